Source: an optimization exercise on an open RTL-to-GDS flow (aim: small area). Production flows keep margins and buffers that such runs may drop.
Function was checked by simulation only, so behaviour that the tests miss may differ from the original.
Order is by start time. A run may have started before the one above it ended, and the first run may already hold edits.
Not every run is shown, and edits may drop behaviour that the tests do not exercise.

File: flow/run.sh
#!/bin/bash
# synth_recipe.tcl (not shown) runs the flow's synth.tcl, then flattens the netlist and writes it again
# the make line also repeats each setting of config.mk as NAME=value (left out here)
make -C /OpenROAD-flow-scripts/flow DESIGN_CONFIG=/design/flow/config.mk WORK_HOME=/design/flow/orfs CLKGATE_MAP_FILE= SYNTH_SCRIPT=/design/flow/synth_recipe.tcl finish
File: flow/config.mk
export PLATFORM = sky130hd
export DESIGN_NAME = mips_cpu
export DESIGN_NICKNAME = mips_cpu
export VERILOG_FILES = /design/flow/design.v
export SDC_FILE = /design/flow/constraint.sdc
export NUM_CORES = 4
export LEC_CHECK = 0
export CAP_MARGIN = 20
export CORE_MARGIN = 2
export CORE_UTILIZATION = 40
export SLEW_MARGIN = 20
File: flow/constraint.sdc
create_clock -name core_clock -period 90.0 [get_ports {clock}]
set_input_delay 18.0000 -clock core_clock [delete_from_list [all_inputs] [get_ports {clock}]]
set_output_delay 18.0000 -clock core_clock [all_outputs]
set_load 0.01 [all_outputs]
File: flow/design.v
module fetch (clock, reset, pc_out, rw, stall, address, access_size, i_mem_enable, pc_effective, do_branch);
input wire clock;
input wire reset;
input wire stall;
input wire [31:0] pc_effective;
input wire do_branch;
output reg [31:0] pc_out;
output reg rw;
output reg [31:0] address;
output reg [1:0] access_size;
output reg i_mem_enable;
reg [31:0] pc;
parameter base_addr = 32'h80020000;
parameter word_size = 2'b00;     
always @(*)
begin
    case(stall)
        1'b0: i_mem_enable <= 1;
        1'b1: i_mem_enable <= 0;
    endcase
    access_size <= word_size;
    rw <= 1;
    address <= pc;
end
always @(posedge clock)
begin
    if (reset) begin
        pc <= base_addr;
        pc_out <= 32'h0;
    end else
    case(stall)
        1'b0: begin
            case(do_branch)
                1'b0: begin
                    pc <= pc + 32'h4;
                    pc_out <= pc;
                end
                1'b1: begin
                    pc <= pc_effective;
                    pc_out <= 32'h0;
                end
                default: begin
                    pc <= pc + 32'h4;
                    pc_out <= pc;
                end
            endcase
        end
        1'b1: begin
            case(do_branch)
                1'b0: begin
                    pc <= pc;
                    pc_out <= pc;
                end
                1'b1: begin 
                    pc <= pc_effective;
                    pc_out <= 32'h0;
                end
            endcase
        end
    endcase
end
endmodule
module regfile(clock, s1, s2, d, rs, rt, rd, rwe);
input wire clock;
input wire [4:0] s1;
input wire [4:0] s2;
input wire [4:0] d;
input wire [31:0] rd;
input wire rwe;
output [31:0] rs;
output [31:0] rt;
reg [31:0] REGFILE [31:0];
assign rs = (s1 != 0) ? ((rwe == 1 && d == s1) ? rd : REGFILE[s1]) : 0;
assign rt = (s2 != 0) ? ((rwe == 1 && d == s2) ? rd : REGFILE[s2]) : 0;
always @(posedge clock)
begin
    if (rwe == 1) begin
        REGFILE[d] <= rd;
    end
end
endmodule
module decode(clock, pc, insn, rA, rB, br, jp, aluinb, aluop, dmwe, rwe, rdst, rwd, dm_byte, dm_half, rd, d, rwe_wb);
parameter ADD           = 6'b100000; 
parameter ADDU          = 6'b100001; 
parameter SUB           = 6'b100010; 
parameter SUBU          = 6'b100011;    
parameter MULT          = 6'b011000;    
parameter MULTU         = 6'b011001;        
parameter DIV           = 6'b011010;        
parameter DIVU          = 6'b011011;        
parameter MFHI          = 6'b010000;        
parameter MFLO          = 6'b010010;        
parameter SLT           = 6'b101010; 
parameter SLTU          = 6'b101011; 
parameter SLL           = 6'b000000; 
parameter SLLV          = 6'b000100; 
parameter SRL           = 6'b000010; 
parameter SRLV          = 6'b000110; 
parameter SRA           = 6'b000011; 
parameter SRAV          = 6'b000111; 
parameter AND           = 6'b100100; 
parameter OR            = 6'b100101; 
parameter XOR           = 6'b100110; 
parameter NOR           = 6'b100111; 
parameter JALR          = 6'b001001;        
parameter JR            = 6'b001000;
parameter MUL_OP        = 6'b011100;     
parameter MUL_FUNC      = 6'b000010;     
parameter ADDI          = 6'b001000; 
parameter ADDIU         = 6'b001001; 
parameter SLTI          = 6'b001010; 
parameter SLTIU         = 6'b001011; 
parameter ANDI          = 6'b001100; 
parameter ORI           = 6'b001101; 
parameter XORI          = 6'b001110; 
parameter LW            = 6'b100011; 
parameter LH            = 6'b100001;
parameter LHU           = 6'b100101;
parameter SW            = 6'b101011; 
parameter SH            = 6'b101001;
parameter LB            = 6'b100000; 
parameter LUI           = 6'b001111; 
parameter SB            = 6'b101000; 
parameter LBU           = 6'b100100; 
parameter BEQ           = 6'b000100; 
parameter BNE           = 6'b000101; 
parameter BGTZ          = 6'b000111; 
parameter BLEZ          = 6'b000110; 
parameter BLTZ          = 6'b00000; 
parameter BGEZ          = 6'b00001; 
parameter J             = 6'b000010;
parameter JAL           = 6'b000011;
parameter NOP           = 6'b000000;
parameter RTYPE         = 6'b000000;
parameter ADD_OP        = 6'b000000;
parameter SUB_OP        = 6'b000001;
parameter MULT_OP       = 6'b000010;
parameter DIV_OP        = 6'b000011;
parameter MFHI_OP       = 6'b000100;
parameter MFLO_OP       = 6'b000101;
parameter SLT_OP        = 6'b000110;
parameter SLL_OP        = 6'b000111;
parameter SLLV_OP       = 6'b001000;
parameter SRL_OP        = 6'b001001;
parameter SRLV_OP       = 6'b001010;
parameter SRA_OP        = 6'b001011;
parameter SRAV_OP       = 6'b001100;
parameter AND_OP        = 6'b001101;
parameter OR_OP         = 6'b001110;
parameter XOR_OP        = 6'b001111;
parameter NOR_OP        = 6'b010000;
parameter JALR_OP       = 6'b010001;
parameter JR_OP         = 6'b010010;
parameter LW_OP         = 6'b010011;
parameter SW_OP         = 6'b010100;
parameter LB_OP         = 6'b010101;
parameter LUI_OP        = 6'b010110;
parameter SB_OP         = 6'b010111;
parameter LBU_OP        = 6'b011000;
parameter BEQ_OP        = 6'b011001;
parameter BNE_OP        = 6'b011010;
parameter BGTZ_OP       = 6'b011011;
parameter BLEZ_OP       = 6'b011100;
parameter BLTZ_OP       = 6'b011101;
parameter BGEZ_OP       = 6'b011110;
parameter J_OP          = 6'b011111;
parameter JAL_OP        = 6'b100000;
parameter NOP_OP        = 6'b100001;
parameter MUL_PSEUDO_OP = 6'b100010;
parameter LH_OP         = 6'b100011;
parameter SH_OP         = 6'b100100;
parameter LHU_OP        = 6'b100101;
input clock;
input wire [31:0] pc;        
input wire [31:0] insn;      
input wire [31:0] rd;        
input wire [4:0] d;          
input wire rwe_wb;
output [31:0] rA;            
output [31:0] rB;            
output reg br;               
output reg jp;               
output reg aluinb;           
output reg [5:0] aluop;      
output reg dmwe;             
output reg rwe;              
output reg rdst;             
output reg rwd;              
output reg dm_byte;          
output reg dm_half;          
reg [4:0] s1;
reg [4:0] s2;
regfile R0 (
    .clock(clock),
    .s1(s1),
    .s2(s2),
    .d(d),
    .rs(rA),
    .rt(rB),
    .rd(rd),
    .rwe(rwe_wb)
);
always @(*)
begin : DECODE
    br = 0;
    jp = 0;
    aluinb = 0;
    aluop = NOP_OP;
    rwe = 0;
    rdst = 1;
    rwd = 0;
    dmwe = 0;
    dm_byte = 0;
    dm_half = 0;
    s1 = 5'h0;
    s2 = 5'h0;
    if (insn == 32'h0) begin
        br = 0;
        jp = 0;
        aluinb = 0;
        aluop = NOP_OP;
        rwe = 0;
        rdst = 1;
        rwd = 0;
        dmwe = 0;
        dm_byte = 0;
        dm_half = 0;
        s1 = 5'h0;
        s2 = 5'h0;
    end else if (insn[31:26] == RTYPE || insn[31:26] == MUL_OP) begin
        case(insn[5:0])
            ADD: begin
                br = 0;
                jp = 0;
                aluinb = 0;
                aluop = ADD_OP;
                dmwe = 0;
                rwe = 1;
                rdst = 1;
                rwd = 0;
                dm_byte = 0;
                dm_half = 0;
                s1 = insn[25:21];   
                s2 = insn[20:16];
            end
            ADDU: begin
                br = 0;
                jp = 0;
                aluinb = 0;
                aluop = ADD_OP;
                dmwe = 0;
                rwe = 1;
                rdst = 1;
                rwd = 0;
                dm_byte = 0;
                dm_half = 0;
                s1 = insn[25:21];   
                s2 = insn[20:16];   
            end
            SUB: begin
                br = 0;
                jp = 0;
                aluinb = 0;
                aluop = SUB_OP;
                dmwe = 0;
                rwe = 1;
                rdst = 1;
                rwd = 0;
                dm_byte = 0;
                dm_half = 0;
                s1 = insn[25:21];   
                s2 = insn[20:16];   
            end
            SUBU: begin
                br = 0;
                jp = 0;
                aluinb = 0;
                aluop = SUB_OP;
                dmwe = 0;
                rwe = 1;
                rdst = 1;
                rwd = 0;
                dm_byte = 0;
                dm_half = 0;
                s1 = insn[25:21];   
                s2 = insn[20:16];   
            end
            MUL_FUNC: begin
                br = 0;
                jp = 0;
                aluinb = 0;
                aluop = MUL_PSEUDO_OP;
                dmwe = 0;
                rwe = 1;
                rdst = 1;
                rwd = 0;
                dm_byte = 0;
                dm_half = 0;
                s1 = insn[25:21];   
                s2 = insn[20:16];   
            end
            MULT: begin
                br = 0;
                jp = 0;
                aluinb = 0;
                aluop = MULT_OP;
                dmwe = 0;
                rwe = 0;
                rdst = 1'b0;
                rwd = 1'b0;
                dm_byte = 0;
                dm_half = 0;
                s1 = insn[25:21];   
                s2 = insn[20:16];   
            end
            MULTU: begin
                br = 0;
                jp = 0;
                aluinb = 0;
                aluop = MULT_OP;
                dmwe = 0;
                rwe = 0;
                rdst = 1'b0;
                rwd = 1'b0;
                dm_byte = 0;
                dm_half = 0;
                s1 = insn[25:21];   
                s2 = insn[20:16];   
            end
            DIV: begin
                br = 0;
                jp = 0;
                aluinb = 0;
                aluop = DIV_OP;
                dmwe = 0;
                rwe = 0;
                rdst = 1'b0;
                rwd = 1'b0;
                dm_byte = 0;
                dm_half = 0;
                s1 = insn[25:21];   
                s2 = insn[20:16];   
            end
            DIVU: begin
                br = 0;
                jp = 0;
                aluinb = 0;
                aluop = DIV_OP;
                dmwe = 0;
                rwe = 0;
                rdst = 1'b0;
                rwd = 1'b0;
                dm_byte = 0;
                dm_half = 0;
                s1 = insn[25:21];   
                s2 = insn[20:16];   
            end
            MFHI: begin
                br = 0;
                jp = 0;
                aluinb = 0;
                aluop = MFHI_OP;
                dmwe = 0;
                rwe = 1;
                rdst = 1;
                rwd = 0;        
                dm_byte = 0;
                dm_half = 0;
                s1 = 5'h0;   
                s2 = 5'h0;   
            end
            MFLO: begin
                br = 0;
                jp = 0;
                aluinb = 0;
                aluop = MFLO_OP;
                dmwe = 0;
                rwe = 1;
                rdst = 1;
                rwd = 0;        
                dm_byte = 0;
                dm_half = 0;
                s1 = 5'h0;   
                s2 = 5'h0;   
            end
            SLT: begin
                br = 0;
                jp = 0;
                aluinb = 0;
                aluop = SLT_OP;
                dmwe = 0;
                rwe = 1;
                rdst = 1;
                rwd = 0;
                dm_byte = 0;
                dm_half = 0;
                s1 = insn[25:21];   
                s2 = insn[20:16];   
            end
            SLTU: begin
                br = 0;
                jp = 0;
                aluinb = 0;
                aluop = SLT_OP;
                dmwe = 0;
                rwe = 1;
                rdst = 1;
                rwd = 0;
                dm_byte = 0;
                dm_half = 0;
                s1 = insn[25:21];   
                s2 = insn[20:16];   
            end
            SLL: begin
                br = 0;
                jp = 0;
                aluinb = 0;
                aluop = SLL_OP;
                dmwe = 0;
                rwe = 1;
                rdst = 1;
                rwd = 0;
                dm_byte = 0;
                dm_half = 0;
                s1 = 5'h0;      
                s2 = insn[20:16];   
            end
            SLLV: begin
                br = 0;
                jp = 0;
                aluinb = 0;
                aluop = SLLV_OP;
                dmwe = 0;
                rwe = 1;
                rdst = 1;
                rwd = 0;
                dm_byte = 0;
                dm_half = 0;
                s1 = insn[25:21];   
                s2 = insn[20:16];   
            end
            SRL: begin
                br = 0;
                jp = 0;
                aluinb = 0;
                aluop = SRL_OP;
                dmwe = 0;
                rwe = 1;
                rdst = 1;
                rwd = 0;
                dm_byte = 0;
                dm_half = 0;
                s1 = 5'h0;          
                s2 = insn[20:16];   
            end
            SRLV: begin
                br = 0;
                jp = 0;
                aluinb = 0;
                aluop = SRLV_OP;
                dmwe = 0;
                rwe = 1;
                rdst = 1;
                rwd = 0;
                dm_byte = 0;
                dm_half = 0;
                s1 = insn[25:21];   
                s2 = insn[20:16];   
            end
            SRA: begin
                br = 0;
                jp = 0;
                aluinb = 0;
                aluop = SRA_OP;
                dmwe = 0;
                rwe = 1;
                rdst = 1;
                rwd = 0;
                dm_byte = 0;
                dm_half = 0;
                s1 = 5'h0;          
                s2 = insn[20:16];   
            end
            SRAV: begin
                br = 0;
                jp = 0;
                aluinb = 0;
                aluop = SRAV_OP;
                dmwe = 0;
                rwe = 1;
                rdst = 1;
                rwd = 0;
                dm_byte = 0;
                dm_half = 0;
                s1 = insn[25:21];
                s2 = insn[20:16];
            end
            AND: begin
                br = 0;
                jp = 0;
                aluinb = 0;
                aluop = AND_OP;
                dmwe = 0;
                rwe = 1;
                rdst = 1;
                rwd = 0;
                dm_byte = 0;
                dm_half = 0;
                s1 = insn[25:21];
                s2 = insn[20:16];
            end
            OR: begin
                br = 0;
                jp = 0;
                aluinb = 0;
                aluop = OR_OP;
                dmwe = 0;
                rwe = 1;
                rdst = 1;
                rwd = 0;
                dm_byte = 0;
                dm_half = 0;
                s1 = insn[25:21];
                s2 = insn[20:16];
            end
            NOR: begin
                br = 0;
                jp = 0;
                aluinb = 0;
                aluop = NOR_OP;
                dmwe = 0;
                rwe = 1;
                rdst = 1;
                rwd = 0;
                dm_byte = 0;
                dm_half = 0;
                s1 = insn[25:21];
                s2 = insn[20:16];
            end
            JALR: begin
                br = 0;
                jp = 1;
                aluinb = 0;
                aluop = JALR_OP;
                dmwe = 0;
                rwe = 1;
                rdst = 1;
                rwd = 0;
                dm_byte = 0;
                dm_half = 0;
                s1 = insn[25:21];
                s2 = 5'h0;
            end
            JR: begin
                br = 0;
                jp = 1;
                aluinb = 0;
                aluop = JR_OP;  
                dmwe = 0;
                rwe = 0;
                rdst = 1;
                rwd = 0;
                dm_byte = 0;
                dm_half = 0;
                s1 = insn[25:21];
                s2 = 5'h0;
            end
        endcase
    end else if (insn[31:26] != RTYPE && insn[31:27] != 5'b00001 && insn[31:26] != 6'b000001) begin
        case (insn[31:26])
            ADDI: begin
                br = 0;
                jp = 0;
                aluinb = 1;
                aluop = ADD_OP;
                dmwe = 0;
                rwe = 1;
                rdst = 0;
                rwd = 0;
                dm_byte = 0;
                dm_half = 0;
                s1 = insn[25:21];
                s2 = insn[20:16];
            end
            ADDIU: begin
                br = 0;
                jp = 0;
                aluinb = 1;
                aluop = ADD_OP;
                dmwe = 0;
                rwe = 1;
                rdst = 0;
                rwd = 0;
                dm_byte = 0;
                dm_half = 0;
                s1 = insn[25:21];
                s2 = insn[20:16];
            end
            SLTI: begin
                br = 0;
                jp = 0;
                aluinb = 1;
                aluop = SLT_OP;
                dmwe = 0;
                rwe = 1;
                rdst = 0;
                rwd = 0;
                dm_byte = 0;
                dm_half = 0;
                s1 = insn[25:21];
                s2 = insn[20:16];
            end
            SLTIU: begin
                br = 0;
                jp = 0;
                aluinb = 1;
                aluop = SLT_OP;
                dmwe = 0;
                rwe = 1;
                rdst = 0;
                rwd = 0;
                dm_byte = 0;
                dm_half = 0;
                s1 = insn[25:21];
                s2 = insn[20:16];
            end
            ANDI: begin
                br = 0;
                jp = 0;
                aluinb = 1;
                aluop = AND_OP;
                dmwe = 0;
                rwe = 1;
                rdst = 0;
                rwd = 0;
                dm_byte = 0;
                dm_half = 0;
                s1 = insn[25:21];
                s2 = insn[20:16];
            end
            ORI: begin
                br = 0;
                jp = 0;
                aluinb = 1;
                aluop = OR_OP;
                dmwe = 0;
                rwe = 1;
                rdst = 0;
                rwd = 0;
                dm_byte = 0;
                dm_half = 0;
                s1 = insn[25:21];
                s2 = insn[20:16];
            end
            XORI: begin
                br = 0;
                jp = 0;
                aluinb = 1;
                aluop = XOR_OP;
                dmwe = 0;
                rwe = 1;
                rdst = 0;
                rwd = 0;
                dm_byte = 0;
                dm_half = 0;
                s1 = insn[25:21];
                s2 = insn[20:16];
            end
            LW: begin
                br = 0;
                jp = 0;
                aluinb = 1;
                aluop = LW_OP;
                dmwe = 0;
                rwe = 1;
                rdst = 0;
                rwd = 1;
                dm_byte = 0;
                dm_half = 0;
                s1 = insn[25:21];
                s2 = insn[20:16];
            end
            LH: begin
                br = 0;
                jp = 0;
                aluinb = 1;
                aluop = LH_OP;
                dmwe = 0;
                rwe = 1;
                rdst = 0;
                rwd = 1;
                dm_byte = 0;
                dm_half = 1;
                s1 = insn[25:21];
                s2 = insn[20:16];
            end
            LHU: begin
                br = 0;
                jp = 0;
                aluinb = 1;
                aluop = LH_OP;
                dmwe = 0;
                rwe = 1;
                rdst = 0;
                rwd = 1;
                dm_byte = 0;
                dm_half = 1;
                s1 = insn[25:21];
                s2 = insn[20:16];
            end
            SW: begin
                br = 0;
                jp = 0;
                aluinb = 1;
                aluop = SW_OP;
                dmwe = 1;
                rwe = 0;
                dm_byte = 0;
                dm_half = 0;
                s1 = insn[25:21];
                s2 = insn[20:16];
            end
            SH: begin
                br = 0;
                jp = 0;
                aluinb = 1;
                aluop = SH_OP;
                dmwe = 1;
                rwe = 0;
                dm_byte = 0;
                dm_half = 1;
                s1 = insn[25:21];
                s2 = insn[20:16];
            end
            LB: begin
                br = 0;
                jp = 0;
                aluinb = 1;
                aluop = LB_OP;
                dmwe = 0;
                rwe = 1;
                rdst = 0;
                rwd = 1;
                dm_byte = 1;
                dm_half = 0;
                s1 = insn[25:21];
                s2 = insn[20:16];
            end
            LUI: begin
                br = 0;
                jp = 0;
                aluinb = 1;
                aluop = LUI_OP;
                dmwe = 0;
                rwe = 1;
                rdst = 0;
                rwd = 0;
                dm_byte = 0;
                dm_half = 0;
                s1 = 5'h0;
                s2 = insn[20:16];
            end
            SB: begin
                br = 0;
                jp = 0;
                aluinb = 1;
                aluop = SB_OP;
                dmwe = 1;
                rwe = 0;
                dm_byte = 1;
                dm_half = 0;
                s1 = insn[25:21];
                s2 = insn[20:16];
            end
            LBU: begin
                br = 0;
                jp = 0;
                aluinb = 1;
                aluop = LBU_OP;
                dmwe = 0;
                rwe = 1;
                rdst = 0;
                rwd = 1;
                dm_byte = 1;
                dm_half = 0;
                s1 = insn[25:21];
                s2 = insn[20:16];
            end
            BEQ: begin
                br = 1;
                jp = 0;
                aluinb = 0;
                aluop = BEQ_OP;
                dmwe = 0;
                rwe = 0;
                dm_byte = 0;
                dm_half = 0;
                s1 = insn[25:21];
                s2 = insn[20:16];
            end
            BNE: begin
                br = 1;
                jp = 0;
                aluinb = 0;
                aluop = BNE_OP;
                dmwe = 0;
                rwe = 0;
                dm_byte = 0;
                dm_half = 0;
                s1 = insn[25:21];
                s2 = insn[20:16];
            end
            BGTZ: begin
                br = 1;
                jp = 0;
                aluinb = 0;
                aluop = BGTZ_OP;
                dmwe = 0;
                rwe = 0;
                dm_byte = 0;
                dm_half = 0;
                s1 = insn[25:21];
                s2 = 5'h0;
            end
            BLEZ: begin
                br = 1;
                jp = 0;
                aluinb = 0;
                aluop = BLEZ_OP;
                dmwe = 0;
                rwe = 0;
                dm_byte = 0;
                dm_half = 0;
                s1 = insn[25:21];
                s2 = 5'h0;
            end
        endcase
    end else if (insn[31:6] == 6'b000001) begin
        case (insn[20:16])
            BLTZ: begin
                br = 1;
                jp = 0;
                aluinb = 0;
                aluop = BLTZ_OP;
                dmwe = 0;
                rwe = 0;
                dm_byte = 0;
                dm_half = 0;
                s1 = insn[25:21];
                s2 = 5'h0;
            end
            BGEZ: begin
                br = 1;
                jp = 0;
                aluinb = 0;
                aluop = BGEZ_OP;
                dmwe = 0;
                rwe = 0;
                dm_byte = 0;
                dm_half = 0;
                s1 = insn[25:21];
                s2 = 5'h0;
            end
        endcase
    end else if (insn[31:27] == 5'b00001) begin
        case (insn[31:26])
            J: begin
                br = 0;
                jp = 1;
                aluinb = 0;
                aluop = J_OP;
                dmwe = 0;
                rwe = 0;
                dm_byte = 0;
                dm_half = 0;
            end
            JAL: begin
                br = 0;
                jp = 1;
                aluinb = 0;
                aluop = JAL_OP;
                dmwe = 0;
                rwe = 1;
                rwd = 0;
                dm_byte = 0;
                dm_half = 0;
            end
        endcase
    end
end
endmodule
module execute (clock, pc, rA, rB, insn, aluOut, rBOut, br, jp, aluinb, aluop, dmwe, rwe, rdst, rwd, dm_byte, dm_half, pc_effective, do_branch, mx_bypass, do_mx_bypass_a, wx_bypass, do_wx_bypass_a, mx_bypass_b, do_mx_bypass_b, wx_bypass_b, do_wx_bypass_b);
parameter ADD_OP        = 6'b000000;
parameter SUB_OP        = 6'b000001;
parameter MULT_OP       = 6'b000010;
parameter DIV_OP        = 6'b000011;
parameter MFHI_OP       = 6'b000100;
parameter MFLO_OP       = 6'b000101;
parameter SLT_OP        = 6'b000110;
parameter SLL_OP        = 6'b000111;
parameter SLLV_OP       = 6'b001000;
parameter SRL_OP        = 6'b001001;
parameter SRLV_OP       = 6'b001010;
parameter SRA_OP        = 6'b001011;
parameter SRAV_OP       = 6'b001100;
parameter AND_OP        = 6'b001101;
parameter OR_OP         = 6'b001110;
parameter XOR_OP        = 6'b001111;
parameter NOR_OP        = 6'b010000;
parameter JALR_OP       = 6'b010001;
parameter JR_OP         = 6'b010010;
parameter LW_OP         = 6'b010011;
parameter SW_OP         = 6'b010100;
parameter LB_OP         = 6'b010101;
parameter LUI_OP        = 6'b010110;
parameter SB_OP         = 6'b010111;
parameter LBU_OP        = 6'b011000;
parameter BEQ_OP        = 6'b011001;
parameter BNE_OP        = 6'b011010;
parameter BGTZ_OP       = 6'b011011;
parameter BLEZ_OP       = 6'b011100;
parameter BLTZ_OP       = 6'b011101;
parameter BGEZ_OP       = 6'b011110;
parameter J_OP          = 6'b011111;
parameter JAL_OP        = 6'b100000;
parameter NOP_OP        = 6'b100001;
parameter MUL_PSEUDO_OP = 6'b100010;
parameter LH_OP         = 6'b100011;
parameter SH_OP         = 6'b100100;
parameter LHU_OP        = 6'b100101;
input wire clock;
input wire [31:0] pc;
input wire [31:0] insn;
input wire [31:0] rA;
input wire [31:0] rB;
input wire [31:0] mx_bypass;
input wire do_mx_bypass_a;
input wire [31:0] wx_bypass;
input wire do_wx_bypass_a;
input wire [31:0] mx_bypass_b;
input wire do_mx_bypass_b;
input wire [31:0] wx_bypass_b;
input wire do_wx_bypass_b;
input wire br;
input wire jp;
input wire aluinb;
input wire [5:0] aluop;
input wire dmwe;
input wire rwe;
input wire rdst;
input wire rwd;
input wire dm_byte;
input wire dm_half;
output reg [31:0] aluOut;
output wire [31:0] rBOut;
output [31:0] pc_effective;
output do_branch;
reg branch_output;
reg [31:0] branch_effective_address;
reg [31:0] jump_effective_address;
reg [31:0] hi;
reg [31:0] lo;
reg [31:0] rA_REG, rB_REG;
reg [63:0] temp;
wire [25:0] imm;
assign rBOut = rB_REG;
assign pc_effective = (jp) ? jump_effective_address : (br ? branch_effective_address : 32'h0);
assign do_branch = (branch_output && br) | jp;
assign imm = insn[25:0];
always @ (posedge clock)
begin
    case(aluop)
        DIV_OP: begin
            hi <= temp[63:32];
            lo <= temp[31:0];
        end
        MULT_OP: begin
            hi <= temp[63:32];
            lo <= temp[31:0];
        end
        default: begin
            hi <= hi;
            lo <= lo;
        end
    endcase
end
always @(*)
begin : EXECUTE
    aluOut = 32'h0;
    temp = 64'h0;
    jump_effective_address = 32'h0;
    branch_effective_address = 32'h0;
    branch_output = 1'b0;
    if (do_wx_bypass_a == 1) begin
        rA_REG = wx_bypass;
    end else if (do_mx_bypass_a == 1) begin
        rA_REG = mx_bypass;
    end else begin
        rA_REG = rA;
    end
    if (do_wx_bypass_b == 1) begin
        rB_REG = wx_bypass_b;
    end else if (do_mx_bypass_b == 1) begin
        rB_REG = mx_bypass_b;
    end else begin
        rB_REG = rB;
    end
    case (aluop)
        ADD_OP: begin
            case (aluinb)
                1'b0: aluOut = rA_REG + rB_REG;
                1'b1: aluOut = rA_REG + { { 16{ imm[15] } }, imm[15:0] };
            endcase
        end
        SUB_OP: begin
            case (aluinb)
                1'b0: aluOut = rA_REG - rB_REG;
                1'b1: aluOut = rA_REG - { { 16{ imm[15] } }, imm[15:0] };
            endcase
        end
        MUL_PSEUDO_OP: begin
            temp = rA_REG * rB_REG;
            aluOut = temp[31:0];
        end
        MULT_OP: begin
            temp = rA_REG * rB_REG;
        end
        DIV_OP: begin
            temp[31:0] = (rB_REG == 32'h0) ? 32'hffffffff : rA_REG / rB_REG;
            temp[63:32] = (rB_REG == 32'h0) ? rA_REG : rA_REG % rB_REG;
        end
        MFHI_OP: begin
            aluOut = hi;
        end
        MFLO_OP: begin
            aluOut = lo;
        end
        SLT_OP: begin
            case (aluinb)
                1'b0: aluOut = (rA_REG < rB_REG) ? 32'h1 : 32'h0;
                1'b1: aluOut = (rA_REG < { { 16{ imm[15] } }, imm[15:0] }) ? 32'h1 : 32'h0;
            endcase
        end
        SLL_OP: begin
            aluOut = rB_REG << insn[10:6];
        end
        SLLV_OP: begin
            aluOut = rB_REG << rA_REG;
        end
        SRL_OP: begin
            aluOut = rB_REG >> insn[10:6];
        end
        SRLV_OP: begin
            aluOut = rB_REG >> rA_REG;
        end
        SRA_OP: begin   
            aluOut = rB_REG >>> insn[10:6];
        end
        SRAV_OP: begin  
            aluOut = rB_REG >>> rA_REG;
        end
        AND_OP: begin
            case (aluinb)
                1'b0: aluOut = rA_REG & rB_REG;
                1'b1: aluOut = rA_REG & { { 16{ 1'b0 } }, imm[15:0] };
            endcase
        end
        OR_OP: begin
            case (aluinb)
                1'b0: aluOut = rA_REG | rB_REG;
                1'b1: aluOut = rA_REG | { { 16{ 1'b0 } }, imm[15:0] };
            endcase
        end
        XOR_OP: begin
            case (aluinb)
                1'b0: aluOut = rA_REG ^ rB_REG;
                1'b1: aluOut = rA_REG ^ { { 16{ 1'b0 } }, imm[15:0] };
            endcase
        end
        NOR_OP: begin
            aluOut = ~(rA_REG | rB_REG);
        end
        J_OP: begin
            jump_effective_address = {pc[31:28], imm[25:0], 2'b00};
        end
        JAL_OP: begin
            jump_effective_address = {pc[31:28], imm[25:0], 2'b00};
            aluOut = pc + 32'h8;
        end
        JALR_OP: begin
            jump_effective_address = rA_REG;
            aluOut = pc + 32'h8;
        end
        JR_OP: begin
            jump_effective_address = rA_REG;
        end
        LW_OP: begin
            aluOut = rA_REG + { { 16{ imm[15] } }, imm[15:0] };
        end
        LH_OP: begin
            aluOut = rA_REG + { { 16{ imm[15] } }, imm[15:0] };
        end
        LB_OP: begin
            aluOut = rA_REG + { { 16{ imm[15] } }, imm[15:0] };
        end
        LUI_OP: begin
            aluOut = imm[15:0] << 16;
        end
        SW_OP: begin
            aluOut = rA_REG + { { 16{ imm[15] } }, imm[15:0] };
        end
        SH_OP: begin
            aluOut = rA_REG + { { 16{ imm[15] } }, imm[15:0] };
        end
        SB_OP: begin
            aluOut = rA_REG + { { 16{ imm[15] } }, imm[15:0] };
        end
        LBU_OP: begin
            aluOut = rA_REG + { { 16{ imm[15] } }, imm[15:0] };
        end
        BEQ_OP: begin
            if (rA_REG == rB_REG) begin
                branch_effective_address = pc + {{14{imm[15]}}, imm[15:0], 2'b00} + 32'h4;
                branch_output = 1;              
            end else begin
                branch_output = 0;
            end
        end
        BNE_OP: begin
            if (rA_REG != rB_REG) begin
                branch_effective_address = pc + {{14{imm[15]}}, imm[15:0], 2'b00} + 32'h4;
                branch_output = 1;
            end else begin
                branch_output = 0;
            end
        end
        BGTZ_OP: begin
            if (rA_REG > 32'h0) begin
                branch_effective_address = pc + {{14{imm[15]}}, imm[15:0], 2'b00} + 32'h4;
                branch_output = 1;
            end else begin
                branch_output = 0;
            end
        end
        BLEZ_OP: begin
            if (rA_REG <= 32'h0) begin
                branch_effective_address = pc + {{14{imm[15]}}, imm[15:0], 2'b00} + 32'h4;
                branch_output = 1;
            end else begin
                branch_output = 0;
            end
        end
        BLTZ_OP: begin
            if (rA_REG < 32'h0) begin
                branch_effective_address = pc + {{14{imm[15]}}, imm[15:0], 2'b00} + 32'h4;
                branch_output = 1;
            end else begin
                branch_output = 0;
            end
        end
        BGEZ_OP: begin
            if (rA_REG >= 32'h0) begin
                branch_effective_address = pc + {{14{imm[15]}}, imm[15:0], 2'b00} + 32'h4;
                branch_output = 1;
            end else begin
                branch_output = 0;
            end
        end
    endcase
end
endmodule
module writeback(o, d, dataout, insn, br, jp, aluinb, aluop, dmwe, rwe, rdst, rwd, dm_byte, dm_half, insn_to_d, rwe_wb);
parameter JAL_OP    = 6'b100000;
parameter JALR_OP   = 6'b010001;
parameter LB_OP     = 6'b010101;
parameter LBU_OP    = 6'b011000;
parameter LH_OP     = 6'b100011;
parameter SH_OP     = 6'b100100;
parameter LHU_OP    = 6'b100101;
input wire [31:0] o;  
input wire [31:0] d;  
input wire [31:0] insn;
input wire br;
input wire jp;
input wire aluinb;
input wire [5:0] aluop;
input wire dmwe;
input wire rwe;
input wire rdst;
input wire rwd;
input wire dm_byte;
input wire dm_half;
output reg [31:0] dataout;
output reg [4:0] insn_to_d;  
output reg rwe_wb;
always @(*)
begin : WRITEBACK
    case (rwd)
        1'b0: dataout <= o;  
        1'b1: dataout <= d;  
    endcase
    case (rdst)
        1'b0: insn_to_d <= insn[20:16];  
        1'b1: insn_to_d <= insn[15:11];  
    endcase
    case(aluop)
        LB_OP: dataout <= { { 24{ d[31] } }, d[31:24] };
        LBU_OP: dataout <= { { 24{ 1'b0 } }, d[31:24] };
        LH_OP: dataout <= { { 16{ d[31] } }, d[31:16] };
        LHU_OP: dataout <= { { 16{ 1'b0 } }, d[31:16] };
        JAL_OP: insn_to_d <= 5'h1F;
        JALR_OP: insn_to_d <= 5'h1F;
    endcase 
    rwe_wb <= rwe;
end
endmodule
module mips_cpu (
    input  wire        clock,
    input  wire        reset,
    output wire [31:0] imem_addr,
    output wire        imem_en,
    input  wire [31:0] imem_rdata,
    output wire [31:0] dmem_addr,
    output wire [31:0] dmem_wdata,
    output wire        dmem_we,
    output wire        dmem_byte,
    output wire        dmem_half,
    input  wire [31:0] dmem_rdata,
    output wire        wb_we,
    output wire [4:0]  wb_rd,
    output wire [31:0] wb_data
);
parameter base_addr = 32'h80020000;
parameter LW        = 6'b100011; 
parameter SW        = 6'b101011; 
parameter LB        = 6'b100000; 
parameter LUI       = 6'b001111; 
parameter SB        = 6'b101000; 
parameter LBU       = 6'b100100; 
parameter NOP_OP    = 6'b100001;
parameter MULT_OP   = 6'b000010;
parameter DIV_OP    = 6'b000011;
wire [31:0] i_address;
wire [1:0] i_access_size;
wire i_rw;
wire i_mem_enable;
wire stall;
wire [31:0] pc_FD;
reg  [31:0] i_data_out;
reg [31:0] pc_DX;
reg [31:0] IR_DX;
reg [31:0] rA_DX;
reg [31:0] rB_DX;
reg br_DX;
reg jp_DX;
reg aluinb_DX;
reg [5:0] aluop_DX;
reg dmwe_DX;
reg rwe_DX;
reg rdst_DX;
reg rwd_DX;
reg dm_byte_DX;
reg dm_half_DX;
reg [31:0] IR_XM;
reg [31:0] aluOut_XM;
reg [31:0] rBOut_XM;
reg [5:0] aluop_XM;
reg dmwe_XM;
reg rwe_XM;
reg rdst_XM;
reg rwd_XM;
reg dm_byte_XM;
reg dm_half_XM;
reg [31:0] IR_MW;
reg [31:0] o_MW;
reg br_MW;
reg jp_MW;
reg aluinb_MW;
reg [5:0] aluop_MW;
reg dmwe_MW;
reg rwe_MW;
reg rdst_MW;
reg rwd_MW;
reg dm_byte_MW;
reg dm_half_MW;
wire [31:0] rA;
wire [31:0] rB;
wire br;
wire jp;
wire aluinb;
wire [5:0] aluop;
wire dmwe;
wire rwe;
wire rdst;
wire rwd;
wire dm_byte;
wire dm_half;
wire [31:0] aluOut;
wire [31:0] rBOut;
wire [31:0] pc_effective;
wire do_branch;
reg  [31:0] d_data_out;
wire [4:0] insn_to_d;
wire [31:0] dataout;
wire rwe_wb;
wire [4:0] rd_XM, rd_MW, rd_DX;
wire do_mx_bypass_a;
wire do_wx_bypass_a;
wire do_wm_bypass;
wire do_mx_bypass_b;
wire do_wx_bypass_b;
wire do_load_use_stall;
fetch #(.base_addr(base_addr)) F0 (
    .clock(clock),
    .reset(reset),
    .pc_out(pc_FD),
    .rw(i_rw),
    .stall(stall),
    .address(i_address),
    .access_size(i_access_size),
    .i_mem_enable(i_mem_enable),
    .pc_effective(pc_effective),
    .do_branch(do_branch)
);
always @(posedge clock) begin
    if (reset)
        i_data_out <= 32'h0;
    else if (i_mem_enable) begin
        if (do_branch)
            i_data_out <= 32'h0;
        else
            i_data_out <= imem_rdata;
    end
end
assign imem_addr = i_address;
assign imem_en   = i_mem_enable;
decode D0 (
    .clock(clock),
    .pc(pc_FD),
    .insn(i_data_out),
    .rA(rA),
    .rB(rB),
    .br(br),
    .jp(jp),
    .aluinb(aluinb),
    .aluop(aluop),
    .dmwe(dmwe),
    .rwe(rwe),
    .rdst(rdst),
    .rwd(rwd),
    .dm_byte(dm_byte),
    .dm_half(dm_half),
    .rd(dataout),
    .d(insn_to_d),
    .rwe_wb(rwe_wb)
);
execute E0 (
    .clock(clock),
    .pc(pc_DX),
    .rA(rA_DX),
    .rB(rB_DX),
    .insn(IR_DX),
    .br(br_DX),
    .jp(jp_DX),
    .aluinb(aluinb_DX),
    .aluop(aluop_DX),
    .dmwe(dmwe_DX),
    .rwe(rwe_DX),
    .rdst(rdst_DX),
    .rwd(rwd_DX),
    .dm_byte(dm_byte_DX),
    .dm_half(dm_half_DX),
    .aluOut(aluOut),
    .rBOut(rBOut),
    .pc_effective(pc_effective),
    .do_branch(do_branch),
    .mx_bypass(aluOut_XM),
    .do_mx_bypass_a(do_mx_bypass_a),
    .wx_bypass(dataout),
    .do_wx_bypass_a(do_wx_bypass_a),
    .mx_bypass_b(aluOut_XM),
    .do_mx_bypass_b(do_mx_bypass_b),
    .wx_bypass_b(dataout),
    .do_wx_bypass_b(do_wx_bypass_b)
);
assign dmem_addr  = aluOut_XM;
assign dmem_wdata = do_wm_bypass ? dataout : rBOut_XM;
assign dmem_we    = dmwe_XM;
assign dmem_byte  = dm_byte_XM;
assign dmem_half  = dm_half_XM;
always @(posedge clock) begin
    if (reset)
        d_data_out <= 32'h0;
    else if (!dmwe_XM)
        d_data_out <= dmem_rdata;
end
writeback W0 (
    .o(o_MW),
    .d(d_data_out),
    .dataout(dataout),
    .insn(IR_MW),
    .br(br_MW),
    .jp(jp_MW),
    .aluinb(aluinb_MW),
    .aluop(aluop_MW),
    .dmwe(dmwe_MW),
    .rwe(rwe_MW),
    .rdst(rdst_MW),
    .rwd(rwd_MW),
    .dm_byte(dm_byte_MW),
    .dm_half(dm_half_MW),
    .insn_to_d(insn_to_d),
    .rwe_wb(rwe_wb)
);
assign wb_we   = rwe_wb;
assign wb_rd   = insn_to_d;
assign wb_data = dataout;
assign rd_DX = (rdst_DX) ? IR_DX[15:11] : IR_DX[20:16];  
assign rd_XM = (rdst_XM) ? IR_XM[15:11] : IR_XM[20:16];  
assign rd_MW = (rdst_MW) ? IR_MW[15:11] : IR_MW[20:16];  
assign do_mx_bypass_a = rwe_XM & (IR_DX[25:21] == rd_XM);       
assign do_mx_bypass_b = rwe_XM & (rdst_DX | aluop_DX == DIV_OP || aluop_DX == MULT_OP | br_DX) & (IR_DX[20:16] == rd_XM);     
assign do_wx_bypass_a = rwe_MW & (IR_DX[25:21] == rd_MW) & ~do_mx_bypass_a;     
assign do_wx_bypass_b = rwe_MW &  (rdst_DX | aluop_DX == DIV_OP || aluop_DX == MULT_OP | br_DX) & (IR_DX[20:16] == rd_MW) & ~do_mx_bypass_b;
assign do_wm_bypass = rwe_MW & dmwe_XM & (IR_XM[20:16] == rd_MW);
assign do_load_use_stall =  (IR_DX[31:26] == LW | IR_DX[31:26] == LB | IR_DX[31:26] == LBU) & ((i_data_out[25:21] == rd_DX) | ((i_data_out[20:16] == rd_DX)) & (i_data_out[31:26] != SW & i_data_out[31:26] != SB));
assign stall = do_load_use_stall;
always @(posedge clock) begin
    if (reset) begin
        pc_DX       <= 32'h0;
        IR_DX       <= 32'h0;
        rA_DX       <= 32'h0;
        rB_DX       <= 32'h0;
        br_DX       <= 1'h0;
        jp_DX       <= 1'h0;
        aluinb_DX   <= 1'h0;
        aluop_DX    <= NOP_OP;
        dmwe_DX     <= 1'h0;
        rwe_DX      <= 1'h0;
        rdst_DX     <= 1'h0;
        rwd_DX      <= 1'h0;
        dm_byte_DX  <= 1'h0;
        dm_half_DX  <= 1'h0;
        IR_XM       <= 32'h0;
        aluOut_XM   <= 32'h0;
        rBOut_XM    <= 32'h0;
        aluop_XM    <= NOP_OP;
        dmwe_XM     <= 1'h0;
        rwe_XM      <= 1'h0;
        rdst_XM     <= 1'h0;
        rwd_XM      <= 1'h0;
        dm_byte_XM  <= 1'h0;
        dm_half_XM  <= 1'h0;
        IR_MW       <= 32'h0;
        o_MW        <= 32'h0;
        br_MW       <= 1'h0;
        jp_MW       <= 1'h0;
        aluinb_MW   <= 1'h0;
        aluop_MW    <= NOP_OP;
        dmwe_MW     <= 1'h0;
        rwe_MW      <= 1'h0;
        rdst_MW     <= 1'h0;
        rwd_MW      <= 1'h0;
        dm_byte_MW  <= 1'h0;
        dm_half_MW  <= 1'h0;
    end else begin
        pc_DX       <= (stall | do_branch) ? 32'h0 : pc_FD;
        IR_DX       <= (stall | do_branch) ? 32'h0 : i_data_out;
        rA_DX       <= (stall | do_branch) ? 32'h0 : rA;
        rB_DX       <= (stall | do_branch) ? 32'h0 : rB;
        br_DX       <= (stall | do_branch) ? 1'h0 : br;
        jp_DX       <= (stall | do_branch) ? 1'h0 : jp;
        aluinb_DX   <= (stall | do_branch) ? 1'h0 : aluinb;
        aluop_DX    <= (stall | do_branch) ? NOP_OP : aluop;
        dmwe_DX     <= (stall | do_branch) ? 1'h0 : dmwe;
        rwe_DX      <= (stall | do_branch) ? 1'h0 : rwe;
        rdst_DX     <= (stall | do_branch) ? 1'h0 : rdst;
        rwd_DX      <= (stall | do_branch) ? 1'h0 : rwd;
        dm_byte_DX  <= (stall | do_branch) ? 1'h0 : dm_byte;
        dm_half_DX  <= (stall | do_branch) ? 1'h0 : dm_half;
        IR_XM       <= IR_DX;
        aluOut_XM   <= aluOut;
        rBOut_XM    <= rBOut;
        aluop_XM    <= aluop_DX;
        dmwe_XM     <= dmwe_DX;
        rwe_XM      <= rwe_DX;
        rdst_XM     <= rdst_DX;
        rwd_XM      <= rwd_DX;
        dm_byte_XM  <= dm_byte_DX;
        dm_half_XM  <= dm_half_DX;
        IR_MW       <= IR_XM;
        o_MW        <= aluOut_XM;
        br_MW       <= 1'h0;
        jp_MW       <= 1'h0;
        aluinb_MW   <= 1'h0;
        aluop_MW    <= aluop_XM;
        dmwe_MW     <= 1'h0;
        rwe_MW      <= rwe_XM;
        rdst_MW     <= rdst_XM;
        rwd_MW      <= rwd_XM;
        dm_byte_MW  <= dm_byte_XM;
        dm_half_MW  <= dm_half_XM;
    end
end
endmodule
==> flow_summary.json, run 1 <==
{
  "crit_required_ps": 90570,
  "r2r_slack_ps": 5160,
  "ys_warn_count": 6,
  "crit_end": "E0.hi[11]",
  "synth_largest_area_cell": "edfxtp_1",
  "start_kind": "flip-flop",
  "period_share_pct": 94.3,
  "synth_area_mm2": 0.146,
  "synth_area_leaders": "edfxtp_1 (22%), fa_1 (12%), ha_1 (8.8%)",
  "grt_usage_pct": 41.0,
  "avgViaCountPerCell": 6.56,
  "ys_types": 119,
  "ys_seq_area_share_pct": 27.9,
  "slowest_stage": "o21ai_0",
  "coreArea_mm2": 0.363,
  "grt_max_degree": 175,
  "fin_tns_setup_ps": 0,
  "gp_congestion": 1.09,
  "cts_sinks": 1496,
  "fp-row-count": 221,
  "syn2layout_area_growth_pct": 11.3,
  "setup_ws_ps": 5160,
  "synthCells": 17300,
  "r2r_start": "rwd_MW",
  "routedWlPerCell_um": 35.3,
  "fp.dieW_um": 608,
  "pin_count": 204,
  "critPathCaptureType": "flip-flop",
  "path_max_fanout": 50,
  "finalHoldViolCount": 0,
  "antenna_found_initial": 114,
  "tightest_slew_ps": 1360,
  "cap_violations": 0,
  "cp-startpoint": "rwd_MW",
  "drive_gt1_share_pct": 8.49,
  "hpwlAfterDp_um": 557000,
  "avgSynthCellArea_um2": 8.44,
  "cp_common_cell": "o21a_1",
  "place_worst_setup_slack_ps": -333,
  "fp.dieH_um": 608,
  "tritoncts": "done",
  "max_freq_mhz": 11.8,
  "cpPeakStageDelay_ps": 570,
  "nFillCells": 35700,
  "drt.antenna.violating_nets": 0,
  "drv_slew": 0,
  "dr_total_vias": 146000,
  "async_flop_share_pct": 0,
  "clk-insertion-delay-late_ps": 900,
  "htree_levels": 4,
  "relSlewSlack_pct": 8.82,
  "reg2reg_to": "E0.hi[11]",
  "grt.overflow.total": 0,
  "netlist.area_leader.share_pct": 22.4,
  "hp-class": "flip-flop to flip-flop",
  "arrival_ps": 85410,
  "multiInputGateArea_mm2": 0.0981,
  "fin_crit_ps": 84840,
  "cts.path.max_buffers": 4,
  "die_area_mm2": 0.370,
  "path_class": "flip-flop to flip-flop",
  "grt_pass1_wl_um": 1080000,
  "numPortBuffers": 203,
  "cts-hold-fix-buffers": 0,
  "drt_pre_antenna_iters": 7,
  "start_util_pct": 40.3,
  "status": "complete, no violations",
  "cts_buffers": 171,
  "post-route-drc-count": 0,
  "final_util_pct": 44.8,
  "finalClockSkew_ps": 89.6,
  "cts_root_buf": "clkbuf_16",
  "drt_iter0_markers": 20800,
  "routed_wl_um": 784000,
  "grt_pass1_vias": 137000,
  "synth_edf_count": 1088,
  "r2r_cells": 376,
  "nets": 19200,
  "clk_pin_slew_ps": 70,
  "synth_nets": 19300,
  "setup_viol": 0,
  "regArea_mm2": 0.0409,
  "synth-seq-cells": 1496,
  "synth_ff_type": "edfxtp_1"
}
-- registers in the layout, summed over array words and instances, names as in the netlist, 6 cells and up --
name           count
d_data_out        32
aluop_MW           6
aluop_DX           6
rB_DX             32
IR_XM             10
i_data_out        32
o_MW              32
F0.pc             32
E0.lo             32
rBOut_XM          32
pc_DX             32
D0.R0.REGFILE   1024
F0.pc_out         32
E0.hi             32
rA_DX             32
aluop_XM           6
aluOut_XM         32
IR_DX             32
IR_MW             10
-- cells by family (layout without fill, tap and decap cells) --
family                   count (synthesis)  count (layout)  synth area share [%]
AO/OA/AOI/OAI                         4560            4561                  20.7
XOR/XNOR                               594             594                  3.56
adder cells (fa/ha/maj)               1931            1931                  21.2
buffers and inverters                 2407            2436                  6.24
flip-flops                            1496            1496                  27.9
multiplexers                           355             355                  2.57
other                                    0              75                     0
AND/OR/NAND/NOR                       5965            5965                  17.8
-- critical path: cells and delay by family (launching register included) --
kind | cells | cell delay (ps)
compound gates | 226 | 50420
flops | 1 | 520
simple gates | 82 | 15160
buf+inv | 29 | 6410
fa+ha+maj | 31 | 9350
mux | 8 | 2440
-- area by class of cell --
cell class              instances  area share (%)
multi-input cells           13400            60.3
flip-flops and latches       1496            25.1
repair buffers                859            4.43
well taps                    4794            3.69
inverters                    1277            2.95
clock buffers                 221            2.89
clock inverters                79           0.496
diodes                         75           0.115
-- cell usage after synthesis (36+ instances only) --
| cell | n |
|---|---|
| a311oi_1 | 82 |
| o22ai_1 | 397 |
| nand2_1 | 2353 |
| a22o_1 | 45 |
| o31ai_1 | 126 |
| a2111oi_0 | 36 |
| nand3_1 | 274 |
| mux2i_1 | 247 |
| nor2b_1 | 176 |
| a211oi_1 | 174 |
| a22oi_1 | 88 |
| nor3_1 | 414 |
| buf_1 | 138 |
| o211ai_1 | 240 |
| inv_1 | 1244 |
| and3_1 | 160 |
| or2_2 | 68 |
| clkbuf_1 | 947 |
| o311ai_0 | 45 |
| edfxtp_1 | 1088 |
| o221ai_1 | 285 |
| o21ai_1 | 52 |
| nor2_1 | 1923 |
| o21bai_1 | 63 |
| nor4_1 | 107 |
| xor2_1 | 236 |
| a21oi_1 | 887 |
| mux2_2 | 100 |
| nand4_1 | 76 |
| buf_2 | 38 |
| a221oi_1 | 69 |
| or3_1 | 89 |
| fa_1 | 902 |
| o21ai_0 | 888 |
| nand2b_1 | 105 |
| ha_1 | 1029 |
| a21o_1 | 181 |
| o21a_1 | 253 |
| and2_1 | 89 |
| xnor2_1 | 358 |
| dfxtp_1 | 408 |
| a31oi_1 | 295 |
-- per-layer routing --
layer	up-vias	wire length (um)	global-route usage, %
met1	71300	286000	49.8
li1	61400	-	-
met3	2785	90500	11.4
met5	-	574	0.504
met4	44	81900	35.6
met2	10200	325000	59.7
-- layout by cell type (no fill, tap or decap), types with 158 or more instances in the layout --
cell,Yosys,layout
a211oi_1,174,163
a21o_1,181,181
a21oi_1,887,869
a31oi_1,295,291
and3_1,160,158
buf_4,5,629
clkbuf_16,0,177
clkdlybuf4s50_1,0,202
dfxtp_1,408,397
edfxtp_1,1088,1088
fa_1,902,902
ha_1,1029,1029
inv_1,1244,1241
mux2i_1,247,242
nand2_1,2353,2335
nand3_1,274,271
nor2_1,1923,1872
nor2b_1,176,172
nor3_1,414,405
o211ai_1,240,240
o21a_1,253,230
o21ai_0,888,854
o221ai_1,285,285
o22ai_1,397,396
xnor2_1,358,355
xor2_1,236,232
-- repair_timing --
item,4_1_cts,5_1_grt
setup buffers,0,42
cloned,0,1
resized for setup,5,129
pin swaps,0,16
setup endpoints to repair,33,34
-- through the flow --
| stage | std cells | area, um^2 | hold slack, ps |
|---|---|---|---|
| after global placement | 21800 | 156000 | 419 |
| after global routing | 22100 | 163000 | 452 |
| final | 22200 | 163000 | 402 |
| after detailed placement | 21800 | 156000 | 419 |
| after CTS | 22100 | 162000 | 411 |
| after floorplan | 17300 | 146000 | 389 |
-- worst min-delay path by stage --
stage                 startpoint          end  slack [ps]  cells past startpoint
floorplan            aluop_XM[0]  aluop_MW[0]         390                      1
global route        F0.pc_out[7]     pc_DX[7]         450                      1
CTS                 F0.pc_out[8]     pc_DX[8]         410                      1
detailed placement   aluop_XM[5]  aluop_MW[5]         420                      1
finish              F0.pc_out[8]     pc_DX[8]         400                      1
global placement         dmwe_DX      dmwe_XM         420                      1
Power of run 1 is not shown: default switching activity piles up to over one toggle a cycle in this logic, so the estimate is an artifact.
==> run 2: changes to the inputs <==
==> flow/design.v (replaced) <==
module mips_rca #(parameter W = 32) (
    input  wire [W-1:0] a,
    input  wire [W-1:0] b,
    input  wire         ci,
    output wire [W-1:0] s,
    output wire         co
);
wire [W:0] c;
assign c[0] = ci;
genvar k;
generate
    for (k = 0; k < W; k = k + 1) begin : bit_
        assign s[k]   = a[k] ^ b[k] ^ c[k];
        assign c[k+1] = (a[k] & b[k]) | (a[k] & c[k]) | (b[k] & c[k]);
    end
endgenerate
assign co = c[W];
endmodule
module mips_regfile (
    input  wire        clock,
    input  wire [31:1] sa,
    input  wire [31:1] sb,
    output wire [31:0] qa,
    output wire [31:0] qb,
    input  wire        we,
    input  wire [4:0]  wa,
    input  wire [31:0] wd
);
reg [31:0] r [1:31];
integer k;
always @(posedge clock) begin
    for (k = 1; k < 32; k = k + 1)
        if (we && wa == k) r[k] <= wd;
end
reg [31:0] ma, mb;
always @(*) begin
    ma = 32'h0;
    mb = 32'h0;
    for (k = 1; k < 32; k = k + 1) begin
        ma = ma | ({32{sa[k]}} & r[k]);
        mb = mb | ({32{sb[k]}} & r[k]);
    end
end
assign qa = ma;
assign qb = mb;
endmodule
module mips_mul32 (
    input  wire [31:0] a,
    input  wire [31:0] b,
    output wire [63:0] p
);
wire [31:0] s [0:31];
wire [31:0] c [0:31];
genvar i, j;
generate
    for (j = 0; j < 32; j = j + 1) begin : r0
        assign s[0][j] = a[j] & b[0];
        assign c[0][j] = 1'b0;
    end
    for (i = 1; i < 32; i = i + 1) begin : row
        for (j = 0; j < 32; j = j + 1) begin : col
            wire x = a[j] & b[i];
            wire y = (j < 31) ? s[i-1][j+1] : 1'b0;
            wire z = c[i-1][j];
            assign s[i][j] = x ^ y ^ z;
            assign c[i][j] = (x & y) | (x & z) | (y & z);
        end
    end
    for (i = 0; i < 32; i = i + 1) begin : lo
        assign p[i] = s[i][0];
    end
endgenerate
wire [32:0] rc;
assign rc[0] = 1'b0;
generate
    for (j = 0; j < 32; j = j + 1) begin : fin
        wire y = (j < 31) ? s[31][j+1] : 1'b0;
        assign p[32+j] = y ^ c[31][j] ^ rc[j];
        assign rc[j+1] = (y & c[31][j]) | (rc[j] & (y ^ c[31][j]));
    end
endgenerate
endmodule
module mips_div_row #(parameter J = 0, parameter FAST = 0) (
    input  wire [31:0] r_in,
    input  wire [31:0] d,
    input  wire        hz,
    output wire [31:0] r_out,
    output wire        q
);
localparam N = 32 - J;
wire [N-1:0] x = r_in[31:J];
wire [N-1:0] y = ~d[N-1:0];
wire [N-1:0] t;
wire         co;
generate
    if (FAST) begin : fast
        wire [N:0] s = {1'b0, x} + {1'b0, y} + {{N{1'b0}}, 1'b1};
        assign t  = s[N-1:0];
        assign co = s[N];
    end else begin : ripple
        wire [N:0] c;
        assign c[0] = 1'b1;
        genvar k;
        for (k = 0; k < N; k = k + 1) begin : b_
            assign t[k]   = x[k] ^ y[k] ^ c[k];
            assign c[k+1] = (x[k] & y[k]) | (x[k] & c[k]) | (y[k] & c[k]);
        end
        assign co = c[N];
    end
endgenerate
assign q = hz & co;
generate
    if (J > 0) begin : low
        assign r_out[J-1:0] = r_in[J-1:0];
    end
endgenerate
assign r_out[31:J] = q ? t : x;
endmodule
module mips_div_blk (
    input  wire [31:0] r_in,
    input  wire [47:0] d,
    output wire [15:0] q,
    output wire [31:0] r
);
wire [31:0] rr [0:16];
wire [15:0] hz;
wire [16:0] z;
assign z[0] = ~|d[47:32];
genvar j;
generate
    for (j = 1; j <= 16; j = j + 1) begin : hz_
        assign z[j] = z[j-1] & ~d[32-j];
    end
    for (j = 0; j < 16; j = j + 1) begin : hzo
        assign hz[j] = z[j];
    end
    assign rr[16] = r_in;
    for (j = 0; j < 16; j = j + 1) begin : row
        mips_div_row #(.J(j), .FAST(j < 13)) R (.r_in(rr[j+1]), .d(d[31:0]), .hz(hz[j]), .r_out(rr[j]), .q(q[j]));
    end
endgenerate
assign r = rr[0];
endmodule
module mips_cpu (
    input  wire        clock,
    input  wire        reset,
    output wire [31:0] imem_addr,
    output wire        imem_en,
    input  wire [31:0] imem_rdata,
    output wire [31:0] dmem_addr,
    output wire [31:0] dmem_wdata,
    output wire        dmem_we,
    output wire        dmem_byte,
    output wire        dmem_half,
    input  wire [31:0] dmem_rdata,
    output wire        wb_we,
    output wire [4:0]  wb_rd,
    output wire [31:0] wb_data
);
reg  [31:0] pc;         
reg  [31:0] ir_d;       
reg         v_d;        
reg         sf_d;       
reg  [31:0] ir_x;       
reg         v_x;
reg         sf_x;
reg  [31:0] alu_m;      
reg  [31:0] sd_m;       
reg  [4:0]  rd_m;       
reg         rwe_m, dmwe_m, byte_m, half_m;
reg         ld_m, lb_m, lbu_m, lh_m, link_m;
reg  [31:0] data_w;
reg  [4:0]  rd_w;
reg         rwe_w, link_w;
wire        stall;
wire        do_branch;
wire [31:0] br_target;
wire [4:0]  wa_w = link_w ? 5'd31 : rd_w;
assign wb_we   = rwe_w;
assign wb_rd   = wa_w;
assign wb_data = data_w;
wire [31:0] pc4;
wire        pc4_co;
assign pc4[1:0] = pc[1:0];
mips_rca #(30) PCINC (.a(pc[31:2]), .b(30'h0), .ci(1'b1), .s(pc4[31:2]), .co(pc4_co));
assign imem_addr = pc;
assign imem_en   = ~stall;
always @(posedge clock) begin
    if (reset) begin
        pc   <= 32'h80020000;
        v_d  <= 1'b0;
        sf_d <= 1'b0;
    end else begin
        if (do_branch)   pc <= br_target;
        else if (!stall) pc <= pc4;
        if (!stall) begin
            ir_d <= imem_rdata;
            v_d  <= ~do_branch;
        end
        sf_d <= stall;
    end
end
wire [5:0] op_d = ir_d[31:26];
wire [5:0] op_x = ir_x[31:26];
wire ld_stall_x = v_x & (op_x == 6'b100011 | op_x == 6'b100000 | op_x == 6'b100100);
assign stall = ld_stall_x & ((ir_d[25:21] == ir_x[20:16]) |
               ((ir_d[20:16] == ir_x[20:16]) & (op_d != 6'b101011) & (op_d != 6'b101000)));
reg  [31:1] sel_a, sel_b;
integer n;
always @(posedge clock) begin
    for (n = 1; n < 32; n = n + 1) begin
        sel_a[n] <= (ir_d[25:21] == n);
        sel_b[n] <= (ir_d[20:16] == n);
    end
end
always @(posedge clock) begin
    if (reset) begin
        v_x <= 1'b0;
    end else begin
        v_x <= v_d & ~stall & ~do_branch;
    end
    ir_x <= ir_d;
    sf_x <= sf_d;
end
wire [5:0] fn = ir_x[5:0];
wire isz  = (ir_x == 32'h0);
wire rty  = ~isz & (op_x == 6'b000000 | op_x == 6'b011100);
wire ity  = ~isz & (op_x != 6'b000000) & (op_x != 6'b011100) & (op_x[5:1] != 5'b00001) & (op_x != 6'b000001);
wire jty  = ~isz & (op_x[5:1] == 5'b00001);
wire r_add  = rty & (fn == 6'h20 | fn == 6'h21);
wire r_sub  = rty & (fn == 6'h22 | fn == 6'h23);
wire r_mul  = rty & (fn == 6'h02);
wire r_mult = rty & (fn == 6'h18 | fn == 6'h19);
wire r_div  = rty & (fn == 6'h1A | fn == 6'h1B);
wire r_mfhi = rty & (fn == 6'h10);
wire r_mflo = rty & (fn == 6'h12);
wire r_slt  = rty & (fn == 6'h2A | fn == 6'h2B);
wire r_sll  = rty & (fn == 6'h00);
wire r_sllv = rty & (fn == 6'h04);
wire r_srlv = rty & (fn == 6'h06);
wire r_sra  = rty & (fn == 6'h03);
wire r_srav = rty & (fn == 6'h07);
wire r_and  = rty & (fn == 6'h24);
wire r_or   = rty & (fn == 6'h25);
wire r_nor  = rty & (fn == 6'h27);
wire r_jalr = rty & (fn == 6'h09);
wire r_jr   = rty & (fn == 6'h08);
wire i_addi = ity & (op_x == 6'h08 | op_x == 6'h09);
wire i_slti = ity & (op_x == 6'h0A | op_x == 6'h0B);
wire i_andi = ity & (op_x == 6'h0C);
wire i_ori  = ity & (op_x == 6'h0D);
wire i_xori = ity & (op_x == 6'h0E);
wire i_lui  = ity & (op_x == 6'h0F);
wire i_lw   = ity & (op_x == 6'h23);
wire i_lh   = ity & (op_x == 6'h21 | op_x == 6'h25);
wire i_lb   = ity & (op_x == 6'h20);
wire i_lbu  = ity & (op_x == 6'h24);
wire i_sw   = ity & (op_x == 6'h2B);
wire i_sh   = ity & (op_x == 6'h29);
wire i_sb   = ity & (op_x == 6'h28);
wire i_beq  = ity & (op_x == 6'h04);
wire i_bne  = ity & (op_x == 6'h05);
wire i_bgtz = ity & (op_x == 6'h07);
wire i_blez = ity & (op_x == 6'h06);
wire j_j    = jty & ~op_x[0];
wire j_jal  = jty &  op_x[0];
wire x_load  = i_lw | i_lh | i_lb | i_lbu;
wire x_store = i_sw | i_sh | i_sb;
wire x_ialu  = i_addi | i_slti | i_andi | i_ori | i_xori | i_lui;
wire x_rwe   = r_add | r_sub | r_mul | r_mfhi | r_mflo | r_slt | r_sll | r_sllv |
               r_srlv | r_sra | r_srav | r_and | r_or | r_nor | r_jalr |
               x_ialu | x_load | j_jal;
wire x_rdst0 = x_ialu | x_load;      
wire x_link  = r_jalr | j_jal;
wire x_br    = i_beq | i_bne | i_bgtz | i_blez;
wire x_jp    = r_jalr | r_jr | j_j | j_jal;
wire x_md    = r_mult | r_div;
wire [31:0] ra_x, rb_x;
mips_regfile RF (
    .clock(clock),
    .sa(sel_a), .sb(sel_b),
    .qa(ra_x), .qb(rb_x),
    .we(rwe_w), .wa(wa_w), .wd(data_w)
);
wire mx_a = rwe_m & (ir_x[25:21] == rd_m);
wire wx_a = rwe_w & (ir_x[25:21] == rd_w);
wire mx_b = rwe_m & (ir_x[20:16] == rd_m);
wire wx_b = rwe_w & (ir_x[20:16] == rd_w);
wire [31:0] A = mx_a ? alu_m : (wx_a ? data_w : ra_x);
wire [31:0] B = mx_b ? alu_m : (wx_b ? data_w : rb_x);
wire [15:0] imm = ir_x[15:0];
wire [31:0] simm = {{16{imm[15]}}, imm};
wire [31:0] zimm = {16'h0, imm};
wire use_imm_s = i_addi | i_slti | x_load | x_store;
wire do_sub    = r_sub | r_slt | i_slti | x_br;
wire [31:0] opb_s = use_imm_s ? simm : ((i_bgtz | i_blez) ? 32'h0 : B);
wire [31:0] opb_a = do_sub ? ~opb_s : opb_s;
wire [32:0] sum;
mips_rca #(32) ALU (.a(A), .b(opb_a), .ci(do_sub), .s(sum[31:0]), .co(sum[32]));
wire lt  = ~sum[32];
wire zero = (sum[31:0] == 32'h0);
wire sh_var   = r_sllv | r_srlv | r_srav;
wire sh_right = r_sra | r_srlv | r_srav;
wire sh_any   = r_sll | r_sllv | sh_right;
wire [4:0] amt = sh_var ? A[4:0] : ir_x[10:6];
wire big = sh_var & (|A[31:5]);
wire [4:0] amt2 = sh_right ? (5'd0 - amt) : amt;
wire [31:0] pow = big ? 32'h0 : (32'h1 << amt2);
wire [31:0] my = sh_any ? pow : A;
wire [63:0] prod;
mips_mul32 MUL (.a(B), .b(my), .p(prod));
wire take_hi = sh_right & (amt != 5'd0);
reg  [31:0] hs, ls;
reg  [15:0] qs;
reg         dflag;
wire [31:0] dv_r;
wire [15:0] dv_q;
wire [31:0] dv_in = r_div ? A : hs;
wire [47:0] dv_d  = r_div ? {B, 16'h0} : {16'h0, ls};
mips_div_blk DV (.r_in(dv_in), .d(dv_d), .q(dv_q), .r(dv_r));
wire [31:0] hi_v = dflag ? dv_r : hs;
wire [31:0] lo_v = dflag ? {qs, dv_q} : ls;
always @(posedge clock) begin
    if (v_x & r_mult) begin
        hs    <= prod[63:32];
        ls    <= prod[31:0];
        dflag <= 1'b0;
    end else if (v_x & r_div) begin
        hs    <= dv_r;
        ls    <= B;
        qs    <= dv_q;
        dflag <= 1'b1;
    end
end
wire [31:0] pc_x;
wire        pcx_co, bt_co;
assign pc_x[1:0] = pc[1:0];
mips_rca #(30) PCX (.a(pc[31:2]), .b({29'h1fffffff, sf_x}), .ci(1'b0), .s(pc_x[31:2]), .co(pcx_co));
wire [31:0] link   = sf_x ? pc4 : pc;
wire [31:0] b_tgt;
assign b_tgt[1:0] = pc[1:0];
mips_rca #(30) BT (.a(pc_x[31:2]), .b({{14{imm[15]}}, imm}), .ci(1'b1), .s(b_tgt[31:2]), .co(bt_co));
wire [31:0] j_tgt  = {pc_x[31:28], ir_x[25:0], 2'b00};
wire taken = (i_beq & zero) | (i_bne & ~zero) | (i_bgtz & ~zero) | (i_blez & zero);
assign do_branch = v_x & (taken | x_jp);
assign br_target = (r_jr | r_jalr) ? A : ((j_j | j_jal) ? j_tgt : b_tgt);
wire [31:0] opl = (i_andi | i_ori | i_xori) ? zimm : B;
reg  [31:0] res;
always @(*) begin
    res = sum[31:0];
    if (r_slt | i_slti)        res = {31'h0, lt};
    if (r_and | i_andi)        res = A & opl;
    if (r_or | i_ori)          res = A | opl;
    if (i_xori)                res = A ^ opl;
    if (r_nor)                 res = ~(A | opl);
    if (i_lui)                 res = {imm, 16'h0};
    if (r_mul | sh_any)        res = take_hi ? prod[63:32] : prod[31:0];
    if (r_mfhi)                res = hi_v;
    if (r_mflo)                res = lo_v;
    if (x_link)                res = link;
end
always @(posedge clock) begin
    if (reset) begin
        rwe_m  <= 1'b0;
        dmwe_m <= 1'b0;
    end else begin
        rwe_m  <= v_x & x_rwe;
        dmwe_m <= v_x & x_store;
    end
    alu_m  <= res;
    sd_m   <= B;
    rd_m   <= (x_rdst0 | x_store) ? ir_x[20:16] : ir_x[15:11];
    byte_m <= i_lb | i_lbu | i_sb;
    half_m <= i_lh | i_sh;
    ld_m   <= i_lw;
    lb_m   <= i_lb;
    lbu_m  <= i_lbu;
    lh_m   <= i_lh;
    link_m <= x_link;
end
wire wm = rwe_w & dmwe_m & (rd_m == rd_w);
assign dmem_addr  = alu_m;
assign dmem_wdata = wm ? data_w : sd_m;
assign dmem_we    = dmwe_m;
assign dmem_byte  = byte_m;
assign dmem_half  = half_m;
reg [31:0] ldv;
always @(*) begin
    ldv = alu_m;
    if (ld_m)  ldv = dmem_rdata;
    if (lb_m)  ldv = {{24{dmem_rdata[31]}}, dmem_rdata[31:24]};
    if (lbu_m) ldv = {24'h0, dmem_rdata[31:24]};
    if (lh_m)  ldv = {{16{dmem_rdata[31]}}, dmem_rdata[31:16]};
end
always @(posedge clock) begin
    if (reset) rwe_w <= 1'b0;
    else       rwe_w <= rwe_m;
    data_w <= ldv;
    rd_w   <= rd_m;
    link_w <= link_m;
end
endmodule
==> flow/flow/run.sh (new file) <==
#!/bin/bash
set -euo pipefail
export CTS_ARGS="-sink_clustering_enable -repair_clock_nets -sink_clustering_size 14 -sink_clustering_max_diameter 45 -buf_list sky130_fd_sc_hd__clkbuf_8 -dont_use_dummy_load"
export BUFFER_PORTS_ARGS="-buffer_cell sky130_fd_sc_hd__buf_1"
bash standard.sh > flow_make.log 2>&1
==> flow/standard.sh (new file) <==
#!/bin/bash
# synth_recipe.tcl (not shown) runs the flow's synth.tcl, then flattens the netlist and writes it again
# the make line also repeats each setting of config.mk as NAME=value (left out here)
make -C /OpenROAD-flow-scripts/flow DESIGN_CONFIG=/design/flow/config.mk WORK_HOME=/design/flow/orfs CLKGATE_MAP_FILE= SYNTH_SCRIPT=/design/flow/synth_recipe.tcl "${@:-finish}"
--- a/flow/config.mk
+++ b/flow/config.mk
@@ -6,6 +6,12 @@
 export NUM_CORES = 4
 export LEC_CHECK = 0
 export CAP_MARGIN = 20
+export CELL_PAD_IN_SITES_DETAIL_PLACEMENT = 1
+export CELL_PAD_IN_SITES_GLOBAL_PLACEMENT = 2
 export CORE_MARGIN = 2
-export CORE_UTILIZATION = 40
+export CORE_UTILIZATION = 35
+export CTS_BUF_LIST = sky130_fd_sc_hd__clkbuf_8
+export CTS_CLUSTER_DIAMETER = 45
+export CTS_CLUSTER_SIZE = 14
+export PLACE_DENSITY = 0.5
 export SLEW_MARGIN = 20
removed: flow/run.sh
==> run 2 against run 1 <==
Compared with the run above:
- still clean on timing, DRC and antenna
- fmax is 7.3% higher
- worst hold slack worse by 77 ps
- non-clock buffer count is 181 lower
- clock skew is 160 ps higher
- utilization is 6.1 points lower
- worst setup slack better by 5800 ps
- sequential cell count is 144 lower
- via count is 29% lower
- count of clock-buffer cells in the layout is 18 higher
- first-iteration DRC count is 25% lower
- design area is 24% lower
- sequential share of layout area is 5.8 points higher
==> flow_summary.json, run 2 <==
{
  "htree_levels": 4,
  "cap_violations": 0,
  "fp.dieW_um": 571,
  "drv_slew": 0,
  "coreArea_mm2": 0.320,
  "critical_path_buf_inv_count": 36,
  "finalClockSkew_ps": 252,
  "mostFrequentLayoutCell": "nor2_1",
  "hold_path_depth": 0,
  "start_kind": "flip-flop",
  "drt_iter0_markers": 15500,
  "synthCells": 11100,
  "hp-class": "flip-flop to flip-flop",
  "synth-seq-cells": 1352,
  "synth_ff_type": "edfxtp_1",
  "ys_warn_count": 5,
  "layout_common_cells": "nor2_1 (1517), edfxtp_1 (1104), fa_1 (1083)",
  "relSlewSlack_pct": 14.3,
  "grt_pass1_vias": 104000,
  "die_area_mm2": 0.325,
  "cts_setup_buffers": 0,
  "avgViaCountPerCell": 6.69,
  "rsz0062_at_grt": "false",
  "drive_gt1_share_pct": 9.94,
  "syn2layout_area_growth_pct": 10.2,
  "status": "complete, no violations",
  "dr_total_vias": 104000,
  "routed_wl_um": 683000,
  "synth-simple-area-share_pct": 13.5,
  "cts_buffers": 239,
  "numPortBuffers": 203,
  "cp-startpoint": "ir_x[22]",
  "fp.dieH_um": 571,
  "hold_path_end": "sf_x",
  "path_class": "flip-flop to flip-flop",
  "arrival_ps": 80020,
  "slowest_stage": "o31ai_1",
  "cp_top_family": "compound AO/OA/AOI/OAI gates",
  "drt.antenna.violating_nets": 0,
  "crit_required_ps": 90950,
  "clk_pin_slew_ps": 80,
  "grt_max_degree": 65,
  "synthTopCellsByCount": "nor2_1 (1561), edfxtp_1 (1104), fa_1 (1083), nand2_1 (757), a22oi_1 (591)",
  "avgSynthCellArea_um2": 10.1,
  "path_max_fanout": 45,
  "start_util_pct": 35.1,
  "synth_nets": 12700,
  "tritoncts": "done",
  "post-route-drc-count": 0,
  "synth-compound-area-share_pct": 18.6,
  "clk-insertion-delay-late_ps": 1260,
  "nets": 13000,
  "drt_pre_antenna_iters": 9,
  "gp_congestion": 1.03,
  "async_flop_share_pct": 0,
  "synth_area_mm2": 0.112,
  "ctsResizeCount": 0,
  "synth_largest_area_cell": "edfxtp_1",
  "synth_top_family_by_area": "adder cells",
  "regArea_mm2": 0.0382,
  "cts-hold-fix-buffers": 0,
  "tightest_slew_ps": 1290,
  "holdWs_ps": 325,
  "fp-row-count": 208,
  "max_freq_mhz": 12.6,
  "period_share_pct": 87.9,
  "hpwlAfterDp_um": 486000,
  "fin_crit_ps": 79070,
  "grt_usage_pct": 41.2,
  "reg2reg_to": "hs[5]",
  "nFillCells": 35500,
  "grt.overflow.total": 0,
  "r2r_slack_ps": 10930,
  "synth.most_common_cell": "nor2_1",
  "netlist.area_leader.share_pct": 29.5,
  "multiInputGateArea_mm2": 0.0703,
  "critPathCaptureType": "flip-flop",
  "antenna_found_initial": 81,
  "synth_xor_area_share_pct": 2.51,
  "largest_register_ffs": 992,
  "regMostFlops": "RF.r",
  "cts_sinks": 1352,
  "cp_common_cell": "fa_1",
  "synth_adder_area_share_pct": 24.8,
  "synth_edf_count": 1104,
  "grt_pass1_wl_um": 916000,
  "r2r_start": "ir_x[22]",
  "cts.path.max_buffers": 4,
  "setup_viol": 0,
  "r2r_cells": 254,
  "synth_mux_area_share_pct": 2.26,
  "cts_root_buf": "clkbuf_8",
  "cpPeakStageDelay_ps": 950,
  "finalHoldViolCount": 0,
  "hp-start": "sf_d",
  "ys_types": 118,
  "ys_seq_area_share_pct": 33.9,
  "pin_count": 204,
  "routedWlPerCell_um": 44.0,
  "fin_tns_setup_ps": 0,
  "synth_area_leaders": "edfxtp_1 (30%), fa_1 (19%), ha_1 (5.5%)"
}
==> run 2: per-stage QoR <==
stage	setup WS (ps)	util, %	std cells	cell area (um^2)
2_1_floorplan	23550	-	11100	112000
3_3_place_gp	13060	37.6	15300	120000
3_5_place_dp	11380	37.6	15300	120000
4_1_cts	11180	38.6	15500	124000
5_1_grt	6720	38.6	15500	124000
6_report	10930	38.7	15500	124000
==> run 2: layout make-up <==
cell class	instances	area share, %
multi-input cells	8464	56.8
flip-flops and latches	1352	30.9
well taps	4200	4.25
repair buffers	678	3.60
clock buffers	239	2.66
inverters	570	1.73
diodes	30	0.0607
==> run 2: worst max-delay path by stage <==
stage	to	slack, ps	depth (start not counted)
4_1_cts	hs[13]	11180	252
6_report	hs[5]	10930	254
3_5_place_dp	hs[13]	11380	252
5_1_grt	hs[13]	6720	255
2_1_floorplan	hs[16]	23550	269
3_3_place_gp	hs[13]	13060	248
==> run 2: cells by family after synthesis <==
logic type,Yosys count
and+or+nand+nor,3383
AOI/OAI and AO/OA,2935
xor gates and xnor gates,322
DFF,1352
buffers and inverters,1276
adders and majority gates,1580
muxes,244
==> run 2: worst register-to-register path, delay by kind of cell, from the launching register on <==
family,cells,cell delay [ps]
mux,4,1550
fa+ha+maj,65,24760
buf+inv,36,10630
flops,1,570
xor+xnor,1,120
simple gates,50,12880
compound gates,98,28390
==> run 2: metal layers <==
layer	vias to the layer above	track usage (%)	wire, um
met5	-	0	486
met2	6817	61.6	292000
li1	40700	-	-
met1	54500	54.1	267000
met4	50	25.9	52500
met3	1728	8.91	70800
Power of run 2 is left out for the same reason.
==> run 3: changes to the inputs <==
==> flow/run.sh (new file) <==
#!/bin/bash
# synth_recipe.tcl (not shown) runs the flow's synth.tcl, then flattens the netlist and writes it again
# the make line also repeats each setting of config.mk as NAME=value (left out here)
make -C /OpenROAD-flow-scripts/flow DESIGN_CONFIG=/design/flow/config.mk WORK_HOME=/design/flow/orfs CLKGATE_MAP_FILE= SYNTH_SCRIPT=/design/flow/synth_recipe.tcl finish
--- a/flow/config.mk
+++ b/flow/config.mk
@@ -10,8 +10,5 @@
 export CELL_PAD_IN_SITES_GLOBAL_PLACEMENT = 2
 export CORE_MARGIN = 2
 export CORE_UTILIZATION = 35
-export CTS_BUF_LIST = sky130_fd_sc_hd__clkbuf_8
-export CTS_CLUSTER_DIAMETER = 45
-export CTS_CLUSTER_SIZE = 14
 export PLACE_DENSITY = 0.5
 export SLEW_MARGIN = 20
removed: flow/flow/run.sh
removed: flow/standard.sh
==> run 3 against run 2 <==
Compared with the run above:
- still clean
- global-route usage rose by 0.69 points
- critical path depth fell by 15
- via count rose by 0.87%
- sequential share of layout area fell by 0.90 points
- clock skew fell by 110 ps
- register-to-register slack got worse by 480 ps
- area after synthesis did not move
- wire length rose by 1.6%
- count of clock-buffer cells in the layout fell by 26
- design area rose by 3.0%
- synthesized cell count did not move
- non-clock buffer count rose by 1
==> flow_summary.json, run 3 <==
{
  "finalHoldViolCount": 0,
  "rsz0062_at_grt": "false",
  "synth-seq-cells": 1352,
  "gp_congestion": 1.04,
  "clk-insertion-delay-late_ps": 950,
  "setup_viol": 0,
  "finalClockSkew_ps": 137,
  "cpPeakStageDelay_ps": 1110,
  "ys_types": 118,
  "dp_cells": 15300,
  "layout_common_cells": "nor2_1 (1519), edfxtp_1 (1104), fa_1 (1083)",
  "async_flop_share_pct": 0,
  "start_kind": "flip-flop",
  "critPathCaptureType": "flip-flop",
  "ys_seq_area_share_pct": 33.9,
  "cts_setup_buffers": 0,
  "cts-hold-fix-buffers": 0,
  "drt_pre_antenna_iters": 9,
  "synth_nets": 12700,
  "fp-row-count": 208,
  "multiInputGateArea_mm2": 0.0703,
  "cts_sinks": 1352,
  "grt.overflow.total": 0,
  "tightest_slew_ps": 1340,
  "drt.antenna.violating_nets": 0,
  "cts_buffers": 170,
  "clk_pin_slew_ps": 70,
  "netlist.area_leader.share_pct": 29.5,
  "routedWlPerCell_um": 44.5,
  "hold_path_depth": 0,
  "cts.path.max_buffers": 4,
  "fp.dieH_um": 571,
  "final_cell_count_no_fill": 15600,
  "r2r_start": "rd_w[3]",
  "r2r_slack_ps": 10450,
  "post-route-drc-count": 0,
  "grt_pass1_wl_um": 929000,
  "synth_largest_area_cell": "edfxtp_1",
  "regMostFlops": "RF.r",
  "crit_required_ps": 90770,
  "hp-start": "ir_d[5]",
  "path_class": "flip-flop to flip-flop",
  "synth_area_mm2": 0.112,
  "grt_usage_pct": 41.9,
  "grt_max_degree": 65,
  "path_max_fanout": 43,
  "coreArea_mm2": 0.320,
  "synthTopCellsByCount": "nor2_1 (1561), edfxtp_1 (1104), fa_1 (1083), nand2_1 (757), a22oi_1 (591)",
  "htree_levels": 4,
  "die_area_mm2": 0.325,
  "synthCells": 11100,
  "synth_area_leaders": "edfxtp_1 (30%), fa_1 (19%), ha_1 (5.5%)",
  "avgViaCountPerCell": 6.71,
  "pin_count": 204,
  "arrival_ps": 80320,
  "syn2layout_area_growth_pct": 13.5,
  "slowest_stage": "o31ai_1",
  "mostFrequentLayoutCell": "nor2_1",
  "r2r_cells": 239,
  "status": "complete, no violations",
  "synth_ff_type": "edfxtp_1",
  "hpwlAfterDp_um": 498000,
  "grt_pass1_vias": 104000,
  "routed_wl_um": 694000,
  "drv_slew": 0,
  "synth_edf_count": 1104,
  "max_freq_mhz": 12.6,
  "numPortBuffers": 203,
  "regArea_mm2": 0.0382,
  "avgSynthCellArea_um2": 10.1,
  "relSlewSlack_pct": 10.1,
  "synth.most_common_cell": "nor2_1",
  "drive_gt1_share_pct": 9.93,
  "drt_iter0_markers": 16800,
  "period_share_pct": 88.4,
  "ys_warn_count": 5,
  "fin_crit_ps": 79550,
  "hp-class": "flip-flop to flip-flop",
  "reg2reg_to": "alu_m[10]",
  "largest_register_ffs": 992,
  "cap_violations": 0,
  "nFillCells": 35200,
  "hold_path_end": "ir_x[5]",
  "fp.dieW_um": 571,
  "tritoncts": "done",
  "fin_tns_setup_ps": 0,
  "antenna_found_initial": 100,
  "dr_total_vias": 105000,
  "nets": 12900,
  "start_util_pct": 35.1,
  "ctsResizeCount": 0,
  "cp_common_cell": "fa_1",
  "cts_root_buf": "clkbuf_16"
}
-- run 3: worst max-delay path by stage --
| stage | from | end | slack [ps] |
|---|---|---|---|
| 3_5_place_dp | ir_x[1] | alu_m[10] | 11840 |
| 4_1_cts | ir_x[1] | alu_m[16] | 11500 |
| 3_3_place_gp | ir_x[1] | alu_m[10] | 13270 |
| 5_1_grt | rd_w[3] | alu_m[5] | 7280 |
| 2_1_floorplan | ir_x[4] | hs[16] | 23550 |
| 6_report | rd_w[3] | alu_m[10] | 10450 |
-- run 3: final cells by class --
class | count | share of cell area, %
Clock inverter | 97 | 0.904
Tap cell | 4200 | 4.12
Multi-Input combinational cell | 8464 | 55.2
Sequential cell | 1352 | 30.0
Timing Repair Buffer | 679 | 4.49
Antenna cell | 40 | 0.0785
Inverter | 570 | 1.68
Clock buffer | 213 | 3.58
-- run 3: critical path: cells and delay by family, from the launching register on --
| family | cells | cell delay, ps |
|---|---|---|
| AO/OA/AOI/OAI | 96 | 30590 |
| adder cells (fa/ha/maj) | 65 | 25410 |
| AND/OR/NAND/NOR | 46 | 12560 |
| buffers and inverters | 24 | 6750 |
| multiplexers | 7 | 2820 |
| flip-flops | 1 | 680 |
| XOR/XNOR | 1 | 270 |
-- run 3: cell families (layout without fill, tap and decap cells) --
logic type,Yosys count,after routing,share of synthesized area [%]
flip-flops,1352,1352,33.9
buffers and inverters,1276,1559,4.38
AO/OA/AOI/OAI,2935,2935,18.6
multiplexers,244,244,2.26
other,0,40,0
XOR/XNOR,322,322,2.51
AND/OR/NAND/NOR,3383,3383,13.5
adder cells (fa/ha/maj),1580,1580,24.8
-- run 3: metal layers --
layer	vias to the layer above	GRT usage (%)	share of wire, %
li1	40700	-	-
met1	55200	55.5	39
met2	7173	62.5	43
met3	1640	9.46	11
met4	30	24.7	7.2
met5	-	0	0.048
-- run 3: metrics by stage --
| step | utilization [%] | cell area [um^2] | setup WS (ps) | hold slack [ps] |
|---|---|---|---|---|
| after floorplan | - | 112000 | 23550 | 310 |
| after global placement | 37.9 | 121000 | 13270 | 310 |
| after detailed placement | 38.0 | 122000 | 11840 | 314 |
| after CTS | 39.7 | 127000 | 11500 | 326 |
| after global routing | 39.8 | 127000 | 7280 | 332 |
| final | 39.8 | 127000 | 10450 | 315 |
Power of run 3 is left out for the same reason.
==> run 4: changes to the inputs <==
==> flow/flow/run.sh (new file) <==
#!/bin/bash
set -euo pipefail
export CTS_ARGS="-sink_clustering_enable -repair_clock_nets -dont_use_dummy_load"
export BUFFER_PORTS_ARGS="-buffer_cell sky130_fd_sc_hd__buf_1"
bash standard.sh > flow_make.log 2>&1
==> flow/standard.sh (new file) <==
#!/bin/bash
# synth_recipe.tcl (not shown) runs the flow's synth.tcl, then flattens the netlist and writes it again
# the make line also repeats each setting of config.mk as NAME=value (left out here)
make -C /OpenROAD-flow-scripts/flow DESIGN_CONFIG=/design/flow/config.mk WORK_HOME=/design/flow/orfs CLKGATE_MAP_FILE= SYNTH_SCRIPT=/design/flow/synth_recipe.tcl "${@:-finish}"
removed: flow/run.sh
==> run 4 against run 3 <==
Compared with the run above:
- still clean
- design area down 2.1%
- register-to-register slack better by 110 ps
- clock skew down 0.70 ps
- critical path depth up 14
- highest routed layer unchanged
==> flow_summary.json, run 4 <==
{
  "drt.antenna.violating_nets": 0,
  "status": "complete, no violations",
  "fin_crit_ps": 79440,
  "netlist.area_leader.share_pct": 29.5,
  "relSlewSlack_pct": 9.22,
  "setup_viol": 0,
  "reg2reg_to": "hs[13]",
  "cts-hold-fix-buffers": 0,
  "hold_path_end": "sf_x",
  "synthCells": 11100,
  "syn2layout_area_growth_pct": 11.1,
  "ys_types": 118,
  "grt_max_degree": 65,
  "clk_pin_slew_ps": 50,
  "die_area_mm2": 0.325,
  "routedWlPerCell_um": 44.1,
  "tritoncts": "done",
  "start_util_pct": 35.1,
  "placed_area_mm2": 0.120,
  "ctsResizeCount": 0,
  "ys_seq_area_share_pct": 33.9,
  "finalHoldViolCount": 0,
  "place_worst_setup_slack_ps": 11380,
  "period_share_pct": 88.3,
  "grt_pass1_vias": 104000,
  "start_kind": "flip-flop",
  "largest_register_ffs": 992,
  "synth_edf_count": 1104,
  "hold_path_depth": 0,
  "cap_violations": 0,
  "synth_area_leaders": "edfxtp_1 (30%), fa_1 (19%), ha_1 (5.5%)",
  "mostFrequentLayoutCell": "nor2_1",
  "r2r_slack_ps": 10560,
  "path_max_fanout": 45,
  "cpPeakStageDelay_ps": 960,
  "synth_nets": 12700,
  "numPortBuffers": 203,
  "arrival_ps": 79970,
  "fin_tns_setup_ps": 0,
  "path_class": "flip-flop to flip-flop",
  "cp_common_cell": "fa_1",
  "fp.dieH_um": 571,
  "crit_required_ps": 90530,
  "htree_levels": 4,
  "avgSynthCellArea_um2": 10.1,
  "drv_slew": 0,
  "cts_buffers": 172,
  "synth_largest_area_cell": "edfxtp_1",
  "pin_count": 204,
  "synth-seq-cells": 1352,
  "synth.most_common_cell": "nor2_1",
  "hp-class": "flip-flop to flip-flop",
  "ys_warn_count": 5,
  "synth_area_mm2": 0.112,
  "regMostFlops": "RF.r",
  "antenna_found_initial": 83,
  "drt_pre_antenna_iters": 8,
  "cts_setup_buffers": 0,
  "hp-start": "sf_d",
  "fp.dieW_um": 571,
  "cts_sinks": 1352,
  "nets": 12900,
  "cts_root_buf": "clkbuf_16",
  "coreArea_mm2": 0.320,
  "final_area_mm2": 0.125,
  "fp-row-count": 208,
  "async_flop_share_pct": 0,
  "post-route-drc-count": 0,
  "r2r_cells": 253,
  "finalClockSkew_ps": 136,
  "rsz0062_at_grt": "false",
  "setup_ws_ps": 10560,
  "critPathCaptureType": "flip-flop",
  "synth_ff_type": "edfxtp_1",
  "drt_iter0_markers": 15600,
  "r2r_start": "rd_w[2]",
  "grt_pass1_wl_um": 914000,
  "routed_wl_um": 683000,
  "layout_common_cells": "nor2_1 (1517), edfxtp_1 (1104), fa_1 (1083)",
  "tightest_slew_ps": 1350,
  "slowest_stage": "o31ai_1",
  "synthTopCellsByCount": "nor2_1 (1561), edfxtp_1 (1104), fa_1 (1083), nand2_1 (757), a22oi_1 (591)",
  "avgViaCountPerCell": 6.71,
  "cts.path.max_buffers": 4,
  "clk-insertion-delay-late_ps": 950,
  "hpwlAfterDp_um": 486000,
  "grt_usage_pct": 41.1,
  "drive_gt1_share_pct": 9.39,
  "max_freq_mhz": 12.6,
  "gp_congestion": 1.03,
  "dr_total_vias": 104000,
  "grt.overflow.total": 0
}
==> run 4: how the worst max path moves through the flow <==
stage / from / to / slack (ps) / cells after the start
after floorplan: ir_x[4] / hs[16] / 23550 / 269
after detailed placement: rd_w[2] / hs[13] / 11380 / 252
final: rd_w[2] / hs[13] / 10560 / 253
after CTS: rd_w[2] / hs[13] / 11110 / 252
after global routing: rd_w[2] / hs[13] / 6630 / 255
after global placement: rd_w[2] / hs[13] / 13060 / 248
==> run 4: logic make-up after synthesis <==
logic type	share of synthesized area (%)
adder cells (fa/ha/maj)	24.8
multiplexers	2.26
XOR/XNOR	2.51
AO/OA/AOI/OAI	18.6
AND/OR/NAND/NOR	13.5
flip-flops	33.9
buffers and inverters	4.38
==> run 4: worst max-delay path: cells and delay by family (launching register included) <==
kind	cells	cell delay (ps)
buffers and inverters	36	10600
AND/OR/NAND/NOR	49	12670
multiplexers	4	1570
adder cells (fa/ha/maj)	65	24750
flip-flops	1	610
AO/OA/AOI/OAI	98	28350
XOR/XNOR	1	150
==> run 4: per-layer routing <==
metal	track usage (%)	part of all wire, %	wire, um	vias to the layer above
met1	53.9	39	268000	54600
met4	26.5	7.9	54200	36
met2	61.2	43	290000	6869
met3	9.09	10	70400	1768
li1	-	-	-	40600
met5	0	0.036	246	-
==> run 4: metrics by stage <==
step / utilization (%) / std cells / hold WS, ps
final: 39.0 / 15500 / 325
after global routing: 39.0 / 15400 / 329
after CTS: 38.9 / 15400 / 327
after detailed placement: 37.6 / 15300 / 313
after global placement: 37.6 / 15300 / 314
after floorplan: - / 11100 / 310
==> run 4: final cells by class <==
type	instances	area, um^2
antenna	34	85.1
clock buffer	172	4300
fill	35300	195000
inverter	570	2140
multi-input combinational	8464	70300
sequential	1352	38200
tap	4200	5260
timing repair buffer	678	4450
Power of run 4 is left out for the same reason.

==> afterwards: timing with drivers on the ports <==
The flow's constraints put no driver on any port. The routed layouts listed below were extracted and timed again, unchanged, in two steps. Step 1, drivers: a clkbuf_16 drives clock and a buf_2 each remaining input, both assumed. Step 2 times the ports against the registers' clock, not the clock port: input delays grow and output delays shrink by t, the midpoint of the rising clock arrivals with the driver on. a / b / c = no drivers / after step 1 / after step 2; a / b = the first two.
run | shift t [ns] | slack for setup (ns) | hold slack, ns | latest minus earliest clock arrival (ns) | worst data-port slew with drivers (ns)
run 1 | 0.965 | 5.159 / 5.159 / 5.159 | 0.402 / 0.402 / 0.402 | 0.104 / 0.103 | 0.17
run 2 | 1.195 | 10.934 / 10.934 / 10.934 | 0.325 / 0.325 / 0.325 | 0.298 / 0.299 | 0.43
run 3 | 0.982 | 10.451 / 10.451 / 10.451 | 0.315 / 0.315 / 0.315 | 0.138 / 0.138 | 0.25
run 4 | 0.978 | 10.559 / 10.559 / 10.559 | 0.325 / 0.325 / 0.325 | 0.147 / 0.148 | 0.39
After both steps setup and hold are still met in every run listed.
